Source: an optimization exercise on an open RTL-to-GDS flow (aim: small area). Production flows keep margins and buffers that such runs may drop. The RTL was checked by simulation tests, not by an equivalence proof against the original design. Runs are listed by start time; runs that overlapped did not see each other's results, and the first one shown may already differ from the original design. Some runs may be left out. An edit can pass the tests and still lose a function that they never use. The clock cells of runs 6 to 13 come from the design's own scripts or RTL, not from TritonCTS. The flow treats the clock pin as an ideal source. Dropping or thinning the clock tree relies on that and would not hold on a real chip. Power figures rest on the tool's default switching activity, not on a simulated workload.

**flow/run.sh**
```bash
#!/bin/bash
# synth_recipe.tcl (not shown) runs the flow's synth.tcl, then flattens the netlist and writes it again
# the make line also repeats each setting of config.mk as NAME=value (left out here)
make -C /OpenROAD-flow-scripts/flow DESIGN_CONFIG=/design/flow/config.mk WORK_HOME=/design/flow/orfs CLKGATE_MAP_FILE= SYNTH_SCRIPT=/design/flow/synth_recipe.tcl finish
```
**flow/config.mk**
```make
export PLATFORM = sky130hd
export DESIGN_NAME = AHB_MC
export DESIGN_NICKNAME = AHB_MC
export VERILOG_FILES = /design/flow/design.v
export SDC_FILE = /design/flow/constraint.sdc
export NUM_CORES = 4
export LEC_CHECK = 0
export CAP_MARGIN = 20
export CORE_MARGIN = 2
export CORE_UTILIZATION = 40
export PLACE_DENSITY = 0.6
export SLEW_MARGIN = 20
```
**flow/constraint.sdc**
```tcl
create_clock -name core_clock -period 8.0 [get_ports {HCLK}]
set_input_delay 1.6000 -clock core_clock [delete_from_list [all_inputs] [get_ports {HCLK}]]
set_output_delay 1.6000 -clock core_clock [all_outputs]
set_load 0.01 [all_outputs]
```
**flow/design.v**
```verilog
module MC(
	input HCLK,
	input HRESETn,
	input [2:0] BEMF,
	output [2:0] VH,
	output [2:0] VL,
	input [28:0] boot_cmd,
	output [9:0] boot_addr,
	input [11:0] Prediv,
	input [11:0] close_loop_pwm,
	input [9:0] comp_delay,
	input [11:0] ph_overflow,
	input orientation,
	input restart_en,
	input en,
	output [2:0] status,
	output [11:0] ph_cnt,
	output stuck
);
parameter [6:0] IDLE        = 7'b0000001;
parameter [6:0] DELAY       = 7'b0000010;
parameter [6:0] RD_CMD      = 7'b0000100;
parameter [6:0] EXE_CMD     = 7'b0001000;
parameter [6:0] COMP_DELAY  = 7'b0010000;
parameter [6:0] RD_BEMF     = 7'b0100000;
parameter [6:0] EXE_LOOP    = 7'b1000000;
parameter [8:0] PH0 = 9'b000_000_000;
parameter [8:0] PH1 = 9'b100_010_001;
parameter [8:0] PH2 = 9'b010_100_001;
parameter [8:0] PH3 = 9'b001_100_010;
parameter [8:0] PH4 = 9'b100_001_010;
parameter [8:0] PH5 = 9'b010_001_100;
parameter [8:0] PH6 = 9'b001_010_100;
(* mark_debug="true" *)reg [6:0] current_state;
wire [6:0] next_state;
always@(posedge HCLK or negedge HRESETn) begin
  if(~HRESETn) current_state <= IDLE;
  else current_state <= next_state;
end
(* mark_debug="true" *)reg [9:0]  shad_comp_delay;        
(* mark_debug="true" *)reg        shad_orientation;       
(* mark_debug="true" *)reg        shad_restart_en;        
(* mark_debug="true" *)reg [11:0] shad_ph_overflow;       
(* mark_debug="true" *)reg [11:0] shad_Prediv;            
(* mark_debug="true" *)reg [11:0] shad_close_loop_pwm;    
(* mark_debug="true" *)reg [11:0] shad_phcnt;             
(* mark_debug="true" *)reg [13:0] shad_cmd_delay;         
(* mark_debug="true" *)reg [11:0] shad_cmd_PWM;           
(* mark_debug="true" *)reg [2:0] BEMF_reg;
(* mark_debug="true" *)reg [13:0] cmd_delay_cnt;    
(* mark_debug="true" *)reg [8:0] current_phase;     
(* mark_debug="true" *)reg [8:0] last_phase;        
(* mark_debug="true" *)reg [11:0] PWM_cnt;          
(* mark_debug="true" *)reg [10:0] addr_cnt;         
(* mark_debug="true" *)reg [11:0] phase_cnt;        
(* mark_debug="true" *)reg [9:0] comp_delay_cnt;    
(* mark_debug="true" *)reg [2:0] BEMF_cnt;          
(* mark_debug="true" *)reg [2:0] BEMF_HI_cnt;       
(* mark_debug="true" *)wire PWM_cnt_done         = (PWM_cnt == shad_Prediv)? 1'b1 : 1'b0;                    
(* mark_debug="true" *)wire PWM_CMD              = (PWM_cnt <= shad_cmd_PWM)? 1'b1 : 1'b0;
(* mark_debug="true" *)wire PWM_LOOP             = (PWM_cnt <= shad_close_loop_pwm)? 1'b1 : 1'b0;
(* mark_debug="true" *)wire PWM_OUT              = (current_state == EXE_CMD)? PWM_CMD : PWM_LOOP;          
(* mark_debug="true" *)wire CMD_empty            = ((boot_cmd[14:12] == 3'b0) | addr_cnt[10])? 1'b1 : 1'b0;   
(* mark_debug="true" *)wire EXE_CMD_done         = (cmd_delay_cnt == shad_cmd_delay)? 1'b1 : 1'b0;           
(* mark_debug="true" *)wire COMP_DELAY_done      = (comp_delay_cnt == shad_comp_delay)? 1'b1 : 1'b0;         
(* mark_debug="true" *)wire RD_BEMF_done         = (BEMF_cnt == 3'd7)? 1'b1 : 1'b0;                          
(* mark_debug="true" *)wire EXE_LOOP_done        = (PWM_cnt_done)? 1'b1 : 1'b0;                              
(* mark_debug="true" *)wire phase_overflow       = (phase_cnt == shad_ph_overflow)? 1'b1 : 1'b0;             
(* mark_debug="true" *)wire phase_change         = (current_phase == last_phase)? 1'b0 : 1'b1;               
(* mark_debug="true" *)wire BEMF_HI              = (BEMF_HI_cnt <= 3'd3)? 1'b0 : 1'b1;                       
wire [8:0] next_phase_cmd  = {(9){(boot_cmd[14:12] == 3'd0)}} & PH0 |                 
                              {(9){(boot_cmd[14:12] == 3'd1)}} & PH1 |
							  {(9){(boot_cmd[14:12] == 3'd2)}} & PH2 |
							  {(9){(boot_cmd[14:12] == 3'd3)}} & PH3 |
							  {(9){(boot_cmd[14:12] == 3'd4)}} & PH4 |
							  {(9){(boot_cmd[14:12] == 3'd5)}} & PH5 |
							  {(9){(boot_cmd[14:12] == 3'd6)}} & PH6;
wire [8:0] next_phase_loop_cw  = {(9){((current_phase == PH1) & BEMF_HI) | ((current_phase == PH6) & BEMF_HI)}} & PH1 |        
                                  {(9){((current_phase == PH2) & ~BEMF_HI) | ((current_phase == PH1) & ~BEMF_HI)}} & PH2 |
								  {(9){((current_phase == PH3) & BEMF_HI) | ((current_phase == PH2) & BEMF_HI)}} & PH3 |
								  {(9){((current_phase == PH4) & ~BEMF_HI) | ((current_phase == PH3) & ~BEMF_HI)}} & PH4 |
								  {(9){((current_phase == PH5) & BEMF_HI) | ((current_phase == PH4) & BEMF_HI)}} & PH5 |
								  {(9){((current_phase == PH6) & ~BEMF_HI) | ((current_phase == PH5) & ~BEMF_HI)}} & PH6;
wire [8:0] next_phase_loop_ccw  = {(9){((current_phase == PH6) & BEMF_HI) | ((current_phase == PH1) & BEMF_HI)}} & PH6 |        
                                   {(9){((current_phase == PH5) & ~BEMF_HI) | ((current_phase == PH6) & ~BEMF_HI)}} & PH5 |
								   {(9){((current_phase == PH4) & BEMF_HI) | ((current_phase == PH5) & BEMF_HI)}} & PH4 |
								   {(9){((current_phase == PH3) & ~BEMF_HI) | ((current_phase == PH4) & ~BEMF_HI)}} & PH3 |
								   {(9){((current_phase == PH2) & BEMF_HI) | ((current_phase == PH3) & BEMF_HI)}} & PH2 |
								   {(9){((current_phase == PH1) & ~BEMF_HI) | ((current_phase == PH2) & ~BEMF_HI)}} & PH1;									 
wire [8:0] next_phase_loop = (shad_orientation)? next_phase_loop_ccw : next_phase_loop_cw;
(* mark_debug="true" *)wire [8:0] next_phase      = (current_state == RD_CMD)? next_phase_cmd : next_phase_loop;
(* mark_debug="true" *)wire phase_change_pulse;          
(* mark_debug="true" *)reg phase_change_reg0;
always@(posedge HCLK) begin
    phase_change_reg0 <= phase_change;
end
assign phase_change_pulse = ~phase_change_reg0 & phase_change;
always@(posedge HCLK) begin
    BEMF_reg <= BEMF;
end
always@(posedge HCLK or negedge HRESETn) begin
	if(~HRESETn) shad_comp_delay <= 10'b0;
	else if(current_state == DELAY) shad_comp_delay <= comp_delay;
end
always@(posedge HCLK or negedge HRESETn) begin
	if(~HRESETn) shad_orientation <= 1'b0;
	else if(current_state == DELAY) shad_orientation <= orientation;
end
always@(posedge HCLK or negedge HRESETn) begin
	if(~HRESETn) shad_restart_en <= 1'b0;
	else if(current_state == DELAY) shad_restart_en <= restart_en;
end
always@(posedge HCLK or negedge HRESETn) begin
	if(~HRESETn) shad_Prediv <= 12'b0;
	else if((current_state == DELAY) | COMP_DELAY_done) shad_Prediv <= Prediv;
end
always@(posedge HCLK or negedge HRESETn) begin
	if(~HRESETn) shad_ph_overflow <= 12'b0;
	else if(current_state == DELAY) shad_ph_overflow <= ph_overflow;
end
always@(posedge HCLK or negedge HRESETn) begin
	if(~HRESETn) shad_close_loop_pwm <= 8'b0;
	else if(COMP_DELAY_done) shad_close_loop_pwm <= close_loop_pwm;
end
always@(posedge HCLK or negedge HRESETn) begin
	if(~HRESETn) shad_phcnt <= 12'b0;
	else if(phase_change_pulse) shad_phcnt <= phase_cnt;
end
always@(posedge HCLK or negedge HRESETn) begin
	if(~HRESETn) shad_cmd_delay <= 14'b0;
	else if(current_state == RD_CMD) shad_cmd_delay <= boot_cmd[28:15];
end
always@(posedge HCLK or negedge HRESETn) begin
	if(~HRESETn) shad_cmd_PWM <= 12'b0;
	else if(current_state == RD_CMD) shad_cmd_PWM <= boot_cmd[11:0];
end
always@(posedge HCLK or negedge HRESETn) begin
	if(~HRESETn) cmd_delay_cnt <= 14'b0;
	else if(~(current_state == EXE_CMD)) cmd_delay_cnt <= 14'b0;
	else if((current_state == EXE_CMD) & PWM_cnt_done) cmd_delay_cnt <= cmd_delay_cnt + 1'b1;
end
always@(posedge HCLK or negedge HRESETn) begin
	if(~HRESETn) current_phase <= PH0;
	else if(RD_BEMF_done | ((current_state == RD_CMD) & ~CMD_empty)) current_phase <= next_phase;
end
always@(posedge HCLK or negedge HRESETn) begin
	if(~HRESETn) last_phase <= PH0;
	else if(RD_BEMF_done) last_phase <= current_phase;
end
always@(posedge HCLK or negedge HRESETn) begin
	if(~HRESETn) PWM_cnt <= 12'b0;
	else if(~((current_state == EXE_CMD) | (current_state == EXE_LOOP)) | PWM_cnt_done) PWM_cnt <= 12'b0;
	else PWM_cnt <= PWM_cnt + 1'b1;
end
always@(posedge HCLK or negedge HRESETn) begin
	if(~HRESETn) addr_cnt <= 11'b0;
	else if(~((current_state == RD_CMD) | (current_state == EXE_CMD))) addr_cnt <= 11'b0;
	else if(current_state == RD_CMD) addr_cnt <= addr_cnt + 1'b1;
end
always@(posedge HCLK or negedge HRESETn) begin
	if(~HRESETn) phase_cnt <= 14'b0;
	else if(phase_change_pulse | ~((current_state == COMP_DELAY) | (current_state == RD_BEMF) | (current_state == EXE_LOOP))) phase_cnt <= 14'b0;
	else if(~phase_change_pulse & RD_BEMF_done) phase_cnt <= phase_cnt + 1'b1;
end
always@(posedge HCLK or negedge HRESETn) begin
	if(~HRESETn) comp_delay_cnt <= 10'b0;
	else if(current_state == COMP_DELAY) comp_delay_cnt <= comp_delay_cnt + 1'b1;
	else comp_delay_cnt <= 10'b0;
end
always@(posedge HCLK or negedge HRESETn) begin
	if(~HRESETn) BEMF_cnt <= 3'b0;
	else if(current_state == RD_BEMF) BEMF_cnt <= BEMF_cnt + 1'b1;
	else BEMF_cnt <= 3'b0;
end
always@(posedge HCLK or negedge HRESETn) begin
	if(~HRESETn) BEMF_HI_cnt <= 3'b0;
	else if(~(current_state == RD_BEMF)) BEMF_HI_cnt <= 3'b0;
	else if((current_state == RD_BEMF) & (|(current_phase[8:6] & BEMF_reg))) BEMF_HI_cnt <= BEMF_HI_cnt + 1'b1;
end
assign next_state = (((current_state == EXE_CMD) & ~en) | ((current_state == EXE_LOOP) & ((en & phase_overflow & ~shad_restart_en) | ~en)))? IDLE :
                    (((current_state == IDLE) & en) | ((current_state == EXE_LOOP) & (phase_overflow & en & shad_restart_en)))? DELAY :
					((current_state == DELAY) | ((current_state == EXE_CMD) & en & EXE_CMD_done))? RD_CMD :
					((current_state == RD_CMD) & ~CMD_empty)? EXE_CMD :
					(((current_state == RD_CMD) & CMD_empty) | ((current_state == EXE_LOOP) & (en & EXE_LOOP_done)))? COMP_DELAY :
					((current_state == COMP_DELAY) & COMP_DELAY_done)? RD_BEMF :
					((current_state == RD_BEMF) & RD_BEMF_done)? EXE_LOOP :
					current_state;
assign stuck = phase_overflow & (current_state == EXE_LOOP) ;
assign ph_cnt = shad_phcnt;
assign status[0] = (current_state == IDLE)? 1'b0 : 1'b1;
assign status[1] = ((current_state == COMP_DELAY) | (current_state == RD_BEMF) | (current_state == EXE_LOOP))? 1'b1 : 1'b0;
assign status[2] = ((current_state == EXE_CMD) | (current_state == EXE_LOOP))? 1'b1 : 1'b0;
assign {VL,VH} = ((current_state == EXE_CMD) | (current_state == EXE_LOOP))? {current_phase[5:3],current_phase[2:0] & {(3){PWM_OUT}}} : 6'b0;
assign boot_addr = addr_cnt[9:0];
endmodule
module AHB_MC(
	input HCLK,
	input HRESETn,
	input HSEL,
	input [1:0] HTRANS,
	input HREADY,
	input [31:0] HADDR,
	input [31:0] HWDATA,
	input HWRITE,
	output [31:0] HRDATA,
	output HRESP,
	output HREADYOUT,
	input [2:0] BEMF,
	output [2:0] VH,
	output [2:0] VL,
	output stuck,
	output cmd_we,
	output [9:0] cmd_addr,
	output [28:0] cmd_wdata,
	input [28:0] cmd_rdata
);
assign HRESP = 1'b0;
assign HREADYOUT = 1'b1;
reg [11:0] Prediv;   
reg [11:0] ph_overflow;   
reg [11:0] close_loop_pwm;   
reg [9:0] comp_delay;   
reg [1:0] ctrl;   
reg en;   
wire [2:0] status;   
wire [9:0] boot_addr;   
wire [9:0] boot_addr_wr;
wire [9:0] boot_addr_rd;
wire [28:0] boot_cmd_wr;   
wire [28:0] boot_cmd_rd;
wire [11:0] ph_cnt;
wire boot_wr_en;
wire [11:0] Prediv_next = (|HWDATA[11:8])? HWDATA[11:0] : 12'd256;
wire write_en = HSEL & HTRANS[1] & HREADY & HWRITE;
wire read_en = HSEL & HTRANS[1] & HREADY & (~HWRITE);
reg wr_en_reg;
reg rd_en_reg;
reg [10:0] addr_reg;
always@(posedge HCLK or negedge HRESETn) begin
  if(~HRESETn) wr_en_reg <= 1'b0;
  else if(write_en) wr_en_reg <= 1'b1;
  else wr_en_reg <= 1'b0;
end
always@(posedge HCLK or negedge HRESETn) begin
  if(~HRESETn) rd_en_reg <= 1'b0;
  else if(read_en) rd_en_reg <= 1'b1;
  else rd_en_reg <= 1'b0;
end
always@(posedge HCLK or negedge HRESETn) begin
  if(~HRESETn) addr_reg <= 11'b0;
  else if(write_en | read_en) addr_reg <= HADDR[12:2];
end
assign boot_addr = (en)? boot_addr_rd : boot_addr_wr;
assign boot_addr_wr = addr_reg[9:0];
assign boot_wr_en = (wr_en_reg & ~addr_reg[10] & ~en);
assign boot_cmd_wr = {HWDATA[29:16],HWDATA[14:12],HWDATA[11:0]};
assign HRDATA = (rd_en_reg & addr_reg[10])? (
                {(32){(addr_reg[2:0] == 3'd0)}} & {20'b0,close_loop_pwm} |
                {(32){(addr_reg[2:0] == 3'd1)}} & {20'b0,Prediv} |
                {(32){(addr_reg[2:0] == 3'd2)}} & {22'b0,comp_delay} |
                {(32){(addr_reg[2:0] == 3'd3)}} & {30'b0,ctrl} |
				{(32){(addr_reg[2:0] == 3'd4)}} & {20'b0,ph_cnt} |
				{(32){(addr_reg[2:0] == 3'd5)}} & {31'b0,en} |
				{(32){(addr_reg[2:0] == 3'd6)}} & {29'b0,status} |
				{(32){(addr_reg[2:0] == 3'd7)}} & {20'b0,ph_overflow}
				)
		        : 32'b0;
always@(posedge HCLK or negedge HRESETn) begin
  if(~HRESETn) close_loop_pwm <= 12'b0;
  else if(wr_en_reg & addr_reg[10] & (addr_reg[2:0] == 3'd0)) close_loop_pwm <= HWDATA[11:0];
end
always@(posedge HCLK or negedge HRESETn) begin
  if(~HRESETn) Prediv <= 12'd2048;
  else if(wr_en_reg & addr_reg[10] & (addr_reg[2:0] == 3'd1)) Prediv <= Prediv_next;
end
always@(posedge HCLK or negedge HRESETn) begin
  if(~HRESETn) comp_delay <= 10'd512;
  else if(wr_en_reg & addr_reg[10] & (addr_reg[2:0] == 3'd2)) comp_delay <= HWDATA[9:0];
end
always@(posedge HCLK or negedge HRESETn) begin
  if(~HRESETn) ctrl <= 2'b0;
  else if(wr_en_reg & addr_reg[10] & (addr_reg[2:0] == 3'd3)) ctrl <= HWDATA[1:0];
end
always@(posedge HCLK or negedge HRESETn) begin
  if(~HRESETn) ph_overflow <= 12'd2048;
  else if(wr_en_reg & addr_reg[10] & (addr_reg[2:0] == 3'd7)) ph_overflow <= HWDATA[11:0];
end
always@(posedge HCLK or negedge HRESETn) begin
  if(~HRESETn) en <= 1'b0;
  else if(wr_en_reg & addr_reg[10] & (addr_reg[2:0] == 3'd5)) en <= HWDATA[0:0];
  else if(stuck & ~ctrl[1]) en <= 1'b0;
end
MC u1_MC(
	.HCLK             (HCLK),
	.HRESETn          (HRESETn),
	.BEMF             (BEMF),
	.VH               (VH),
	.VL               (VL),
	.boot_cmd         (boot_cmd_rd),
	.boot_addr        (boot_addr_rd),
	.Prediv           (Prediv),
	.close_loop_pwm   (close_loop_pwm),
	.comp_delay       (comp_delay),
	.ph_overflow      (ph_overflow),
	.orientation      (ctrl[0]),
	.restart_en       (ctrl[1]),
	.en               (en),
	.status           (status),
	.ph_cnt           (ph_cnt),
	.stuck            (stuck)
);
assign cmd_we = boot_wr_en;
assign cmd_addr = boot_addr;
assign cmd_wdata = boot_cmd_wr;
assign boot_cmd_rd = cmd_rdata;
endmodule
```
==> results.yml, run 1 <==
run_status:
  status: "finished clean"
die:
  rows: 64
  die_area_sq_um: 32900
  start_util_pct: 40.9
  core_sq_um: 30800
  die_x_um: 181
  die_y_um: 181
  pin_count: 184
final_layout:
  fin_cells: 1731
  reg.largest.list: "u1_MC.cmd_delay_cnt (14), u1_MC.shad_cmd_delay (14)"
  finalCoreUtilization_pct: 47.0
  diodes: 0
  drive_above_1_share_pct: 12.3
  area_growth_pct: 15.1
  fin_nets: 1451
cts:
  cts_root_buf: "clkbuf_16"
  cts_tree: "done"
  clk_path_buf_depth: 3
  path_clk_slew_ns: 0.06
  post_cts_buffers: 0
  worstSkewPairLatency_ns: 0.54
  htree_levels: 1
  clock_sinks: 242
  ctsResizeCount: 0
  cts_hold_buf: 0
  cts_made_buffers: 28
job:
  drv_cap: 0
logic_synthesis:
  yosysWarningCount: 2
  synth.most_common_cell: "dfrtp_1"
  synth_top_cell_area_share_pct: 46.5
  synth_ff_type: "dfrtp_1"
  synth_commonest_cells: "234 x dfrtp_1, 204 x nand2_1, 106 x nor2_1"
  async_flop_share_pct: 98.3
  synth_area_leaders: "dfrtp_1 46%, mux2_2 7.8%, nand2_1 6.1%"
  synth_top_cell_by_area: "dfrtp_1"
  synth.distinct_cells: 67
  syn-instance-count: 1261
  synth_edf_count: 0
  ys_ff_latch: 242
  syn-cell-area_sq_um: 12600
  synth_area_per_cell_sq_um: 9.99
  ys_seq_area_share_pct: 47.9
global_routing:
  grt_antenna_before_repair: 0
  grt_pass1_vias: 8933
  overflow: 0
  track_usage_pct: 18.4
  grt_pass1_wl_um: 49100
  grt_max_degree: 136
route:
  top_layer_used: "met4"
  drtPass1Iterations: 4
  drtIter0Drc: 566
  wl_met3_um: 869
  wl_met2_um: 14400
  wirelength_um: 29900
  wire_per_inst_um: 17.3
  drc: 0
  via_per_inst: 5.18
  met1Wirelength_um: 13800
  postRouteAntennaNets: 0
  via_count: 8959
worst_setup_path:
  r2r_slack_ns: 5.33
  startpoint_type: "flop"
  cp.required_ns: 6.40
  setup.worst_path.class: "reg -> out"
  endpoint_kind: "output port"
  crit_fanout: 7
  cp_data_arrival_time_ns: 3.43
power:
  ir_worst_vdd_v: 0.000182
  total_power_w: 0.00410
  p_leak_nw: 6.56
  p_per_area_nw_per_um2: 283
sta:
  max_slew_margin_pct: 26.4
  fmax_ghz: 0.199
  fin_tns_setup_ns: 0
  hold_violations: 0
  rsz0062_at_grt: "no"
  worst-slew-pin-transition_ns: 1.10
  final.setup_skew_ns: 0.0146
  layout_min_cycle_time_ns: 5.03
  setup_ws_ns: 2.97
  setup_viol: 0
  maxSlewViolCount: 0
  layout_worst_path_cycle_share_pct: 62.9
placed_design:
  dpl.hpwl_um: 21200
  dpl_worst_slack_ns: 3.44
  gp_congestion: 0.876
  numPortBuffers: 102
  place_inst: 1681
worst_hold_path:
  min_path_type: "reg -> reg"
## critical path, stage by stage (launching register included)
cell	delay [ns]
dfrtp_1	0.49
ha_1	0.35
a21oi_1	0.14
o22ai_1	0.10
o21a_1	0.17
a2111oi_0	0.55
o31a_1	0.36
and3_1	0.19
clkdlybuf4s50_1	0.56
## cell usage in the layout, fill, tap and decap left out, drive strengths merged, types with 42 or more instances in the layout
master / synthesis / routed
xnor2: 58 / 58
mux2: 97 / 97
o21ai: 56 / 56
nand3: 42 / 42
nor2: 106 / 106
dfrtp: 234 / 234
clkdlybuf4s50: 0 / 101
nand2: 204 / 204
xor2: 47 / 47
## report_power, final
part | switching (W) | internal, W | total, W | leakage, nW
sequential | 0.000244 | 0.00146 | 0.00170 | 3.14
clock | 0.000495 | 0.000706 | 0.00120 | 0.433
combinational | 0.000685 | 0.000514 | 0.00120 | 2.98
total | 0.00142 | 0.00268 | 0.00410 | 6.56
## kinds of logic (layout without fill, tap and decap cells)
group | after synthesis | count (layout) | synth area share [%]
xor gates and xnor gates | 105 | 105 | 7.30
adders and majority gates | 33 | 33 | 3.28
and+or+nand+nor | 466 | 466 | 17.3
buffers and inverters | 151 | 205 | 6.51
other | 2 | 22 | 0.0596
AOI/OAI and AO/OA | 149 | 149 | 7.36
DFF | 242 | 242 | 47.9
muxes | 113 | 113 | 10.2
## final cells by class
type / count / area [sq um]
Clock buffer: 41 / 821
Clock inverter: 9 / 47.5
Fill cell: 2863 / 16300
Inverter: 42 / 158
Multi-Input combinational cell: 888 / 5820
Sequential cell: 242 / 6040
Tap cell: 396 / 495
Timing Repair Buffer: 113 / 1120
## layer usage
layer / track usage [%] / vias to the layer above
met5: 0 / -
met4: 5.53 / 0
met3: 2.31 / 47
met2: 31.1 / 159
met1: 24.8 / 4411
li1: - / 4342
## per-stage QoR
step	area [sq um]	hold slack [ns]
finish	14500	0.442
global route	14500	0.475
CTS	14500	0.439
detailed placement	13600	0.432
global placement	13600	0.424
floorplan	12700	0.410
## final timing paths
path	startpoint	end	depth (start not counted)
max in group asynchronous	HRESETn	u1_MC.last_phase[0]	2
min	u1_MC.BEMF_cnt[0]	u1_MC.BEMF_cnt[0]	1
min in group asynchronous	HRESETn	u1_MC.shad_Prediv[4]	1
max reg2reg	u1_MC.current_state[3]	u1_MC.current_phase[0]	6
max	u1_MC.PWM_cnt[2]	VH[0]	8
min reg2reg	u1_MC.BEMF_cnt[0]	u1_MC.BEMF_cnt[0]	1
==> run 2: changes to the inputs <==
==> flow/design.v (replaced) <==
module MC(
	input HCLK,
	input HRESETn,
	input [2:0] BEMF,
	output [2:0] VH,
	output [2:0] VL,
	input [28:0] boot_cmd,
	output [9:0] boot_addr,
	input [11:0] Prediv,
	input [11:0] close_loop_pwm,
	input [9:0] comp_delay,
	input [11:0] ph_overflow,
	input orientation,
	input restart_en,
	input en,
	output [2:0] status,
	output [11:0] ph_cnt,
	output stuck
);
localparam [2:0] IDLE       = 3'b000;
localparam [2:0] DELAY      = 3'b001;
localparam [2:0] RD_CMD     = 3'b010;
localparam [2:0] EXE_CMD    = 3'b011;
localparam [2:0] COMP_DELAY = 3'b100;
localparam [2:0] RD_BEMF    = 3'b101;
localparam [2:0] EXE_LOOP   = 3'b111;
reg [2:0] state;
reg [2:0] next_state;
wire s_idle  = (state == IDLE);
wire s_delay = (state == DELAY);
wire s_rd    = (state == RD_CMD);
wire s_exc   = (state == EXE_CMD);
wire s_comp  = (state == COMP_DELAY);
wire s_rb    = (state == RD_BEMF);
wire s_exl   = (state == EXE_LOOP);
wire s_loop  = state[2];
wire s_drive = s_exc | s_exl;
reg [9:0]  shad_comp_delay;    
reg        shad_orientation;   
reg        shad_restart_en;    
reg [11:0] shad_ph_overflow;   
reg [11:0] shad_Prediv;        
reg [11:0] duty;               
reg [11:0] shad_phcnt;         
reg [11:0] pwm_cnt;     
reg [13:0] dly_cnt;     
reg [11:0] seq_cnt;     
reg [2:0]  hi_cnt;      
reg [2:0]  cur_phase;   
reg [2:0]  last_phase;
reg        bemf_s;
reg        phase_change_reg0;
wire [2:0] cmd_phase = boot_cmd[14:12];
wire cmd_empty   = (cmd_phase == 3'd0) | seq_cnt[10];
wire pwm_done    = (pwm_cnt == shad_Prediv);
wire pwm_out     = (pwm_cnt <= duty);
wire dly_done    = (dly_cnt == 14'd0);
wire cd_eq       = (pwm_cnt[9:0] == shad_comp_delay);
wire cd_zero     = (shad_comp_delay == 10'd0);
wire rb_first    = s_rb & (pwm_cnt[2:0] == 3'd0);
wire cd_done     = s_comp ? cd_eq : (cd_zero & ~rb_first);
wire rb_done     = s_rb & (pwm_cnt[2:0] == 3'd7);
wire ph_ovf      = (seq_cnt == shad_ph_overflow);
wire bemf_hi     = hi_cnt[2];
wire phase_change = (cur_phase != last_phase);
wire phase_change_pulse = ~phase_change_reg0 & phase_change;
wire adv = bemf_hi ^ cur_phase[0] ^ shad_orientation;
wire [2:0] ph_fwd = (cur_phase == 3'd6) ? 3'd1 : cur_phase + 3'd1;
wire [2:0] ph_bwd = (cur_phase == 3'd1) ? 3'd6 : cur_phase - 3'd1;
wire [2:0] next_phase_loop = (cur_phase == 3'd0 | ~adv) ? cur_phase :
                             shad_orientation ? ph_bwd : ph_fwd;
wire [2:0] next_phase_cmd = (cmd_phase == 3'd7) ? 3'd0 : cmd_phase;
wire bemf_sel = ((cur_phase == 3'd1) | (cur_phase == 3'd4)) & BEMF[2] |
                ((cur_phase == 3'd2) | (cur_phase == 3'd5)) & BEMF[1] |
                ((cur_phase == 3'd3) | (cur_phase == 3'd6)) & BEMF[0];
always@(posedge HCLK) begin
  phase_change_reg0 <= phase_change;
  bemf_s <= bemf_sel;
end
always@(posedge HCLK) begin
  if(s_delay) begin
    shad_comp_delay <= comp_delay;
    shad_orientation <= orientation;
    shad_restart_en <= restart_en;
    shad_ph_overflow <= ph_overflow;
  end
  if(s_delay | cd_done) shad_Prediv <= Prediv;
  if(s_rd) duty <= boot_cmd[11:0];
  else if(cd_done & ~s_exc) duty <= close_loop_pwm;
  if(s_rd) dly_cnt <= boot_cmd[28:15];
  else if(s_exc & pwm_done) dly_cnt <= dly_cnt - 1'b1;
  if(~s_rb) hi_cnt <= 3'd0;
  else if(bemf_s) hi_cnt <= hi_cnt + 1'b1;
  if(~(s_loop | s_exc) | (s_drive & pwm_done) | (s_comp & cd_eq) | rb_done) pwm_cnt <= 12'd0;
  else pwm_cnt <= pwm_cnt + 1'b1;
  if(s_idle | s_delay | (s_rd & cmd_empty) | (phase_change_pulse & s_loop) | (s_exl & (ph_ovf | ~en))) seq_cnt <= 12'd0;
  else if((s_rd & ~cmd_empty) | rb_done) seq_cnt <= seq_cnt + 1'b1;
end
always@(posedge HCLK or negedge HRESETn) begin
  if(~HRESETn) shad_phcnt <= 12'b0;
  else if(phase_change_pulse) shad_phcnt <= seq_cnt & {12{s_loop}};
end
always@(posedge HCLK or negedge HRESETn) begin
  if(~HRESETn) cur_phase <= 3'd0;
  else if(rb_done) cur_phase <= next_phase_loop;
  else if(s_rd & ~cmd_empty) cur_phase <= next_phase_cmd;
end
always@(posedge HCLK or negedge HRESETn) begin
  if(~HRESETn) last_phase <= 3'd0;
  else if(rb_done) last_phase <= cur_phase;
end
always@(*) begin
  case(state)
    IDLE:       next_state = en ? DELAY : IDLE;
    DELAY:      next_state = RD_CMD;
    RD_CMD:     next_state = cmd_empty ? COMP_DELAY : EXE_CMD;
    EXE_CMD:    next_state = ~en ? IDLE : dly_done ? RD_CMD : EXE_CMD;
    COMP_DELAY: next_state = cd_eq ? RD_BEMF : COMP_DELAY;
    RD_BEMF:    next_state = rb_done ? EXE_LOOP : RD_BEMF;
    EXE_LOOP:   next_state = ~en ? IDLE : ph_ovf ? (shad_restart_en ? DELAY : IDLE) :
                             pwm_done ? COMP_DELAY : EXE_LOOP;
    default:    next_state = IDLE;
  endcase
end
always@(posedge HCLK or negedge HRESETn) begin
  if(~HRESETn) state <= IDLE;
  else state <= next_state;
end
reg [2:0] vh_p, vl_p;
always@(*) begin
  case(cur_phase)
    3'd1: begin vl_p = 3'b010; vh_p = 3'b001; end
    3'd2: begin vl_p = 3'b100; vh_p = 3'b001; end
    3'd3: begin vl_p = 3'b100; vh_p = 3'b010; end
    3'd4: begin vl_p = 3'b001; vh_p = 3'b010; end
    3'd5: begin vl_p = 3'b001; vh_p = 3'b100; end
    3'd6: begin vl_p = 3'b010; vh_p = 3'b100; end
    default: begin vl_p = 3'b000; vh_p = 3'b000; end
  endcase
end
assign VL = vl_p & {3{s_drive}};
assign VH = vh_p & {3{s_drive & pwm_out}};
assign stuck = ph_ovf & s_exl;
assign ph_cnt = shad_phcnt;
assign status = {s_drive, s_loop, ~s_idle};
assign boot_addr = seq_cnt[9:0];
endmodule
module AHB_MC(
	input HCLK,
	input HRESETn,
	input HSEL,
	input [1:0] HTRANS,
	input HREADY,
	input [31:0] HADDR,
	input [31:0] HWDATA,
	input HWRITE,
	output [31:0] HRDATA,
	output HRESP,
	output HREADYOUT,
	input [2:0] BEMF,
	output [2:0] VH,
	output [2:0] VL,
	output stuck,
	output cmd_we,
	output [9:0] cmd_addr,
	output [28:0] cmd_wdata,
	input [28:0] cmd_rdata
);
assign HRESP = 1'b0;
assign HREADYOUT = 1'b1;
reg [11:0] Prediv;
reg [11:0] ph_overflow;
reg [11:0] close_loop_pwm;
reg [9:0] comp_delay;
reg [1:0] ctrl;
reg en;
wire [2:0] status;
wire [9:0] boot_addr_rd;
wire [11:0] ph_cnt;
wire sel = HSEL & HTRANS[1] & HREADY;
reg wr_en_reg;
reg [10:0] addr_reg;    
always@(posedge HCLK or negedge HRESETn) begin
  if(~HRESETn) wr_en_reg <= 1'b0;
  else wr_en_reg <= sel & HWRITE;
end
always@(posedge HCLK) begin
  if(sel) addr_reg <= HADDR[12:2];
end
wire wr_reg = wr_en_reg & addr_reg[10];
wire [2:0] idx = addr_reg[2:0];
reg [11:0] rd_mux;
always@(*) begin
  case(idx)
    3'd0: rd_mux = close_loop_pwm;
    3'd1: rd_mux = Prediv;
    3'd2: rd_mux = {2'b0, comp_delay};
    3'd3: rd_mux = {10'b0, ctrl};
    3'd4: rd_mux = ph_cnt;
    3'd5: rd_mux = {11'b0, en};
    3'd6: rd_mux = {9'b0, status};
    default: rd_mux = ph_overflow;
  endcase
end
assign HRDATA = {20'b0, rd_mux & {12{addr_reg[10]}}};
wire [11:0] Prediv_next = (|HWDATA[11:8])? HWDATA[11:0] : 12'd256;
always@(posedge HCLK or negedge HRESETn) begin
  if(~HRESETn) close_loop_pwm <= 12'b0;
  else if(wr_reg & (idx == 3'd0)) close_loop_pwm <= HWDATA[11:0];
end
always@(posedge HCLK or negedge HRESETn) begin
  if(~HRESETn) Prediv <= 12'd2048;
  else if(wr_reg & (idx == 3'd1)) Prediv <= Prediv_next;
end
always@(posedge HCLK or negedge HRESETn) begin
  if(~HRESETn) comp_delay <= 10'd512;
  else if(wr_reg & (idx == 3'd2)) comp_delay <= HWDATA[9:0];
end
always@(posedge HCLK or negedge HRESETn) begin
  if(~HRESETn) ctrl <= 2'b0;
  else if(wr_reg & (idx == 3'd3)) ctrl <= HWDATA[1:0];
end
always@(posedge HCLK or negedge HRESETn) begin
  if(~HRESETn) ph_overflow <= 12'd2048;
  else if(wr_reg & (idx == 3'd7)) ph_overflow <= HWDATA[11:0];
end
always@(posedge HCLK or negedge HRESETn) begin
  if(~HRESETn) en <= 1'b0;
  else if(wr_reg & (idx == 3'd5)) en <= HWDATA[0];
  else if(stuck & ~ctrl[1]) en <= 1'b0;
end
MC u1_MC(
	.HCLK             (HCLK),
	.HRESETn          (HRESETn),
	.BEMF             (BEMF),
	.VH               (VH),
	.VL               (VL),
	.boot_cmd         (cmd_rdata),
	.boot_addr        (boot_addr_rd),
	.Prediv           (Prediv),
	.close_loop_pwm   (close_loop_pwm),
	.comp_delay       (comp_delay),
	.ph_overflow      (ph_overflow),
	.orientation      (ctrl[0]),
	.restart_en       (ctrl[1]),
	.en               (en),
	.status           (status),
	.ph_cnt           (ph_cnt),
	.stuck            (stuck)
);
assign cmd_we = wr_en_reg & ~addr_reg[10] & ~en;
assign cmd_addr = en ? boot_addr_rd : addr_reg[9:0];
assign cmd_wdata = {HWDATA[29:16], HWDATA[14:12], HWDATA[11:0]};
endmodule
==> run 2 against run 1 <==
Net effect:
- final area shrank 27%
- clock skew fell by 0.0046 ns
- hold slack improved by 0.036 ns
==> results.yml, run 2 <==
worst_setup_path:
  setup.worst_path.class: "reg -> out"
  r2r_slack_ns: 5.11
  path_delay_family: "compound AO/OA/AOI/OAI gates"
  cp.required_ns: 6.40
  worstPathCellList: "ha_1 > a21o_1 > a221o_1 > a22o_1 > o32a_1 > nor4_1 > clkdlybuf4s50_1"
  startpoint_type: "flop"
  timing.rr.start: "u1_MC.state[0]"
  crit_fanout: 6
  cpPeakStageDelay_ns: 0.60
  cp_data_arrival_time_ns: 3.21
  rr_endpoint: "u1_MC.cur_phase[2]"
  endpoint_kind: "output port"
  reg2reg_depth: 4
  crit_buf_inv: 1
  worst_path_max_delay_cell: "clkdlybuf4s50_1"
worst_hold_path:
  min_path_cells: 0
  min_to: "u1_MC.shad_ph_overflow[1]"
  min_path_type: "reg -> reg"
  min_from: "ph_overflow[1]"
logic_synthesis:
  synth_ff_type: "edfxtp_1"
  synth_commonest_cells: "123 x nand2_1, 73 x edfxtp_1, 68 x dfrtp_1"
  synth_top_family_by_area: "simple AND/OR/NAND/NOR gates"
  synth-simple-area-share_pct: 15.4
  synth_top_cell_area_share_pct: 24.2
  synth_area_per_cell_sq_um: 10.4
  synth_compound_area_share_pct: 8.34
  synth-xor-area-share_pct: 6.96
  syn-cell-area_sq_um: 9060
  synth_area_leaders: "edfxtp_1 24%, dfrtp_1 19%, mux2_2 6.5%"
  synth.distinct_cells: 63
  synthAdderAreaFrac_pct: 3.45
  yosysWarningCount: 2
  muxShareOfSynthArea_pct: 8.26
  synth_top_cell_by_area: "edfxtp_1"
  synth.most_common_cell: "nand2_1"
  ys_seq_area_share_pct: 50.2
  async_flop_share_pct: 41.0
  synth_edf_count: 73
  ys_ff_latch: 173
  syn-instance-count: 872
cts:
  path_clk_slew_ns: 0.07
  cts_root_buf: "clkbuf_16"
  post_cts_buffers: 0
  cts_hold_buf: 0
  clk_path_buf_depth: 2
  clock_sinks: 173
  cts_made_buffers: 17
  htree_levels: 4
  ctsResizeCount: 0
  worstSkewPairLatency_ns: 0.43
  cts_tree: "done"
sta:
  fin_tns_setup_ns: 0
  maxSlewViolCount: 0
  hold_violations: 0
  rsz0062_at_grt: "no"
  worst-slew-pin-transition_ns: 0.966
  layout_min_cycle_time_ns: 4.81
  fmax_ghz: 0.208
  hold_slack_ns: 0.478
  setup_viol: 0
  layout_worst_path_cycle_share_pct: 60.1
  setup_ws_ns: 3.19
  final.setup_skew_ns: 0.0100
  max_slew_margin_pct: 35.6
route:
  drtPass1Iterations: 4
  via_count: 6331
  drc: 0
  postRouteAntennaNets: 0
  drtIter0Drc: 519
  wirelength_um: 21700
  via_per_inst: 5.17
  wire_per_inst_um: 17.7
final_layout:
  top_register: "u1_MC.dly_cnt"
  final_cell_mix: "123 x nand2_1, 101 x clkdlybuf4s50_1, 73 x edfxtp_1"
  diodes: 0
  area_growth_pct: 17.1
  seq_area_sq_um: 4550
  nFillCells: 2089
  drive_above_1_share_pct: 11.4
  layout_commonest_cell: "nand2_1"
  multi_input_area_sq_um: 3950
  fin_nets: 1055
  largest_reg_flops: 14
  fin_cells: 1225
die:
  rows: 55
  core_sq_um: 22400
  die_y_um: 155
  start_util_pct: 40.4
  die_x_um: 155
  die_area_sq_um: 23900
  pin_count: 184
power:
  internal-power_w: 0.00190
  p_leak_nw: 4.28
  p_comb_share_pct: 27.5
  sw_frac_of_total_pct: 35.2
  clkPwrFrac_pct: 27.5
  power_frac_seq_pct: 45.0
  p_sw_w: 0.00103
  p_per_area_nw_per_um2: 277
  total_power_w: 0.00294
  ir_worst_vdd_v: 0.000171
placed_design:
  dpl_worst_slack_ns: 3.52
  place_inst: 1192
  dpl.hpwl_um: 15600
  numPortBuffers: 102
  gp_congestion: 0.835
global_routing:
  grt_pass1_vias: 6114
  grt_max_degree: 72
  grt_pass1_wl_um: 34100
  track_usage_pct: 18.5
  overflow: 0
  grt_antenna_before_repair: 0
job:
  drv_cap: 0
run_status:
  status: "finished clean"
[run 2: cell type report]
cell class	instances	share of cell area (%)
sequential	173	42.9
tap	285	3.36
inverter	25	0.885
clock buffer	17	4.01
timing repair buffer	111	10.3
clock inverter	15	1.30
multi-input combinational	599	37.3
[run 2: per-layer routing]
layer | share of wire (%) | track usage [%]
met2 | 47 | 29.1
met4 | 2.3 | 7.14
met3 | 4.0 | 3.25
met1 | 47 | 25.6
met5 | 0 | 0
[run 2: worst register-to-register path, stage by stage, from the launching register on]
cell     delay, ns
dfrtp_1       0.55
or3b_1        0.83
o31ai_4       0.77
o21ai_1       0.29
mux2_2        0.34
[run 2: worst max path at each step]
stage,depth (start not counted),to,startpoint
2_1_floorplan,6,VH[0],u1_MC.pwm_cnt[5]
3_5_place_dp,2,cmd_wdata[4],HWDATA[4]
3_3_place_gp,2,cmd_wdata[4],HWDATA[4]
6_report,7,VH[2],u1_MC.pwm_cnt[5]
4_1_cts,7,VH[2],u1_MC.pwm_cnt[5]
5_1_grt,7,VH[2],u1_MC.pwm_cnt[5]
[run 2: kinds of logic (layout without fill, tap and decap cells)]
group | count (synthesis) | after routing
AND/OR/NAND/NOR | 296 | 296
flip-flops | 173 | 173
buffers and inverters | 120 | 168
AO/OA/AOI/OAI | 117 | 117
XOR/XNOR | 72 | 72
multiplexers | 67 | 67
adder cells (fa/ha/maj) | 25 | 25
other | 2 | 22
[run 2: stage by stage]
stage	instance area, sq um	utilization (%)
global placement	10000	44.7
detailed placement	10000	44.7
global route	10600	47.3
finish	10600	47.3
CTS	10600	47.2
floorplan	9140	-
[run 2: power groups by stage]
stage / combinational, W / clock (W) / sequential (W)
6_report: 0.000807 / 0.000807 / 0.00132
5_1_grt: 0.000907 / 0.000859 / 0.00135
4_1_cts: 0.000814 / 0.000822 / 0.00132
3_5_place_dp: 0.000810 / 0 / 0.00134
3_3_place_gp: 0.000794 / 0 / 0.00134
2_1_floorplan: 0.000617 / 0 / 0.00127
==> run 3: changes to the inputs <==
==> flow/flow/run.sh (new file) <==
#!/bin/bash
# Standard layout with smaller port buffers and clock buffers, no CTS dummy loads,
# and power recovery (downsizing of non-critical cells) after global routing.
set -euo pipefail
bash standard.sh \
  "BUFFER_PORTS_ARGS=-buffer_cell sky130_fd_sc_hd__buf_1" \
  "CTS_ARGS=-sink_clustering_enable -repair_clock_nets -dont_use_dummy_load -buf_list {sky130_fd_sc_hd__clkbuf_2 sky130_fd_sc_hd__clkbuf_4 sky130_fd_sc_hd__clkbuf_8}" \
  "RECOVER_POWER=100" \
  finish > make.log 2>&1
==> flow/standard.sh (new file) <==
#!/bin/bash
# synth_recipe.tcl (not shown) runs the flow's synth.tcl, then flattens the netlist and writes it again
# the make line also repeats each setting of config.mk as NAME=value (left out here)
make -C /OpenROAD-flow-scripts/flow DESIGN_CONFIG=/design/flow/config.mk WORK_HOME=/design/flow/orfs CLKGATE_MAP_FILE= SYNTH_SCRIPT=/design/flow/synth_recipe.tcl "${@:-finish}"
removed: flow/run.sh
==> run 3 against run 2 <==
Net effect:
- the layout now fails its checks (capacitance limit, slew limit)
- count of clock-buffer cells in the layout is the same
- wire length down 3.4%
- area after synthesis stayed put
- worst setup slack lost 0.17 ns
- final area shrank 9.8%
- hold slack worse by 0.012 ns
- clock skew rose by 0.029 ns
- combinational power is 8.1% lower
- sequential power hardly changed
- register-to-register slack worse by 1.7 ns
- final cell count shrank 1.3%
- critical path type is now in -> async
- critical endpoint is now close_loop_pwm[0]
- highest routed layer unchanged
==> results.yml, run 3 <==
run_status:
  status: "finished with violations"
  so.violations: "capacitance limit, slew limit"
cts:
  clock_sinks: 173
  cts_root_buf: "clkbuf_8"
  cts_made_buffers: 17
  ctsResizeCount: 0
  cts_tree: "done"
  cts_hold_buf: 0
  htree_levels: 4
  post_cts_buffers: 0
  clk_path_buf_depth: 2
  worstSkewPairLatency_ns: 0.48
  path_clk_slew_ns: 0.09
die:
  die_x_um: 155
  core_sq_um: 22400
  die_area_sq_um: 23900
  die_y_um: 155
  start_util_pct: 40.4
  pin_count: 184
  rows: 55
placed_design:
  placed_cell_area_sq_um: 9400
  gp_congestion: 0.905
  numPortBuffers: 102
  place_inst: 1192
  dpl.hpwl_um: 15300
worst_hold_path:
  min_path_type: "reg -> reg"
  min_path_cells: 0
  min_from: "ph_overflow[2]"
  min_to: "u1_MC.shad_ph_overflow[2]"
worst_setup_path:
  cp_data_arrival_time_ns: 4.58
  crit_buf_inv: 2
  critPathLaunch: "HRESETn"
  reg2reg_depth: 5
  cpPeakStageDelay_ns: 2.79
  endpoint_kind: "async pin"
  worstPathCellList: "buf_2 > clkbuf_1"
  path_delay_family: "buffers and inverters"
  startpoint_type: "input port"
  rr_endpoint: "u1_MC.cur_phase[1]"
  crit_fanout: 71
  cp.required_ns: 7.61
  timing.rr.start: "u1_MC.state[2]"
  setup.worst_path.class: "in -> async"
  r2r_slack_ns: 3.42
  worst_path_max_delay_cell: "clkbuf_1"
sta:
  fmax_ghz: 0.201
  maxSlewViolCount: 185
  hold_slack_ns: 0.466
  final.setup_skew_ns: 0.0387
  layout_worst_path_cycle_share_pct: 62.1
  max_slew_margin_pct: -169
  worst-slew-pin-transition_ns: 4.04
  rsz0062_at_grt: "no"
  hold_violations: 0
  setup_viol: 0
  fin_tns_setup_ns: 0
  layout_min_cycle_time_ns: 4.97
route:
  postRouteAntennaNets: 0
  wirelength_um: 21000
  via_per_inst: 5.16
  via_count: 6237
  wire_per_inst_um: 17.3
  drtIter0Drc: 456
  drtPass1Iterations: 5
  drc: 0
logic_synthesis:
  syn-instance-count: 872
  synth_area_leaders: "edfxtp_1 24%, dfrtp_1 19%, mux2_2 6.5%"
  synth_top_cell_area_share_pct: 24.2
  ys_ff_latch: 173
  synth_ff_type: "edfxtp_1"
  synth_commonest_cells: "123 x nand2_1, 73 x edfxtp_1, 68 x dfrtp_1"
  synth.most_common_cell: "nand2_1"
  synth_area_per_cell_sq_um: 10.4
  synth_top_cell_by_area: "edfxtp_1"
  synth.distinct_cells: 63
  syn-cell-area_sq_um: 9060
  synth_edf_count: 73
  ys_seq_area_share_pct: 50.2
  yosysWarningCount: 2
  async_flop_share_pct: 41.0
final_layout:
  nFillCells: 2190
  final_cell_mix: "123 x nand2_1, 91 x buf_1, 73 x edfxtp_1"
  diodes: 0
  fin_nets: 1054
  layout_commonest_cell: "nand2_1"
  fin_cells: 1209
  largest_reg_flops: 14
  final_area_sq_um: 9570
  drive_above_1_share_pct: 8.12
  area_growth_pct: 5.62
  top_register: "u1_MC.dly_cnt"
global_routing:
  grt_pass1_wl_um: 32900
  overflow: 0
  grt_antenna_before_repair: 0
  track_usage_pct: 18.0
  grt_pass1_vias: 6001
  grt_max_degree: 72
power:
  p_per_area_nw_per_um2: 264
  ir_worst_vdd_v: 0.000118
  p_leak_nw: 3.82
job:
  drv_cap: 6
==> run 3: cell count changes in the layout (fill, tap and decap cells not counted), sizes merged <==
cell           before  now
clkbuf             17   34
inv                38   25
clkdlybuf4s50     101    0
buf                10   93
clkinvlp            1    0
clkinv              1    0
==> run 3: how the worst max path moves through the flow <==
stage | endpoint | slack (ns) | cells past startpoint
after floorplan | VH[0] | 4.32 | 6
after global placement | VH[0] | 4.05 | 7
after detailed placement | VH[2] | 4.07 | 7
after CTS | VH[2] | 3.54 | 7
after global routing | close_loop_pwm[10] | 2.34 | 2
final | close_loop_pwm[0] | 3.03 | 2
==> run 3: per-stage QoR <==
step | total power, W | utilization, % | worst slack (ns)
CTS | 0.00256 | 42.9 | 3.54
finish | 0.00253 | 42.7 | 3.03
global route | 0.00271 | 42.7 | 2.34
detailed placement | 0.00210 | 41.9 | 4.07
global placement | 0.00209 | 41.8 | 4.05
floorplan | 0.00189 | - | 4.32
==> run 3: final cells by class <==
class	count	area (sq um)	area share, %
multi-input cells	599	3920	40.9
repair buffers	110	418	4.37
flip-flops and latches	173	4550	47.6
inverters	25	93.8	0.981
well taps	285	357	3.73
clock buffers	17	234	2.44
==> run 3: per-layer routing <==
metal  global-route usage, %  vias to the layer above  share of wire [%]
met1                    24.3                     2972                 46
met5                       0                        -                  0
met4                    5.82                        0                2.0
li1                        -                     3074                  -
met2                    29.1                      164                 48
met3                    3.64                       27                4.4
==> run 3: cells by family (layout without fill, tap and decap cells) <==
group | count (synthesis) | count (layout) | synth area share, %
and+or+nand+nor | 296 | 296 | 15.4
DFF | 173 | 173 | 50.2
buffers and inverters | 120 | 152 | 7.30
AOI/OAI and AO/OA | 117 | 117 | 8.34
xor gates and xnor gates | 72 | 72 | 6.96
muxes | 67 | 67 | 8.26
adders and majority gates | 25 | 25 | 3.45
other | 2 | 22 | 0.0829
==> run 3: power breakdown <==
part / internal, W / switching, W
registers: 0.00116 / 0.000160
clock network: 0.000188 / 0.000274
logic: 0.000273 / 0.000468
total: 0.00162 / 0.000902
==> run 4: changes to the inputs <==
==> flow/flow/run.sh (replaced) <==
#!/bin/bash
# Standard layout with smaller port buffers and clock buffers, and no CTS dummy loads.
set -euo pipefail
bash standard.sh \
  "BUFFER_PORTS_ARGS=-buffer_cell sky130_fd_sc_hd__buf_1" \
  "CTS_ARGS=-sink_clustering_enable -repair_clock_nets -dont_use_dummy_load -buf_list {sky130_fd_sc_hd__clkbuf_2 sky130_fd_sc_hd__clkbuf_4 sky130_fd_sc_hd__clkbuf_8}" \
  finish > make.log 2>&1
==> run 4 against run 3 <==
Net effect:
- the run now finishes clean
- flip-flop and latch count stayed put
- non-clock buffer count stayed put
- die area stayed put
- total power increased by 0.43%
- sequential share of layout area is 0.31 points lower
- core utilization rose by 0.28 points
- maximum frequency grew 13%
- first-iteration DRC count shrank 9.6%
- synthesized cell count did not move
- critical endpoint is now VH[2]
==> results.yml, run 4 <==
run_status:
  status: "finished clean"
worst_setup_path:
  r2r_slack_ns: 5.12
  cp_data_arrival_time_ns: 2.80
  rr_endpoint: "Prediv[10]"
  endpoint_kind: "output port"
  timing.rr.start: "addr_reg[2]"
  setup.worst_path.class: "reg -> out"
  cp.required_ns: 6.40
  startpoint_type: "flop"
  reg2reg_depth: 3
  crit_fanout: 6
die:
  core_sq_um: 22400
  die_area_sq_um: 23900
  die_y_um: 155
  start_util_pct: 40.4
  pin_count: 184
  rows: 55
  die_x_um: 155
placed_design:
  gp_congestion: 0.905
  dpl_worst_slack_ns: 4.07
  dpl.hpwl_um: 15300
  numPortBuffers: 102
logic_synthesis:
  syn-instance-count: 872
  ys_ff_latch: 173
  synth_top_cell_by_area: "edfxtp_1"
  synth_edf_count: 73
  synth_area_leaders: "edfxtp_1 24%, dfrtp_1 19%, mux2_2 6.5%"
  synth.distinct_cells: 63
  synth_ff_type: "edfxtp_1"
  syn-cell-area_sq_um: 9060
  synth_area_per_cell_sq_um: 10.4
  yosysWarningCount: 2
  synth_commonest_cells: "123 x nand2_1, 73 x edfxtp_1, 68 x dfrtp_1"
  async_flop_share_pct: 41.0
  synth.most_common_cell: "nand2_1"
  ys_seq_area_share_pct: 50.2
  synth_top_cell_area_share_pct: 24.2
sta:
  rsz0062_at_grt: "no"
  worst-slew-pin-transition_ns: 1.02
  max_slew_margin_pct: 32.1
  setup_viol: 0
  setup_ws_ns: 3.60
  hold_violations: 0
  maxSlewViolCount: 0
  final.setup_skew_ns: 0.0397
  layout_worst_path_cycle_share_pct: 55.0
  fmax_ghz: 0.227
  layout_min_cycle_time_ns: 4.40
  fin_tns_setup_ns: 0
cts:
  cts_hold_buf: 0
  cts_made_buffers: 17
  clk_path_buf_depth: 2
  post_cts_buffers: 0
  cts_root_buf: "clkbuf_8"
  htree_levels: 4
  ctsResizeCount: 0
  cts_tree: "done"
  worstSkewPairLatency_ns: 0.47
  path_clk_slew_ns: 0.09
  clock_sinks: 173
worst_hold_path:
  min_from: "ph_overflow[2]"
  min_to: "u1_MC.shad_ph_overflow[2]"
  min_path_type: "reg -> reg"
  min_path_cells: 0
final_layout:
  layout_commonest_cell: "nand2_1"
  nFillCells: 2179
  top_register: "u1_MC.dly_cnt"
  largest_reg_flops: 14
  fin_nets: 1054
  diodes: 0
  final_cell_mix: "123 x nand2_1, 101 x buf_1, 73 x edfxtp_1"
  drive_above_1_share_pct: 9.74
  area_growth_pct: 6.31
power:
  p_per_area_nw_per_um2: 263
  ir_worst_vdd_v: 0.000117
  p_leak_nw: 3.85
job:
  drv_cap: 0
global_routing:
  grt_pass1_wl_um: 32900
  track_usage_pct: 18.0
  overflow: 0
  grt_max_degree: 72
  grt_pass1_vias: 6001
  grt_antenna_before_repair: 0
route:
  drtPass1Iterations: 5
  via_per_inst: 5.19
  drtIter0Drc: 412
  drc: 0
  wirelength_um: 20900
  via_count: 6269
  postRouteAntennaNets: 0
  wire_per_inst_um: 17.3
==> run 4: cell counts after synthesis <==
Identical to the previous run, type by type.
==> run 4: metrics by stage <==
stage               cells  utilization [%]  cell area (sq um)  total power [W]  hold slack (ns)
CTS                  1209             42.9               9630          0.00256            0.457
global placement     1191             41.8               9380          0.00209            0.446
floorplan             892                -               9140          0.00189            0.436
detailed placement   1192             41.9               9400          0.00210            0.454
global route         1209             42.9               9630          0.00272            0.480
finish               1209             42.9               9630          0.00254            0.460
==> run 4: area by class of cell <==
type / instances / area, sq um / area share [%]
clock buffers: 17 / 234 / 2.43
inverters: 25 / 93.8 / 0.974
multi-input cells: 599 / 3950 / 41.0
flip-flops and latches: 173 / 4550 / 47.3
well taps: 285 / 357 / 3.70
repair buffers: 110 / 444 / 4.61
==> run 4: routing by layer <==
metal	vias to the layer above	track usage (%)	part of all wire (%)	wire (um)
met4	0	5.82	2.2	456
met5	-	0	0	0
met3	31	3.64	4.8	1000
li1	3080	-	-	-
met2	178	29.1	48	9980
met1	2980	24.3	45	9440
==> run 4: cell families after synthesis <==
kind of cell	Yosys count	share of synthesized area (%)
simple gates	296	15.4
flops	173	50.2
buf+inv	120	7.30
compound gates	117	8.34
xor+xnor	72	6.96
mux	67	8.26
fa+ha+maj	25	3.45
other cells	2	0.0829
==> run 4: worst max-delay path: stages, from the launching register on <==
cell and delay (ns):
dfxtp_1 0.49, ha_1 0.30, a21o_1 0.18, a221o_1 0.31
a22o_1 0.19, o32a_1 0.40, nor4_1 0.27, buf_1 0.19
==> run 4: power breakdown <==
group / total [W] / switching, W / internal [W]
logic: 0.000754 / 0.000469 / 0.000284
registers: 0.00132 / 0.000161 / 0.00116
clock network: 0.000462 / 0.000274 / 0.000188
total: 0.00254 / 0.000905 / 0.00163
==> run 4: worst max path at each step <==
stage                           startpoint    end
after floorplan           u1_MC.pwm_cnt[5]  VH[0]
after global placement    u1_MC.pwm_cnt[5]  VH[0]
after detailed placement  u1_MC.pwm_cnt[5]  VH[2]
after CTS                 u1_MC.pwm_cnt[5]  VH[2]
after global routing      u1_MC.pwm_cnt[5]  VH[2]
final                     u1_MC.pwm_cnt[5]  VH[2]
==> run 5: changes to the inputs <==
==> flow/flow/run.sh (replaced) <==
#!/bin/bash
# Standard layout with smaller port buffers and clock buffers, no CTS dummy loads, and
# after global routing a downsizing pass for non-critical cells (flow/post_grt.tcl).
set -euo pipefail
bash standard.sh \
  "BUFFER_PORTS_ARGS=-buffer_cell sky130_fd_sc_hd__buf_1" \
  "CTS_ARGS=-sink_clustering_enable -repair_clock_nets -dont_use_dummy_load -buf_list {sky130_fd_sc_hd__clkbuf_2 sky130_fd_sc_hd__clkbuf_4 sky130_fd_sc_hd__clkbuf_8}" \
  "POST_GLOBAL_ROUTE_TCL=$PWD/flow/post_grt.tcl" \
  finish > make.log 2>&1
==> flow/flow/post_grt.tcl (new file) <==
# After global routing: downsize cells that have timing slack to spare, then repair any
# slew/capacitance violations this causes, re-legalise, re-route the changed nets and
# rewrite the route guides for detailed routing.
global_route -start_incremental
repair_timing -recover_power 100 -verbose
repair_design -verbose -cap_margin 20 -slew_margin 20
detailed_placement
global_route -end_incremental
estimate_parasitics -global_routing
repair_timing -setup -hold -verbose
write_guides $::env(RESULTS_DIR)/route.guide
==> run 5 against run 4 <==
Net effect:
- sequential power about the same
- combinational power up 0.7%
- maximum frequency about the same
- wire length up 0.20%
- clock skew about the same
- synthesized cell count unchanged
- hold slack better by 0.012 ns
- total power up 0.19%
- critical path type unchanged
- critical endpoint unchanged
- largest cell class unchanged
==> results.yml, run 5 <==
cts:
  path_clk_slew_ns: 0.09
  cts_tree: "done"
  post_cts_buffers: 0
  clk_path_buf_depth: 2
  htree_levels: 4
  clock_sinks: 173
  ctsResizeCount: 0
  cts_made_buffers: 17
  cts_hold_buf: 0
  cts_root_buf: "clkbuf_8"
  worstSkewPairLatency_ns: 0.47
power:
  p_comb_share_pct: 29.8
  clkPwrFrac_pct: 18.2
  internal-power_w: 0.00163
  power_frac_seq_pct: 52.0
  sw_frac_of_total_pct: 35.7
  p_per_area_nw_per_um2: 263
  p_leak_nw: 3.87
  ir_worst_vdd_v: 0.000114
  p_sw_w: 0.000907
job:
  drv_cap: 0
logic_synthesis:
  synth.distinct_cells: 63
  async_flop_share_pct: 41.0
  synth_ff_type: "edfxtp_1"
  ys_seq_area_share_pct: 50.2
  synth_area_leaders: "edfxtp_1 24%, dfrtp_1 19%, mux2_2 6.5%"
  synth_edf_count: 73
  syn-cell-area_sq_um: 9060
  synth_commonest_cells: "123 x nand2_1, 73 x edfxtp_1, 68 x dfrtp_1"
  ys_ff_latch: 173
  yosysWarningCount: 2
  synth_area_per_cell_sq_um: 10.4
  synth_top_cell_area_share_pct: 24.2
  syn-instance-count: 872
  synth.most_common_cell: "nand2_1"
  synth_top_cell_by_area: "edfxtp_1"
route:
  wire_per_inst_um: 17.2
  postRouteAntennaNets: 0
  drtIter0Drc: 445
  wirelength_um: 20900
  via_per_inst: 5.18
  via_count: 6288
  drc: 0
  drtPass1Iterations: 5
sta:
  fin_tns_setup_ns: 0
  maxSlewViolCount: 0
  layout_min_cycle_time_ns: 4.40
  fmax_ghz: 0.227
  max_slew_margin_pct: 37.3
  final.setup_skew_ns: 0.0394
  hold_violations: 0
  setup_ws_ns: 3.60
  layout_worst_path_cycle_share_pct: 55.0
  setup_viol: 0
  worst-slew-pin-transition_ns: 0.940
die:
  die_area_sq_um: 23900
  die_x_um: 155
  rows: 55
  die_y_um: 155
  core_sq_um: 22400
  start_util_pct: 40.4
  pin_count: 184
worst_hold_path:
  min_from: "ph_overflow[2]"
  min_path_cells: 0
  min_to: "u1_MC.shad_ph_overflow[2]"
  min_path_type: "reg -> reg"
final_layout:
  top_register: "u1_MC.dly_cnt"
  largest_reg_flops: 14
  diodes: 0
  layout_commonest_cell: "nand2_1"
  area_growth_pct: 6.57
  final_cell_mix: "123 x nand2_1, 91 x buf_1, 73 x edfxtp_1"
  finalCoreUtilization_pct: 43.0
  drive_above_1_share_pct: 9.36
  fin_nets: 1059
global_routing:
  grt_pass1_vias: 6001
  overflow: 0
  grt_antenna_before_repair: 0
  track_usage_pct: 18.0
  grt_max_degree: 72
  grt_pass1_wl_um: 32900
worst_setup_path:
  rr_endpoint: "u1_MC.cur_phase[1]"
  cp_data_arrival_time_ns: 2.80
  cpPeakStageDelay_ns: 0.49
  timing.rr.start: "u1_MC.state[2]"
  r2r_slack_ns: 4.76
  endpoint_kind: "output port"
  worst_path_max_delay_cell: "dfxtp_1"
  crit_buf_inv: 1
  cp.required_ns: 6.40
  path_delay_family: "compound AO/OA/AOI/OAI gates"
  setup.worst_path.class: "reg -> out"
  worstPathCellList: "ha_1 > a21o_1 > a221o_1 > a22o_1 > o32a_1 > nor4_1 > buf_1"
  reg2reg_depth: 5
  startpoint_type: "flop"
  crit_fanout: 6
placed_design:
  gp_congestion: 0.905
  dpl_worst_slack_ns: 4.07
  numPortBuffers: 102
  dpl.hpwl_um: 15300
run_status:
  status: "finished clean"
## run 5: metrics by stage
stage / hold slack, ns / cell area, sq um / instances / power, W
global placement: 0.446 / 9380 / 1191 / 0.00209
CTS: 0.457 / 9630 / 1209 / 0.00256
detailed placement: 0.454 / 9400 / 1192 / 0.00210
floorplan: 0.436 / 9140 / 892 / 0.00189
finish: 0.472 / 9660 / 1214 / 0.00254
## run 5: area by class of cell
cell class	count	area [sq um]
timing repair buffer	115	482
fill	2187	12800
multi-input combinational	599	3940
tap	285	357
sequential	173	4550
inverter	25	93.8
clock buffer	17	234
## run 5: cells by family (layout without fill, tap and decap cells)
group / count (synthesis) / count (layout) / synth area share, %
XOR/XNOR: 72 / 72 / 6.96
AND/OR/NAND/NOR: 296 / 296 / 15.4
buffers and inverters: 120 / 157 / 7.30
adder cells (fa/ha/maj): 25 / 25 / 3.45
flip-flops: 173 / 173 / 50.2
other: 2 / 22 / 0.0829
AO/OA/AOI/OAI: 117 / 117 / 8.34
multiplexers: 67 / 67 / 8.26
## run 5: worst max-delay path by stage
stage             to  slack, ns             start  cells past startpoint
6_report       VH[2]       3.60  u1_MC.pwm_cnt[5]                      7
4_1_cts        VH[2]       3.54  u1_MC.pwm_cnt[5]                      7
3_3_place_gp   VH[0]       4.05  u1_MC.pwm_cnt[5]                      7
2_1_floorplan  VH[0]       4.32  u1_MC.pwm_cnt[5]                      6
3_5_place_dp   VH[2]       4.07  u1_MC.pwm_cnt[5]                      7
## run 5: power by group through the flow
stage                     logic, W  registers [W]  clock network [W]
final                     0.000759        0.00132           0.000462
after CTS                 0.000767        0.00132           0.000476
after detailed placement  0.000763        0.00134                  0
after global placement    0.000751        0.00134                  0
after floorplan           0.000617        0.00127                  0
## run 5: layer usage
metal	GRT usage, %	vias to the layer above	share of wire (%)
met5	0	-	0
met4	5.82	0	2.0
met3	3.64	28	4.9
met2	29.1	166	48
met1	24.3	3011	45
li1	-	3083	-
==> run 6: changes to the inputs <==
--- a/flow/design.v
+++ b/flow/design.v
@@ -50,3 +50,2 @@
 reg [2:0]  last_phase;
-reg        bemf_s;
 reg        phase_change_reg0;
@@ -59,4 +58,3 @@
 wire cd_zero     = (shad_comp_delay == 10'd0);
-wire rb_first    = s_rb & (pwm_cnt[2:0] == 3'd0);
-wire cd_done     = s_comp ? cd_eq : (cd_zero & ~rb_first);
+wire cd_done     = (s_comp & cd_eq) | cd_zero;
 wire rb_done     = s_rb & (pwm_cnt[2:0] == 3'd7);
@@ -77,3 +75,2 @@
   phase_change_reg0 <= phase_change;
-  bemf_s <= bemf_sel;
 end
@@ -91,4 +88,4 @@
   else if(s_exc & pwm_done) dly_cnt <= dly_cnt - 1'b1;
-  if(~s_rb) hi_cnt <= 3'd0;
-  else if(bemf_s) hi_cnt <= hi_cnt + 1'b1;
+  if(s_comp & cd_eq) hi_cnt <= {2'b0, bemf_sel};
+  else if(s_rb & ~(pwm_cnt[2] & pwm_cnt[1])) hi_cnt <= hi_cnt + bemf_sel;
   if(~(s_loop | s_exc) | (s_drive & pwm_done) | (s_comp & cd_eq) | rb_done) pwm_cnt <= 12'd0;
@@ -187,3 +184,4 @@
 always@(posedge HCLK) begin
-  if(sel) addr_reg <= HADDR[12:2];
+  if(sel) addr_reg[9:0] <= HADDR[11:2];
+  addr_reg[10] <= HADDR[12];    
 end
@@ -191,15 +189,11 @@
 wire [2:0] idx = addr_reg[2:0];
-reg [11:0] rd_mux;
-always@(*) begin
-  case(idx)
-    3'd0: rd_mux = close_loop_pwm;
-    3'd1: rd_mux = Prediv;
-    3'd2: rd_mux = {2'b0, comp_delay};
-    3'd3: rd_mux = {10'b0, ctrl};
-    3'd4: rd_mux = ph_cnt;
-    3'd5: rd_mux = {11'b0, en};
-    3'd6: rd_mux = {9'b0, status};
-    default: rd_mux = ph_overflow;
-  endcase
-end
+wire [7:0] rsel = 8'd1 << idx;
+wire [11:0] rd_mux = {12{rsel[0]}} & close_loop_pwm |
+                     {12{rsel[1]}} & Prediv |
+                     {12{rsel[2]}} & {2'b0, comp_delay} |
+                     {12{rsel[3]}} & {10'b0, ctrl} |
+                     {12{rsel[4]}} & ph_cnt |
+                     {12{rsel[5]}} & {11'b0, en} |
+                     {12{rsel[6]}} & {9'b0, status} |
+                     {12{rsel[7]}} & ph_overflow;
 assign HRDATA = {20'b0, rd_mux & {12{addr_reg[10]}}};
==> flow/flow/run.sh (replaced) <==
#!/bin/bash
# Standard layout with smaller port buffers, one tie cell for all constant outputs, and a
# two-level clock tree built by flow/pre_cts.tcl in place of TritonCTS.
set -euo pipefail
bash standard.sh \
  "BUFFER_PORTS_ARGS=-buffer_cell sky130_fd_sc_hd__buf_1" \
  "SKIP_REPAIR_TIE_FANOUT=1" \
  "PRE_CTS_TCL=$PWD/flow/pre_cts.tcl" \
  finish > make.log 2>&1
==> flow/flow/pre_cts.tcl (new file) <==
# Clock tree built here instead of by TritonCTS: the flip-flops are split into nclk groups of
# about equal size by k-means on their placed positions; each group is driven by one leaf
# clock buffer at the group's centre, and the leaves by one root buffer at their centre, which
# is the clock port's only load.
set nclk 11
set clkbuf_master sky130_fd_sc_hd__clkbuf_8
set root_master sky130_fd_sc_hd__clkbuf_8
proc clock_tree_synthesis {args} { puts "clock tree already built by pre_cts.tcl" }

set block [ord::get_db_block]
set clk_port_net [$block findNet HCLK]
set sinks [$clk_port_net getITerms]
set xs {}; set ys {}
foreach it $sinks {
  set bb [[$it getInst] getBBox]
  lappend xs [expr {([$bb xMin] + [$bb xMax]) / 2.0}]
  lappend ys [expr {([$bb yMin] + [$bb yMax]) / 2.0}]
}
set n [llength $sinks]
# initial centres: a grid over the sinks' bounding box
set x0 [tcl::mathfunc::min {*}$xs]; set x1 [tcl::mathfunc::max {*}$xs]
set y0 [tcl::mathfunc::min {*}$ys]; set y1 [tcl::mathfunc::max {*}$ys]
set nr [expr {max(1, int(round(sqrt($nclk))))}]
set nc [expr {int(ceil($nclk / double($nr)))}]
set cx {}; set cy {}
for {set k 0} {$k < $nclk} {incr k} {
  set r [expr {$k / $nc}]; set c [expr {$k % $nc}]
  lappend cx [expr {$x0 + ($x1-$x0)*($c+0.5)/$nc}]
  lappend cy [expr {$y0 + ($y1-$y0)*($r+0.5)/$nr}]
}
set cap [expr {int(ceil($n / double($nclk)))}]
for {set iter 0} {$iter < 30} {incr iter} {
  # balanced assignment: sinks in order of how much they prefer their best centre
  set cnt [lrepeat $nclk 0]
  set assign [lrepeat $n -1]
  set order {}
  for {set i 0} {$i < $n} {incr i} {
    set ds {}
    for {set k 0} {$k < $nclk} {incr k} {
      lappend ds [expr {abs([lindex $xs $i]-[lindex $cx $k]) + abs([lindex $ys $i]-[lindex $cy $k])}]
    }
    set s [lsort -real $ds]
    lappend order [list $i [expr {[lindex $s 1] - [lindex $s 0]}] $ds]
  }
  foreach e [lsort -real -decreasing -index 1 $order] {
    lassign $e i regret ds
    set best -1; set bd 1e18
    for {set k 0} {$k < $nclk} {incr k} {
      if {[lindex $cnt $k] < $cap && [lindex $ds $k] < $bd} { set bd [lindex $ds $k]; set best $k }
    }
    lset assign $i $best
    lset cnt $best [expr {[lindex $cnt $best] + 1}]
  }
  set sx [lrepeat $nclk 0.0]; set sy [lrepeat $nclk 0.0]
  for {set i 0} {$i < $n} {incr i} {
    set k [lindex $assign $i]
    lset sx $k [expr {[lindex $sx $k] + [lindex $xs $i]}]
    lset sy $k [expr {[lindex $sy $k] + [lindex $ys $i]}]
  }
  for {set k 0} {$k < $nclk} {incr k} {
    if {[lindex $cnt $k] > 0} {
      lset cx $k [expr {[lindex $sx $k] / [lindex $cnt $k]}]
      lset cy $k [expr {[lindex $sy $k] / [lindex $cnt $k]}]
    }
  }
}
puts "clock groups: $cnt"
set master [[ord::get_db] findMaster $clkbuf_master]
set rmaster [[ord::get_db] findMaster $root_master]
set root [odb::dbInst_create $block $rmaster "clkbuf_root"]
set rootnet [odb::dbNet_create $block "clknet_root"]
$rootnet setSigType CLOCK
[$root findITerm A] connect $clk_port_net
[$root findITerm X] connect $rootnet
set w [[$root getBBox] getDX]; set h [[$root getBBox] getDY]
set mx [expr {([tcl::mathfunc::min {*}$cx] + [tcl::mathfunc::max {*}$cx]) / 2}]
set my [expr {([tcl::mathfunc::min {*}$cy] + [tcl::mathfunc::max {*}$cy]) / 2}]
$root setLocation [expr {int($mx - $w/2)}] [expr {int($my - $h/2)}]
$root setPlacementStatus PLACED
for {set k 0} {$k < $nclk} {incr k} {
  set inst [odb::dbInst_create $block $master "clkbuf_grp_$k"]
  set net [odb::dbNet_create $block "clknet_grp_$k"]
  $net setSigType CLOCK
  [$inst findITerm A] connect $rootnet
  [$inst findITerm X] connect $net
  set w [[$inst getBBox] getDX]; set h [[$inst getBBox] getDY]
  $inst setLocation [expr {int([lindex $cx $k] - $w/2)}] [expr {int([lindex $cy $k] - $h/2)}]
  $inst setPlacementStatus PLACED
  set grpnet($k) $net
}
for {set i 0} {$i < $n} {incr i} {
  set it [lindex $sinks $i]
  $it disconnect
  $it connect $grpnet([lindex $assign $i])
}
global_connect
set_propagated_clock [all_clocks]
removed: flow/flow/post_grt.tcl
==> run 6 against run 5 <==
Net effect:
- via count down 2.6%
- clock power down 14%
- flip-flop and latch count down 1
- combinational power down 16%
- critical path type unchanged
- sequential power down 5%
- register-to-register slack better by 0.21 ns
- largest power group unchanged
- hold slack worse by 0.00063 ns
- critical path depth down 1
- final area down 2.5%
- wire length up 1.0%
==> results.yml, run 6 <==
run_status:
  status: "finished clean"
power:
  ir_worst_vdd_v: 0.000128
  sw_frac_of_total_pct: 34.7
  p_per_area_nw_per_um2: 244
  clkPwrFrac_pct: 17.3
  p_comb_share_pct: 27.8
  internal-power_w: 0.00150
  p_sw_w: 0.000797
  total_power_w: 0.00230
  p_leak_nw: 3.69
  power_frac_seq_pct: 54.8
sta:
  max_slew_margin_pct: 27.7
  hold_slack_ns: 0.471
  final.setup_skew_ns: 0.0130
  maxSlewViolCount: 0
  rsz0062_at_grt: "no"
  fin_tns_setup_ns: 0
  layout_min_cycle_time_ns: 4.58
  hold_violations: 0
  setup_viol: 0
  layout_worst_path_cycle_share_pct: 57.2
  fmax_ghz: 0.218
  worst-slew-pin-transition_ns: 1.08
logic_synthesis:
  syn-instance-count: 855
  synth_area_per_cell_sq_um: 10.6
  syn-cell-area_sq_um: 9020
  synth_ff_type: "edfxtp_1"
  synth_top_cell_by_area: "edfxtp_1"
  ys_ff_latch: 172
  synth_area_leaders: "edfxtp_1 24%, dfrtp_1 19%, mux2_2 7.1%"
  yosysWarningCount: 2
  synth_commonest_cells: "114 x nand2_1, 73 x edfxtp_1, 68 x dfrtp_1"
  ys_seq_area_share_pct: 50.2
  synth_top_cell_area_share_pct: 24.3
  synth_edf_count: 73
  synth.distinct_cells: 68
  async_flop_share_pct: 41.3
  synth.most_common_cell: "nand2_1"
die:
  rows: 54
  start_util_pct: 41.1
  die_area_sq_um: 23800
  core_sq_um: 22000
  die_y_um: 154
  pin_count: 184
  die_x_um: 154
cts:
  ctsResizeCount: 0
  cts_hold_buf: 0
  worstSkewPairLatency_ns: 0.45
  path_clk_slew_ns: 0.10
  post_cts_buffers: 0
final_layout:
  fin_cells: 1160
  multi_input_area_sq_um: 3830
  nFillCells: 2103
  layout_commonest_cell: "nand2_1"
  area_growth_pct: 4.34
  fin_nets: 1007
  top_register: "u1_MC.dly_cnt"
  drive_above_1_share_pct: 11.3
  seq_area_sq_um: 4530
  final_cell_mix: "114 x nand2_1, 101 x buf_1, 73 x edfxtp_1"
  largest_reg_flops: 14
worst_setup_path:
  crit_path_frequent_cell: "nor2b_1"
  worst_path_max_delay_cell: "edfxtp_1"
  worstPathCellList: "nor2b_1 > nor2b_1 > a22oi_1 > o21ai_0 > and2_1 > buf_1"
  endpoint_kind: "output port"
  setup.worst_path.class: "reg -> out"
  startpoint_type: "flop"
  cp.required_ns: 6.40
  cpPeakStageDelay_ns: 0.91
  reg2reg_depth: 5
  cp_data_arrival_time_ns: 2.98
  timing.rr.start: "u1_MC.state[2]"
  rr_endpoint: "u1_MC.shad_Prediv[10]"
  crit_fanout: 22
  r2r_slack_ns: 4.97
worst_hold_path:
  min_path_cells: 0
  min_path_type: "reg -> reg"
  min_from: "comp_delay[4]"
  min_to: "u1_MC.shad_comp_delay[4]"
placed_design:
  place_inst: 1147
  dpl.hpwl_um: 15100
  gp_congestion: 0.809
  numPortBuffers: 102
global_routing:
  grt_max_degree: 72
  grt_antenna_before_repair: 1
  overflow: 0
  grt_pass1_vias: 5984
  grt_pass1_wl_um: 33100
  track_usage_pct: 17.3
route:
  via_count: 6123
  wirelength_um: 21100
  wire_per_inst_um: 18.2
  drc: 0
  via_per_inst: 5.28
  drtPass1Iterations: 5
  postRouteAntennaNets: 0
  drtIter0Drc: 401
job:
  drv_cap: 0
## run 6: cell types whose count changed after synthesis, sizes merged, moves of 3 or more
| cell | previous run | this run |
|---|---|---|
| a22o | 3 | 0 |
| a22oi | 4 | 12 |
| inv | 25 | 22 |
| mux2 | 52 | 57 |
| nand2 | 123 | 114 |
| a211oi | 8 | 1 |
| nor3b | 12 | 2 |
| or2 | 0 | 3 |
| nor2 | 64 | 55 |
| a221oi | 7 | 2 |
| and2 | 6 | 10 |
| o211a | 3 | 0 |
## run 6: worst max path at each step
stage | endpoint | startpoint | cells past startpoint | slack, ns
6_report | HRDATA[7] | addr_reg[2] | 6 | 3.42
5_1_grt | HRDATA[3] | addr_reg[2] | 6 | 3.22
4_1_cts | HRDATA[7] | addr_reg[2] | 6 | 3.44
3_5_place_dp | HRDATA[7] | addr_reg[2] | 6 | 3.96
3_3_place_gp | HRDATA[3] | addr_reg[2] | 6 | 3.98
2_1_floorplan | cmd_wdata[0] | HWDATA[0] | 1 | 4.68
## run 6: cell type report
class	instances	share of cell area [%]
inverter	22	0.877
timing repair buffer	111	4.80
buffer	12	1.75
tap	280	3.72
antenna	1	0.0266
sequential	172	48.2
multi-input combinational	562	40.7
## run 6: power by group through the flow
stage	logic, W	clock network (W)	registers, W
6_report	0.000639	0.000399	0.00126
5_1_grt	0.000728	0.000438	0.00128
4_1_cts	0.000650	0.000415	0.00126
3_5_place_dp	0.000647	0	0.00128
3_3_place_gp	0.000634	0	0.00127
2_1_floorplan	0.000537	0	0.00121
## run 6: metrics by stage
stage / utilization, % / instance area, sq um / setup WS (ns)
CTS: 42.9 / 9410 / 3.44
global placement: 42.1 / 9250 / 3.98
floorplan: - / 9020 / 4.68
finish: 42.9 / 9410 / 3.42
global route: 42.9 / 9410 / 3.22
detailed placement: 42.1 / 9250 / 3.96
## run 6: critical path: cells and delay by family, from the launching register on
family	cells	cell delay, ns
buffers and inverters	1	0.17
DFF	1	0.91
AOI/OAI and AO/OA	2	0.31
and+or+nand+nor	3	1.14
## run 6: cell families after synthesis
kind of cell | count (synthesis) | share of synthesized area, %
AOI/OAI and AO/OA | 112 | 7.90
other | 2 | 0.0832
xor gates and xnor gates | 71 | 6.89
buffers and inverters | 121 | 7.54
adders and majority gates | 23 | 3.19
muxes | 74 | 9.28
and+or+nand+nor | 280 | 14.9
DFF | 172 | 50.2
## run 6: routing by layer
layer	track usage (%)	wire, um	vias to the layer above
met3	1.46	967	24
met2	28.3	9520	164
met4	3.25	429	0
met5	0	0	-
met1	25.5	10200	2965
li1	-	-	2970
==> run 7: changes to the inputs <==
--- a/flow/design.v
+++ b/flow/design.v
@@ -189,3 +189,3 @@
 wire [2:0] idx = addr_reg[2:0];
-wire [7:0] rsel = 8'd1 << idx;
+wire [7:0] rsel = {8{addr_reg[10]}} & (8'd1 << idx);    
 wire [11:0] rd_mux = {12{rsel[0]}} & close_loop_pwm |
@@ -198,3 +198,3 @@
                      {12{rsel[7]}} & ph_overflow;
-assign HRDATA = {20'b0, rd_mux & {12{addr_reg[10]}}};
+assign HRDATA = {20'b0, rd_mux};
 wire [11:0] Prediv_next = (|HWDATA[11:8])? HWDATA[11:0] : 12'd256;
--- a/flow/flow/pre_cts.tcl
+++ b/flow/flow/pre_cts.tcl
@@ -2,8 +2,12 @@
 # about equal size by k-means on their placed positions; each group is driven by one leaf
-# clock buffer at the group's centre, and the leaves by one root buffer at their centre, which
-# is the clock port's only load.
-set nclk 11
-set clkbuf_master sky130_fd_sc_hd__clkbuf_8
-set root_master sky130_fd_sc_hd__clkbuf_8
+# inverter at the group's centre, and the leaves by one root inverter at their centre, which
+# is the clock port's only load (two inversions, so the flip-flops see the clock's polarity).
+set nclk 6
+set clkbuf_master sky130_fd_sc_hd__inv_16
+set root_master sky130_fd_sc_hd__inv_8
+proc repair_clock_inverters {args} { puts "clock inverters are placed by pre_cts.tcl" }
 proc clock_tree_synthesis {args} { puts "clock tree already built by pre_cts.tcl" }
+proc out_iterm {inst} {
+  foreach it [$inst getITerms] { if {[$it isOutputSignal]} { return $it } }
+}
 
@@ -73,3 +77,3 @@
 [$root findITerm A] connect $clk_port_net
-[$root findITerm X] connect $rootnet
+[out_iterm $root] connect $rootnet
 set w [[$root getBBox] getDX]; set h [[$root getBBox] getDY]
@@ -84,3 +88,3 @@
   [$inst findITerm A] connect $rootnet
-  [$inst findITerm X] connect $net
+  [out_iterm $inst] connect $net
   set w [[$inst getBBox] getDX]; set h [[$inst getBBox] getDY]
==> run 7 against run 6 <==
Net effect:
- final cell count is 0.26% lower
- final area fell by 2.2%
- core utilization fell by 0.53 points
- maximum frequency grew 14%
- sequential share of layout area up 1.1 points
- clock power fell by 5.3%
- sequential power barely moved
- clock skew increased by 0.0039 ns
- still clean on timing, DRC and antenna
- flip-flop and latch count unchanged
- hold slack gained 0.00095 ns
- synthesized cell count is 0.23% lower
==> results.yml, run 7 <==
logic_synthesis:
  synth_top_cell_by_area: "edfxtp_1"
  synth_area_leaders: "edfxtp_1 25%, dfrtp_1 19%, dfxtp_1 6.4%"
  ys_seq_area_share_pct: 51.4
  muxShareOfSynthArea_pct: 7.10
  synth.most_common_cell: "nand2_1"
  synth-simple-area-share_pct: 14.8
  synth_commonest_cells: "127 x nand2_1, 73 x edfxtp_1, 68 x dfrtp_1"
  synthAdderAreaFrac_pct: 3.27
  synth_ff_type: "edfxtp_1"
  yosysWarningCount: 2
  async_flop_share_pct: 41.3
  syn-cell-area_sq_um: 8810
  synth_compound_area_share_pct: 9.09
  synth_edf_count: 73
  ys_ff_latch: 172
  synth_top_family_by_area: "simple AND/OR/NAND/NOR gates"
  syn-instance-count: 853
  synth_area_per_cell_sq_um: 10.3
  synth-xor-area-share_pct: 6.86
  synth_top_cell_area_share_pct: 24.9
  synth.distinct_cells: 59
placed_design:
  place_inst: 1150
  gp_congestion: 0.890
  numPortBuffers: 102
  dpl.hpwl_um: 15500
  placed_cell_area_sq_um: 9080
sta:
  setup_viol: 0
  rsz0062_at_grt: "no"
  layout_min_cycle_time_ns: 4.01
  fmax_ghz: 0.250
  final.setup_skew_ns: 0.0169
  maxSlewViolCount: 0
  layout_worst_path_cycle_share_pct: 50.1
  fin_tns_setup_ns: 0
  max_slew_margin_pct: 33.2
  hold_violations: 0
  hold_slack_ns: 0.472
  worst-slew-pin-transition_ns: 0.999
die:
  die_x_um: 152
  pin_count: 184
  core_sq_um: 21800
  rows: 54
  die_y_um: 152
  die_area_sq_um: 23200
  start_util_pct: 40.5
power:
  internal-power_w: 0.00142
  sw_frac_of_total_pct: 38.0
  p_comb_share_pct: 27.8
  total_power_w: 0.00229
  p_leak_nw: 3.48
  power_frac_seq_pct: 55.7
  p_per_area_nw_per_um2: 249
  ir_worst_vdd_v: 0.000182
  p_sw_w: 0.000871
  clkPwrFrac_pct: 16.5
cts:
  path_clk_slew_ns: 0.10
  ctsResizeCount: 0
  cts_hold_buf: 0
  post_cts_buffers: 0
  worstSkewPairLatency_ns: 0.26
worst_setup_path:
  cpPeakStageDelay_ns: 0.66
  worst_path_max_delay_cell: "nor2_1"
  crit_buf_inv: 1
  worstPathCellList: "nand2b_1 > nor2_1 > a222oi_1 > o21ai_0 > buf_1"
  path_delay_family: "simple AND/OR/NAND/NOR gates"
  cp_data_arrival_time_ns: 2.41
  setup.worst_path.class: "reg -> out"
  endpoint_kind: "output port"
  crit_fanout: 12
  cp.required_ns: 6.40
  startpoint_type: "flop"
route:
  drc: 0
  drtPass1Iterations: 5
  wire_per_inst_um: 18.2
  via_count: 6178
  wirelength_um: 21100
  postRouteAntennaNets: 0
  drtIter0Drc: 432
  via_per_inst: 5.34
job:
  drv_cap: 0
final_layout:
  drive_above_1_share_pct: 7.87
  seq_area_sq_um: 4530
  top_register: "u1_MC.dly_cnt"
  area_growth_pct: 4.53
  fin_cells: 1157
  layout_commonest_cell: "nand2_1"
  nFillCells: 2151
  final_cell_mix: "127 x nand2_1, 101 x buf_1, 73 x edfxtp_1"
  multi_input_area_sq_um: 3650
  largest_reg_flops: 14
  final_area_sq_um: 9210
  diodes: 0
  fin_nets: 1005
global_routing:
  grt_pass1_vias: 5979
  track_usage_pct: 17.5
  grt_antenna_before_repair: 0
  grt_pass1_wl_um: 33300
  overflow: 0
  grt_max_degree: 72
worst_hold_path:
  min_path_type: "reg -> reg"
run_status:
  status: "finished clean"
run 7: cell types whose count changed after synthesis, moves of 10 or more:
cell	delta
mux2_1	+10
mux2_2	-15
mux2i_1	-11
nand2_1	+13
o21ai_0	-10
o21ai_1	+12
run 7: path summary, 6_finish.rpt:
path                                 start             endpoint  slack [ns]  cells past startpoint
max                            addr_reg[1]            HRDATA[0]        3.99                      5
min                        u1_MC.hi_cnt[1]      u1_MC.hi_cnt[1]        0.47                      2
max reg2reg                 u1_MC.state[1]     u1_MC.seq_cnt[9]        5.06                      5
min reg2reg                u1_MC.hi_cnt[1]      u1_MC.hi_cnt[1]        0.47                      2
max in group asynchronous          HRESETn            Prediv[2]        5.76                      2
min in group asynchronous          HRESETn  u1_MC.last_phase[1]        1.57                      2
run 7: per-stage QoR:
step | setup WS, ns | util, %
2_1_floorplan | 4.54 | -
3_3_place_gp | 4.16 | 41.7
3_5_place_dp | 4.18 | 41.7
4_1_cts | 3.98 | 42.3
5_1_grt | 3.83 | 42.3
6_report | 3.99 | 42.3
run 7: routing by layer:
metal  track usage [%]  share of wire, %  up-vias
met5                 0                 0        -
met4              3.62               2.3        0
met3              1.42               4.2       26
met2              29.8                47      158
met1              24.9                47     3011
li1                  -                 -     2983
run 7: kinds of logic after synthesis:
family,Yosys count
compound gates,126
xor+xnor,69
fa+ha+maj,23
buf+inv,120
flops,172
mux,56
other cells,2
simple gates,285
run 7: layout make-up:
type,count,share of cell area [%]
flip-flops and latches,172,49.2
multi-input cells,561,39.6
repair buffers,110,4.85
well taps,280,3.80
inverters,34,2.53
run 7: worst register-to-register path: cells and delay by family (launching register included):
kind               cells  cell delay [ns]
and+or+nand+nor        3             1.43
AOI/OAI and AO/OA      2             0.77
DFF                    1             0.67
run 7: power by group through the flow:
| stage | clock [W] | combinational, W | sequential, W |
|---|---|---|---|
| 2_1_floorplan | 0 | 0.000514 | 0.00123 |
| 3_3_place_gp | 0 | 0.000633 | 0.00129 |
| 3_5_place_dp | 0 | 0.000641 | 0.00130 |
| 4_1_cts | 0.000395 | 0.000646 | 0.00128 |
| 5_1_grt | 0.000422 | 0.000729 | 0.00130 |
| 6_report | 0.000378 | 0.000638 | 0.00128 |
==> run 8: changes to the inputs <==
==> flow/flow/run.sh (replaced) <==
#!/bin/bash
# Standard layout with: synthesis whose ABC step is area-oriented (flow/synth.tcl), smaller
# port buffers, one tie cell for all constant outputs, and a two-level clock tree built by
# flow/pre_cts.tcl in place of TritonCTS.
set -euo pipefail
bash standard.sh \
  "SYNTH_SCRIPT=$PWD/flow/synth.tcl" \
  "BUFFER_PORTS_ARGS=-buffer_cell sky130_fd_sc_hd__buf_1" \
  "SKIP_REPAIR_TIE_FANOUT=1" \
  "PRE_CTS_TCL=$PWD/flow/pre_cts.tcl" \
  finish > make.log 2>&1
==> flow/flow/synth.tcl (new file) <==
# The standard synthesis (synth_recipe.tcl), except that ABC maps the logic with an
# area-oriented script instead of ORFS's delay-oriented abc_speed.script. The flip-flops are
# mapped before ABC runs, so they keep the standard synthesis's names and cells.
proc synth {args} { yosys synth -nofsm -noshare {*}$args }
proc abc {args} {
  set keep {}
  set i 0
  while {$i < [llength $args]} {
    set a [lindex $args $i]
    if {$a in {-script -D}} {
      incr i 2
    } else {
      lappend keep $a
      incr i
    }
  }
  yosys abc -script "+strash;ifraig;scorr;dc2;strash;&get,-n;&dch,-f;&nf;&put;" {*}$keep
}
source $::env(SCRIPTS_DIR)/synth.tcl
# left out here: clear keep_hierarchy, flatten, clean up, hide names made inside functions, write 1_2_yosys.v
==> run 8 against run 7 <==
Net effect:
- maximum frequency increased by 0.88%
- combinational power increased by 3.9%
- area after synthesis decreased by 4.7%
- highest routed layer unchanged
==> results.yml, run 8 <==
run_status:
  status: "finished clean"
die:
  start_util_pct: 40.3
  core_sq_um: 20800
  pin_count: 184
  rows: 53
  die_area_sq_um: 22200
  die_x_um: 149
  die_y_um: 149
worst_setup_path:
  timing.rr.start: "u1_MC.state[2]"
  path_delay_family: "compound AO/OA/AOI/OAI gates"
  r2r_slack_ns: 4.96
  crit_fanout: 9
  worstPathCellList: "ha_1 > a21oi_1 > o21ai_0 > a21oi_1 > o311a_1 > a21oi_1 > nor4_1 > buf_1"
  crit_buf_inv: 1
  cp.required_ns: 6.40
  rr_endpoint: "u1_MC.seq_cnt[10]"
  cp_data_arrival_time_ns: 2.37
  worst_path_max_delay_cell: "dfxtp_1"
  startpoint_type: "flop"
  reg2reg_depth: 7
  setup.worst_path.class: "reg -> out"
  cpPeakStageDelay_ns: 0.58
  crit_path_frequent_cell: "a21oi_1"
  endpoint_kind: "output port"
route:
  drtPass1Iterations: 4
  postRouteAntennaNets: 0
  wl_met2_um: 8990
  drc: 0
  drtIter0Drc: 410
  met1Wirelength_um: 9090
  wire_per_inst_um: 17.6
  via_per_inst: 5.36
  wirelength_um: 19200
  via_count: 5843
  wl_met3_um: 723
  top_layer_used: "met4"
sta:
  max_slew_margin_pct: 29.4
  layout_min_cycle_time_ns: 3.97
  fmax_ghz: 0.252
  maxSlewViolCount: 0
  hold_violations: 0
  final.setup_skew_ns: 0.0123
  setup_viol: 0
  fin_tns_setup_ns: 0
  worst-slew-pin-transition_ns: 1.05
  rsz0062_at_grt: "no"
  layout_worst_path_cycle_share_pct: 49.6
placed_design:
  gp_congestion: 0.805
  dpl.hpwl_um: 14300
  place_inst: 1083
  numPortBuffers: 102
  placed_cell_area_sq_um: 8810
final_layout:
  fin_nets: 943
  fin_cells: 1090
  final_cell_mix: "102 x nand2_1, 101 x buf_1, 73 x edfxtp_1"
  largest_reg_flops: 14
  diodes: 0
  layout_commonest_cell: "nand2_1"
  final_area_sq_um: 8940
  top_register: "u1_MC.dly_cnt"
  finalCoreUtilization_pct: 43.0
  drive_above_1_share_pct: 2.58
  area_growth_pct: 6.51
cts:
  worstSkewPairLatency_ns: 0.25
  post_cts_buffers: 0
  cts_hold_buf: 0
  path_clk_slew_ns: 0.10
  ctsResizeCount: 0
logic_synthesis:
  synth.most_common_cell: "nand2_1"
  synth_top_cell_area_share_pct: 26.1
  synth_edf_count: 73
  synth_area_per_cell_sq_um: 11.2
  ys_ff_latch: 172
  synth_top_cell_by_area: "edfxtp_1"
  ys_seq_area_share_pct: 54.0
  syn-instance-count: 749
  synth_commonest_cells: "102 x nand2_1, 73 x edfxtp_1, 68 x dfrtp_1"
  synth_ff_type: "edfxtp_1"
  async_flop_share_pct: 41.3
  syn-cell-area_sq_um: 8400
  yosysWarningCount: 2
  synth.distinct_cells: 52
  synth_area_leaders: "edfxtp_1 26%, dfrtp_1 20%, mux2_1 6.7%"
job:
  drv_cap: 0
worst_hold_path:
  min_path_cells: 0
  min_from: "ph_overflow[5]"
  min_to: "u1_MC.shad_ph_overflow[5]"
  min_path_type: "reg -> reg"
global_routing:
  grt_pass1_vias: 5637
  grt_antenna_before_repair: 0
  overflow: 0
  grt_pass1_wl_um: 30300
  track_usage_pct: 17.0
  grt_max_degree: 72
power:
  p_leak_nw: 3.40
  ir_worst_vdd_v: 0.000164
  p_per_area_nw_per_um2: 265
-- run 8: per-layer routing --
layer	track usage (%)	vias up
met2	28.5	137
met3	1.22	25
met4	3.71	0
met1	24.2	2830
met5	0	-
li1	-	2851
-- run 8: how the worst max path moves through the flow --
stage	slack, ns	start	end	cells past startpoint
final	4.03	u1_MC.pwm_cnt[2]	VH[1]	8
after global routing	3.86	u1_MC.pwm_cnt[2]	VH[1]	8
after CTS	3.99	u1_MC.pwm_cnt[2]	VH[1]	8
after detailed placement	4.29	u1_MC.pwm_cnt[2]	VH[1]	8
after global placement	4.31	u1_MC.pwm_cnt[2]	VH[1]	8
after floorplan	4.64	u1_MC.pwm_cnt[5]	VH[1]	7
-- run 8: kinds of logic (layout without fill, tap and decap cells) --
| group | after synthesis | after routing | share of synthesized area (%) |
|---|---|---|---|
| compound gates | 132 | 132 | 10.7 |
| other cells | 2 | 2 | 0.0894 |
| flops | 172 | 172 | 54.0 |
| simple gates | 246 | 246 | 14.2 |
| fa+ha+maj | 23 | 23 | 3.43 |
| mux | 52 | 52 | 6.94 |
| xor+xnor | 49 | 49 | 5.11 |
| buf+inv | 73 | 139 | 5.54 |
-- run 8: power by group --
| group | internal, W | switching [W] |
|---|---|---|
| clock network | 0.0000540 | 0.000322 |
| registers | 0.00116 | 0.000162 |
| logic | 0.000243 | 0.000420 |
| total | 0.00146 | 0.000904 |
-- run 8: cell type report --
class | instances | area [sq um]
fill | 2029 | 11900
sequential | 172 | 4530
multi-input combinational | 504 | 3410
timing repair buffer | 110 | 444
tap | 275 | 344
inverter | 29 | 214
-- run 8: per-stage QoR --
step	power, W	hold WS (ns)	setup WS, ns
detailed placement	0.00202	0.464	4.29
global placement	0.00201	0.462	4.31
finish	0.00237	0.487	4.03
floorplan	0.00179	0.442	4.64
global route	0.00253	0.507	3.86
CTS	0.00240	0.487	3.99
==> run 9: changes to the inputs <==
--- a/flow/flow/synth.tcl
+++ b/flow/flow/synth.tcl
@@ -16,3 +16,3 @@
   }
-  yosys abc -script "+strash;ifraig;scorr;dc2;strash;&get,-n;&dch,-f;&nf;&put;" {*}$keep
+  yosys abc -script "+strash;ifraig;scorr;dc2;strash;&get,-n;&dch,-f;&nf,-R,1000,-p;&put;" {*}$keep
 }
==> run 9 against run 8 <==
Net effect:
- die area decreased by 1.3%
- total power rose by 3.1%
- register-to-register slack worse by 0.38 ns
- core utilization increased by 0.60 points
- flip-flop and latch count stayed put
- maximum frequency is 2.7% lower
- sequential share of layout area grew 0.60 points
- final area is 1.2% lower
- wire length shrank 6.7%
- global-route usage decreased by 0.92 points
- critical path type unchanged
==> results.yml, run 9 <==
worst_setup_path:
  timing.rr.start: "u1_MC.state[2]"
  endpoint_kind: "output port"
  worst_path_max_delay_cell: "dfxtp_1"
  cpPeakStageDelay_ns: 0.57
  r2r_slack_ns: 4.58
  critPathLaunch: "u1_MC.pwm_cnt[2]"
  cp.required_ns: 6.40
  setup.worst_path.class: "reg -> out"
  crit_buf_inv: 1
  crit_fanout: 9
  cp_data_arrival_time_ns: 2.48
  path_delay_family: "compound AO/OA/AOI/OAI gates"
  worstPathCellList: "ha_1 > a21oi_1 > o21ai_0 > a21oi_1 > o221ai_1 > nor2_1 > o21ai_0 > nor3_1 > buf_1"
  startpoint_type: "flop"
route:
  drtIter0Drc: 405
  wirelength_um: 17900
  top_layer_used: "met4"
  postRouteAntennaNets: 0
  drtPass1Iterations: 5
  via_count: 5666
  wl_met3_um: 819
  drc: 0
  wl_met2_um: 8410
  via_per_inst: 5.22
  met1Wirelength_um: 8450
  wire_per_inst_um: 16.5
die:
  die_x_um: 148
  start_util_pct: 40.8
  rows: 52
  pin_count: 184
  core_sq_um: 20300
  die_area_sq_um: 21900
  die_y_um: 148
power:
  p_leak_nw: 3.39
  power_frac_seq_pct: 55.5
  internal-power_w: 0.00150
  clkPwrFrac_pct: 14.8
  p_comb_share_pct: 29.7
  sw_frac_of_total_pct: 38.4
  p_sw_w: 0.000936
  p_per_area_nw_per_um2: 276
  ir_worst_vdd_v: 0.000184
logic_synthesis:
  syn-instance-count: 749
  synth_commonest_cells: "105 x nand2_1, 73 x edfxtp_1, 68 x dfrtp_1"
  yosysWarningCount: 2
  ys_seq_area_share_pct: 54.7
  synth_area_leaders: "edfxtp_1 26%, dfrtp_1 21%, dfxtp_1 6.8%"
  synth_area_per_cell_sq_um: 11.1
  async_flop_share_pct: 41.3
  ys_ff_latch: 172
  syn-cell-area_sq_um: 8290
  synth_top_cell_area_share_pct: 26.5
  synth.distinct_cells: 45
  synth.most_common_cell: "nand2_1"
  synth_top_cell_by_area: "edfxtp_1"
  synth_ff_type: "edfxtp_1"
  synth_edf_count: 73
global_routing:
  track_usage_pct: 16.1
  grt_pass1_vias: 5358
  grt_antenna_before_repair: 0
  overflow: 0
  grt_max_degree: 72
  grt_pass1_wl_um: 28600
final_layout:
  layout_commonest_cell: "nand2_1"
  top_register: "u1_MC.dly_cnt"
  diodes: 0
  final_area_sq_um: 8840
  drive_above_1_share_pct: 2.70
  nFillCells: 1954
  largest_reg_flops: 14
  area_growth_pct: 6.69
  fin_nets: 944
  final_cell_mix: "104 x nand2_1, 101 x buf_1, 73 x edfxtp_1"
sta:
  layout_min_cycle_time_ns: 4.08
  max_slew_margin_pct: 29.5
  fin_tns_setup_ns: 0
  layout_worst_path_cycle_share_pct: 51.0
  maxSlewViolCount: 0
  hold_violations: 0
  fmax_ghz: 0.245
  final.setup_skew_ns: 0.00814
  setup_viol: 0
  worst-slew-pin-transition_ns: 1.06
  rsz0062_at_grt: "no"
worst_hold_path:
  min_from: "comp_delay[2]"
  min_path_type: "reg -> reg"
cts:
  worstSkewPairLatency_ns: 0.25
  ctsResizeCount: 0
  cts_hold_buf: 0
  path_clk_slew_ns: 0.09
  post_cts_buffers: 0
placed_design:
  dpl.hpwl_um: 13700
  numPortBuffers: 102
  gp_congestion: 0.814
  placed_cell_area_sq_um: 8700
run_status:
  status: "finished clean"
job:
  drv_cap: 0
run 9: area by class of cell:
type | count | area [sq um] | share of cell area (%)
Sequential cell | 172 | 4530 | 51.3
Inverter | 28 | 210 | 2.38
Timing Repair Buffer | 111 | 452 | 5.11
Tap cell | 270 | 338 | 3.82
Multi-Input combinational cell | 505 | 3310 | 37.4
run 9: kinds of logic (layout without fill, tap and decap cells):
family | after synthesis | after routing | share of synthesized area, %
multiplexers | 48 | 48 | 6.49
AND/OR/NAND/NOR | 252 | 252 | 14.2
flip-flops | 172 | 172 | 54.7
XOR/XNOR | 44 | 44 | 4.65
adder cells (fa/ha/maj) | 23 | 23 | 3.47
AO/OA/AOI/OAI | 136 | 136 | 10.8
other | 2 | 2 | 0.0906
buffers and inverters | 72 | 139 | 5.57
run 9: layer usage:
layer,GRT usage [%],vias to the layer above
met5,0,-
met4,2.19,0
met3,1.20,23
met2,27.7,139
met1,22.9,2673
li1,-,2831
run 9: worst register-to-register path, delay by kind of cell (launching register included):
kind,cells,cell delay (ns)
flip-flops,1,0.52
AND/OR/NAND/NOR,9,2.50
AO/OA/AOI/OAI,2,0.32
run 9: stage by stage:
| stage | std cells | power, W | utilization, % | setup WS, ns | hold WS [ns] |
|---|---|---|---|---|---|
| global placement | 1079 | 0.00209 | 42.8 | 4.08 | 0.468 |
| detailed placement | 1079 | 0.00211 | 42.8 | 4.02 | 0.468 |
| global route | 1086 | 0.00262 | 43.5 | 3.68 | 0.510 |
| finish | 1086 | 0.00244 | 43.5 | 3.92 | 0.492 |
| floorplan | 749 | 0.00185 | - | 4.66 | 0.442 |
| CTS | 1086 | 0.00247 | 43.5 | 3.79 | 0.493 |
run 9: path summary, 6_finish.rpt:
| kind | endpoint | cells past startpoint |
|---|---|---|
| max | VH[1] | 9 |
| min | u1_MC.shad_comp_delay[2] | 0 |
| max reg2reg | u1_MC.seq_cnt[11] | 11 |
| min reg2reg | u1_MC.shad_comp_delay[2] | 0 |
| max in group asynchronous | close_loop_pwm[8] | 2 |
| min in group asynchronous | u1_MC.cur_phase[2] | 2 |
run 9: power by group through the flow:
stage / clock (W) / combinational, W / sequential [W]
floorplan: 0 / 0.000533 / 0.00132
global placement: 0 / 0.000725 / 0.00137
detailed placement: 0 / 0.000733 / 0.00137
CTS: 0.000378 / 0.000737 / 0.00135
global route: 0.000409 / 0.000831 / 0.00138
finish: 0.000361 / 0.000725 / 0.00135
==> run 10: changes to the inputs <==
==> flow/flow/run.sh (replaced) <==
#!/bin/bash
# Standard layout with: synthesis whose ABC step is area-oriented (flow/synth.tcl) and maps
# adders with the rest of the logic instead of into half/full-adder cells, smaller
# port buffers, one tie cell for all constant outputs, and a two-level clock tree built by
# flow/pre_cts.tcl in place of TritonCTS.
set -euo pipefail
bash standard.sh \
  "SYNTH_SCRIPT=$PWD/flow/synth.tcl" \
  "ADDER_MAP_FILE=" \
  "BUFFER_PORTS_ARGS=-buffer_cell sky130_fd_sc_hd__buf_1" \
  "SKIP_REPAIR_TIE_FANOUT=1" \
  "PRE_CTS_TCL=$PWD/flow/pre_cts.tcl" \
  finish > make.log 2>&1
==> run 10 against run 9 <==
Net effect:
- sequential share of layout area is 1.2 points higher
- via count is 2.9% lower
- global-route usage is 0.52 points higher
- flip-flop and latch count stayed put
- maximum frequency is 1.2% lower
- register-to-register slack worse by 0.59 ns
- die area is 2.1% lower
- critical endpoint is now u1_MC.seq_cnt[11]
==> results.yml, run 10 <==
run_status:
  status: "finished clean"
final_layout:
  diodes: 0
  area_growth_pct: 6.51
  drive_above_1_share_pct: 2.42
  largest_reg_flops: 14
  multi_input_area_sq_um: 3170
  nFillCells: 1964
  fin_nets: 891
  top_register: "u1_MC.dly_cnt"
  layout_commonest_cell: "nand2_1"
  final_cell_mix: "109 x nand2_1, 101 x buf_1, 73 x edfxtp_1"
  seq_area_sq_um: 4530
sta:
  rsz0062_at_grt: "no"
  final.setup_skew_ns: 0.00834
  hold_slack_ns: 0.488
  fin_tns_setup_ns: 0
  maxSlewViolCount: 0
  hold_violations: 0
  worst-slew-pin-transition_ns: 1.02
  layout_worst_path_cycle_share_pct: 51.6
  fmax_ghz: 0.242
  layout_min_cycle_time_ns: 4.13
  setup_viol: 0
  max_slew_margin_pct: 31.6
worst_setup_path:
  worstPathCellList: "buf_1 > nor3_1 > nor3_1 > or2_0 > and3_1 > and3_1 > and2_0 > and3_1 > and2_0 > and3_1 > nand2_1 > xor2_1 > nor2_1"
  cp_data_arrival_time_ns: 4.26
  crit_fanout: 5
  timing.rr.start: "u1_MC.state[2]"
  crit_path_frequent_cell: "and3_1"
  path_delay_family: "simple AND/OR/NAND/NOR gates"
  setup.worst_path.class: "in -> reg"
  worst_path_max_delay_cell: "or2_0"
  critPathLaunch: "cmd_rdata[13]"
  cp.depth: 13
  cpPeakStageDelay_ns: 0.37
  reg2reg_depth: 13
  startpoint_type: "input port"
  r2r_slack_ns: 3.99
  cp.required_ns: 8.13
  endpoint_kind: "flop"
  crit_path_end: "u1_MC.seq_cnt[11]"
  rr_endpoint: "u1_MC.seq_cnt[11]"
  crit_buf_inv: 1
placed_design:
  dpl.hpwl_um: 13400
  gp_congestion: 0.840
  numPortBuffers: 102
route:
  drtPass1Iterations: 5
  via_per_inst: 5.21
  drc: 0
  wire_per_inst_um: 17.1
  postRouteAntennaNets: 0
  drtIter0Drc: 532
  wirelength_um: 18000
  via_count: 5499
cts:
  worstSkewPairLatency_ns: 0.25
  cts_hold_buf: 0
  path_clk_slew_ns: 0.10
  ctsResizeCount: 0
  post_cts_buffers: 0
die:
  die_x_um: 146
  core_sq_um: 20000
  pin_count: 184
  rows: 52
  die_y_um: 146
  start_util_pct: 40.5
  die_area_sq_um: 21400
global_routing:
  overflow: 0
  track_usage_pct: 16.6
  grt_pass1_vias: 5308
  grt_antenna_before_repair: 0
  grt_max_degree: 72
  grt_pass1_wl_um: 29000
logic_synthesis:
  syn-instance-count: 721
  synth_area_per_cell_sq_um: 11.2
  ys_ff_latch: 172
  syn-cell-area_sq_um: 8110
  synth_ff_type: "edfxtp_1"
  yosysWarningCount: 2
  synth_top_cell_area_share_pct: 27.0
  ys_seq_area_share_pct: 55.9
  synth_commonest_cells: "109 x nand2_1, 73 x edfxtp_1, 68 x dfrtp_1"
  synth.most_common_cell: "nand2_1"
  synth_top_cell_by_area: "edfxtp_1"
  synth.distinct_cells: 48
  synth_edf_count: 73
  synth_area_leaders: "edfxtp_1 27%, dfrtp_1 21%, dfxtp_1 6.9%"
  async_flop_share_pct: 41.3
power:
  p_per_area_nw_per_um2: 268
  ir_worst_vdd_v: 0.000159
  p_leak_nw: 3.21
job:
  drv_cap: 0
worst_hold_path:
  min_from: "Prediv[9]"
  min_path_type: "reg -> reg"
-- run 10: cell types whose count changed after synthesis, moves of 5 or more --
| cell | change |
|---|---|
| a21oi_1 | -13 |
| clkinv_1 | -14 |
| nor2_1 | -7 |
| or3_1 | -5 |
| nor3_1 | -5 |
| o21a_1 | +6 |
| ha_1 | -23 |
| xnor2_1 | +16 |
| nand2b_1 | +8 |
-- run 10: kinds of logic after synthesis --
family	after synthesis	share of synthesized area (%)
compound gates	119	9.98
xor+xnor	64	6.91
fa+ha+maj	3	0.370
buf+inv	58	5.04
flops	172	55.9
mux	48	6.66
other cells	2	0.0926
simple gates	255	15.0
-- run 10: area by class of cell --
type / instances / area share [%]
inverter: 14 / 1.83
tap: 270 / 3.91
multi-input combinational: 491 / 36.7
sequential: 172 / 52.5
timing repair buffer: 109 / 5.06
-- run 10: how the worst min path moves through the flow --
stage / to / cells past startpoint
CTS: u1_MC.shad_comp_delay[6] / 0
global placement: u1_MC.shad_Prediv[9] / 0
finish: u1_MC.shad_Prediv[9] / 0
floorplan: u1_MC.shad_Prediv[9] / 0
detailed placement: u1_MC.shad_comp_delay[6] / 0
global route: u1_MC.shad_Prediv[9] / 0
-- run 10: worst reg2reg max path: stages, from the launching register on --
cell and delay (ns):
dfrtp_1 0.51, nor2_1 0.17, nand2_1 0.53, nor3_1 0.54
or2_0 0.37, and3_1 0.29, and3_1 0.22, and2_0 0.27
and3_1 0.24, and2_0 0.25, and3_1 0.23, nand2_1 0.08
xor2_1 0.15, nor2_1 0.05
-- run 10: report_power, final --
part	total, W	switching, W	internal (W)
Sequential	0.00133	0.000164	0.00116
Combinational	0.000618	0.000383	0.000235
Clock	0.000369	0.000315	0.0000539
-- run 10: metal layers --
metal | GRT usage, % | part of all wire (%)
met4 | 2.91 | 2.0
met1 | 24.2 | 47
met5 | 0 | 0
met2 | 27.6 | 47
met3 | 1.28 | 4.2
-- run 10: stage by stage --
| step | power [W] | area [sq um] | cells | setup WS, ns | util (%) |
|---|---|---|---|---|---|
| 2_1_floorplan | 0.00176 | 8110 | 721 | 4.18 | - |
| 3_3_place_gp | 0.00196 | 8510 | 1049 | 3.61 | 42.5 |
| 3_5_place_dp | 0.00197 | 8510 | 1049 | 3.59 | 42.5 |
| 4_1_cts | 0.00235 | 8640 | 1056 | 3.87 | 43.1 |
| 5_1_grt | 0.00248 | 8640 | 1056 | 3.58 | 43.1 |
| 6_report | 0.00232 | 8640 | 1056 | 3.87 | 43.1 |
==> run 11: changes to the inputs <==
--- a/flow/design.v
+++ b/flow/design.v
@@ -178,3 +178,4 @@
 reg wr_en_reg;
-reg [10:0] addr_reg;    
+reg [9:0] addr_reg;     
+reg addr_hi;            
 always@(posedge HCLK or negedge HRESETn) begin
@@ -184,8 +185,11 @@
 always@(posedge HCLK) begin
-  if(sel) addr_reg[9:0] <= HADDR[11:2];
-  addr_reg[10] <= HADDR[12];    
-end
-wire wr_reg = wr_en_reg & addr_reg[10];
+  if(sel) addr_reg <= HADDR[11:2];
+end
+always@(posedge HCLK or negedge HRESETn) begin
+  if(~HRESETn) addr_hi <= 1'b0;
+  else addr_hi <= HADDR[12];
+end
+wire wr_reg = wr_en_reg & addr_hi;
 wire [2:0] idx = addr_reg[2:0];
-wire [7:0] rsel = {8{addr_reg[10]}} & (8'd1 << idx);    
+wire [7:0] rsel = {8{addr_hi}} & (8'd1 << idx);    
 wire [11:0] rd_mux = {12{rsel[0]}} & close_loop_pwm |
@@ -244,4 +248,4 @@
 );
-assign cmd_we = wr_en_reg & ~addr_reg[10] & ~en;
-assign cmd_addr = en ? boot_addr_rd : addr_reg[9:0];
+assign cmd_we = wr_en_reg & ~addr_hi & ~en;
+assign cmd_addr = en ? boot_addr_rd : addr_reg;
 assign cmd_wdata = {HWDATA[29:16], HWDATA[14:12], HWDATA[11:0]};
==> flow/flow/run.sh (replaced) <==
#!/bin/bash
# Standard layout with: synthesis whose ABC step is area-oriented (flow/synth.tcl), with
# ripple-carry adders (flow/lcu_ripple.v) mapped with the rest of the logic instead of into
# half/full-adder cells, smaller port buffers, one tie cell for all constant outputs, and a
# two-level clock tree built by flow/pre_cts.tcl in place of TritonCTS.
set -euo pipefail
bash standard.sh \
  "SYNTH_SCRIPT=$PWD/flow/synth.tcl" \
  "ADDER_MAP_FILE=" \
  "SYNTH_OPERATIONS_ARGS=-extra-map $PWD/flow/lcu_ripple.v" \
  "BUFFER_PORTS_ARGS=-buffer_cell sky130_fd_sc_hd__buf_1" \
  "SKIP_REPAIR_TIE_FANOUT=1" \
  "PRE_CTS_TCL=$PWD/flow/pre_cts.tcl" \
  finish > make.log 2>&1
==> flow/flow/lcu_ripple.v (new file) <==
// Ripple-carry lookahead unit for synthesis (flow/run.sh passes it to synth with -extra-map),
// smaller than the Kogge-Stone one ORFS uses by default.
(* techmap_celltype = "$lcu" *)
module _80_lcu_ripple (P, G, CI, CO);
	parameter WIDTH = 2;

	(* force_downto *)
	input [WIDTH-1:0] P, G;
	input CI;

	(* force_downto *)
	output [WIDTH-1:0] CO;

	integer i;
	(* force_downto *)
	reg [WIDTH-1:0] c;

	wire [1023:0] _TECHMAP_DO_ = "proc; opt -fast";

	always @* begin
		c[0] = G[0] | (P[0] & CI);
		for (i = 1; i < WIDTH; i = i + 1)
			c[i] = G[i] | (P[i] & c[i-1]);
	end

	assign CO = c;
endmodule
==> run 11 against run 10 <==
Net effect:
- sequential power is 5% lower
- largest cell class unchanged
- sequential share of layout area is 0.48 points higher
- still clean on timing, DRC and antenna
- worst setup slack worse by 0.020 ns
==> results.yml, run 11 <==
cts:
  ctsResizeCount: 0
  cts_hold_buf: 0
  path_clk_slew_ns: 0.10
  post_cts_buffers: 0
  worstSkewPairLatency_ns: 0.26
worst_setup_path:
  startpoint_type: "input port"
  reg2reg_depth: 13
  endpoint_kind: "flop"
  worstPathCellList: "buf_1 > nor3_1 > nor3_1 > or2_0 > and3_1 > and3_1 > and2_0 > and3_1 > and2_0 > and3_1 > nand2_1 > xor2_1 > nor2_1"
  rr_endpoint: "u1_MC.seq_cnt[11]"
  path_delay_family: "simple AND/OR/NAND/NOR gates"
  timing.rr.start: "u1_MC.state[2]"
  worst_path_max_delay_cell: "or2_0"
  r2r_slack_ns: 3.98
  cp.required_ns: 8.13
  crit_buf_inv: 1
  cp_data_arrival_time_ns: 4.29
  setup.worst_path.class: "in -> reg"
  cp.depth: 13
  crit_path_frequent_cell: "and3_1"
  critPathLaunch: "cmd_rdata[13]"
  crit_path_end: "u1_MC.seq_cnt[11]"
  cpPeakStageDelay_ns: 0.40
  crit_fanout: 5
global_routing:
  grt_pass1_wl_um: 28500
  grt_pass1_vias: 5301
  grt_max_degree: 73
  overflow: 0
  track_usage_pct: 16.3
  grt_antenna_before_repair: 0
route:
  drtIter0Drc: 385
  via_per_inst: 5.28
  top_layer_used: "met4"
  drtPass1Iterations: 6
  wire_per_inst_um: 17.1
  wl_met2_um: 8340
  wl_met3_um: 792
  met1Wirelength_um: 8410
  drc: 0
  via_count: 5529
  postRouteAntennaNets: 0
  wirelength_um: 17900
die:
  die_x_um: 146
  start_util_pct: 41.0
  pin_count: 184
  die_y_um: 146
  core_sq_um: 19600
  rows: 51
  die_area_sq_um: 21200
worst_hold_path:
  min_path_cells: 0
  min_path_type: "reg -> reg"
logic_synthesis:
  async_flop_share_pct: 41.9
  synth.most_common_cell: "nand2_1"
  ys_seq_area_share_pct: 56.5
  synth.distinct_cells: 44
  syn-instance-count: 716
  syn-cell-area_sq_um: 8040
  yosysWarningCount: 2
  synth_commonest_cells: "101 x nand2_1, 73 x edfxtp_1, 69 x dfrtp_1"
  synth_top_cell_by_area: "edfxtp_1"
  synth_edf_count: 73
  synth_ff_type: "edfxtp_1"
  ys_ff_latch: 172
  synth_area_per_cell_sq_um: 11.2
  synth_top_cell_area_share_pct: 27.3
  synth_area_leaders: "edfxtp_1 27%, dfrtp_1 21%, mux2_1 7.1%"
final_layout:
  fin_nets: 887
  area_growth_pct: 6.65
  diodes: 0
  final_cell_mix: "101 x nand2_1, 101 x buf_1, 73 x edfxtp_1"
  drive_above_1_share_pct: 2.69
  top_register: "u1_MC.dly_cnt"
  fin_cells: 1047
  largest_reg_flops: 14
sta:
  fmax_ghz: 0.241
  fin_tns_setup_ns: 0
  maxSlewViolCount: 0
  layout_min_cycle_time_ns: 4.15
  max_slew_margin_pct: 30.2
  layout_worst_path_cycle_share_pct: 51.9
  final.setup_skew_ns: 0.0131
  setup_viol: 0
  worst-slew-pin-transition_ns: 1.04
  hold_violations: 0
  rsz0062_at_grt: "no"
placed_design:
  gp_congestion: 0.790
  dpl.hpwl_um: 13300
  place_inst: 1040
  numPortBuffers: 102
job:
  drv_cap: 0
power:
  p_leak_nw: 3.20
  p_per_area_nw_per_um2: 253
  ir_worst_vdd_v: 0.000196
run_status:
  status: "finished clean"
run 11: per-stage QoR:
step | util, % | hold WS, ns | area (sq um) | power (W) | worst slack, ns
6_report | 43.7 | 0.489 | 8570 | 0.00217 | 3.85
5_1_grt | 43.7 | 0.508 | 8570 | 0.00231 | 3.54
4_1_cts | 43.7 | 0.493 | 8570 | 0.00220 | 3.85
3_5_place_dp | 43.1 | 0.466 | 8440 | 0.00182 | 3.57
3_3_place_gp | 43.1 | 0.467 | 8440 | 0.00181 | 3.60
2_1_floorplan | - | 0.442 | 8040 | 0.00163 | 4.17
run 11: cell families after synthesis:
logic type / synth area share, %
flops: 56.5
other cells: 0.0935
buf+inv: 5.47
mux: 7.15
simple gates: 13.8
compound gates: 11.2
xor+xnor: 5.78
run 11: how the worst min path moves through the flow:
stage | to | startpoint | slack, ns
floorplan | u1_MC.shad_Prediv[9] | Prediv[9] | 0.44
global placement | u1_MC.shad_comp_delay[1] | comp_delay[1] | 0.47
detailed placement | u1_MC.shad_comp_delay[1] | comp_delay[1] | 0.47
CTS | u1_MC.shad_Prediv[9] | Prediv[9] | 0.49
global route | u1_MC.shad_orientation | ctrl[0] | 0.51
finish | u1_MC.shad_comp_delay[1] | comp_delay[1] | 0.49
run 11: report_power, final:
part | switching [W] | leakage (nW) | internal [W]
Combinational | 0.000334 | 1.39 | 0.000197
Sequential | 0.000137 | 1.75 | 0.00113
Clock | 0.000325 | 0.0648 | 0.0000540
run 11: final cells by class:
type	instances	area, sq um
repair buffers	110	447
multi-input cells	478	3070
inverters	22	188
flip-flops and latches	172	4540
well taps	265	332
fillers	1852	11000
run 11: per-layer routing:
metal	global-route usage (%)	up-vias
li1	-	2700
met5	0	-
met4	3.24	0
met2	27.3	137
met1	23.1	2672
met3	1.50	20
run 11: worst register-to-register path, cell delays in order, from the launching register on:
cell	delay, ns
dfrtp_1	0.53
nor2_1	0.18
nand2_1	0.51
nor3_1	0.52
or2_0	0.40
and3_1	0.29
and3_1	0.22
and2_0	0.26
and3_1	0.23
and2_0	0.25
and3_1	0.23
nand2_1	0.09
xor2_1	0.15
nor2_1	0.05
==> run 12: changes to the inputs <==
--- a/flow/design.v
+++ b/flow/design.v
@@ -47,3 +47,2 @@
 reg [11:0] seq_cnt;     
-reg [2:0]  hi_cnt;      
 reg [2:0]  cur_phase;   
@@ -61,3 +60,3 @@
 wire ph_ovf      = (seq_cnt == shad_ph_overflow);
-wire bemf_hi     = hi_cnt[2];
+wire bemf_hi     = pwm_cnt[5];    
 wire phase_change = (cur_phase != last_phase);
@@ -88,6 +87,6 @@
   else if(s_exc & pwm_done) dly_cnt <= dly_cnt - 1'b1;
-  if(s_comp & cd_eq) hi_cnt <= {2'b0, bemf_sel};
-  else if(s_rb & ~(pwm_cnt[2] & pwm_cnt[1])) hi_cnt <= hi_cnt + bemf_sel;
-  if(~(s_loop | s_exc) | (s_drive & pwm_done) | (s_comp & cd_eq) | rb_done) pwm_cnt <= 12'd0;
-  else pwm_cnt <= pwm_cnt + 1'b1;
+  if(~(s_loop | s_exc) | (s_drive & pwm_done) | rb_done) pwm_cnt <= 12'd0;
+  else if(s_comp & cd_eq) pwm_cnt <= {8'd0, bemf_sel, 3'd0};
+  else pwm_cnt <= {pwm_cnt[11:3] + ((&pwm_cnt[2:0]) | (bemf_sel & s_rb & ~(pwm_cnt[2] & pwm_cnt[1]))),
+                   pwm_cnt[2:0] + 3'd1};
   if(s_idle | s_delay | (s_rd & cmd_empty) | (phase_change_pulse & s_loop) | (s_exl & (ph_ovf | ~en))) seq_cnt <= 12'd0;
==> run 12 against run 11 <==
Net effect:
- core utilization down 0.22 points
- via count down 1.0%
- clock skew is 0.0018 ns lower
- total power is 3.3% higher
- final area decreased by 1.2%
- global-route usage rose by 1.1 points
- flip-flop and latch count down 3
==> results.yml, run 12 <==
worst_setup_path:
  worst_path_max_delay_cell: "nor4_1"
  endpoint_kind: "flop"
  setup.worst_path.class: "in -> reg"
  startpoint_type: "input port"
  cp_data_arrival_time_ns: 4.41
  cpPeakStageDelay_ns: 0.38
  crit_fanout: 5
  worstPathCellList: "buf_1 > nor3_1 > nor4_1 > or2_0 > and3_1 > and3_1 > and2_0 > and3_1 > and2_0 > and3_1 > nand2_1 > xor2_1 > nor2_1"
  crit_path_frequent_cell: "and3_1"
  cp.required_ns: 8.14
final_layout:
  top_register: "u1_MC.dly_cnt"
  final_area_sq_um: 8470
  seq_area_sq_um: 4470
  final_cell_mix: "101 x buf_1, 72 x edfxtp_1, 69 x dfrtp_1"
  layout_commonest_cell: "buf_1"
  drive_above_1_share_pct: 2.67
  diodes: 0
  finalCoreUtilization_pct: 43.5
  fin_nets: 853
  largest_reg_flops: 14
  multi_input_area_sq_um: 3050
  nFillCells: 1851
  area_growth_pct: 6.51
global_routing:
  grt_max_degree: 73
  track_usage_pct: 17.4
  grt_pass1_wl_um: 30200
  grt_antenna_before_repair: 0
  overflow: 0
  grt_pass1_vias: 5575
route:
  drc: 0
  wire_per_inst_um: 18.6
  postRouteAntennaNets: 0
  via_per_inst: 5.40
  wirelength_um: 18800
  drtIter0Drc: 425
  drtPass1Iterations: 7
  via_count: 5471
logic_synthesis:
  synth.distinct_cells: 48
  synth_commonest_cells: "72 x edfxtp_1, 69 x dfrtp_1, 66 x nand2_1"
  synth_area_leaders: "edfxtp_1 27%, dfrtp_1 22%, mux2_1 8.5%"
  async_flop_share_pct: 42.6
  synth_compound_area_share_pct: 11.6
  yosysWarningCount: 2
  muxShareOfSynthArea_pct: 8.50
  synthAdderAreaFrac_pct: 0
  syn-instance-count: 685
  synth_edf_count: 72
  synth_top_cell_area_share_pct: 27.2
  synth-xor-area-share_pct: 5.51
  synth-simple-area-share_pct: 12.5
  synth.most_common_cell: "edfxtp_1"
  ys_seq_area_share_pct: 56.2
  ys_ff_latch: 169
  synth_area_per_cell_sq_um: 11.6
  synth_top_cell_by_area: "edfxtp_1"
  syn-cell-area_sq_um: 7950
  synth_top_family_by_area: "simple AND/OR/NAND/NOR gates"
  synth_ff_type: "edfxtp_1"
sta:
  hold_violations: 0
  fin_tns_setup_ns: 0
  layout_worst_path_cycle_share_pct: 53.4
  rsz0062_at_grt: "no"
  final.setup_skew_ns: 0.0114
  setup_viol: 0
  worst-slew-pin-transition_ns: 0.961
  max_slew_margin_pct: 35.4
  maxSlewViolCount: 0
  layout_min_cycle_time_ns: 4.27
  fmax_ghz: 0.234
job:
  drv_cap: 0
cts:
  path_clk_slew_ns: 0.10
  worstSkewPairLatency_ns: 0.26
  ctsResizeCount: 0
  cts_hold_buf: 0
  post_cts_buffers: 0
power:
  p_leak_nw: 3.06
  p_per_area_nw_per_um2: 265
  ir_worst_vdd_v: 0.000198
worst_hold_path:
  min_path_type: "reg -> reg"
die:
  pin_count: 184
  start_util_pct: 40.9
  die_y_um: 145
  die_x_um: 145
  core_sq_um: 19500
  rows: 51
  die_area_sq_um: 21000
placed_design:
  numPortBuffers: 102
  gp_congestion: 0.836
  dpl.hpwl_um: 13800
  placed_cell_area_sq_um: 8330
run_status:
  status: "finished clean"
## run 12: changes by cell type after synthesis, sizes merged, moves of 4 or more
cell	previous run	this run
nor2	44	30
nand3	9	13
nand2b	11	19
nand2	101	66
xnor2	25	30
xor2	28	20
mux2	51	60
## run 12: final cells by class
cell class | instances | share of cell area [%]
timing repair buffer | 107 | 4.98
sequential | 169 | 52.7
multi-input combinational | 447 | 36.0
tap | 265 | 3.91
inverter | 25 | 2.35
## run 12: critical path, delay by kind of cell
kind | cells | cell delay [ns]
XOR/XNOR | 1 | 0.15
buffers and inverters | 1 | 0.14
AND/OR/NAND/NOR | 11 | 2.53
## run 12: cell families (layout without fill, tap and decap cells)
| family | Yosys count | count (layout) |
|---|---|---|
| AO/OA/AOI/OAI | 134 | 134 |
| flip-flops | 169 | 169 |
| buffers and inverters | 69 | 132 |
| AND/OR/NAND/NOR | 201 | 201 |
| multiplexers | 60 | 60 |
| other | 2 | 2 |
| XOR/XNOR | 50 | 50 |
## run 12: final timing paths
check                                     from                       end  slack [ns]  depth (start not counted)
max in group asynchronous              HRESETn                Prediv[10]        5.82                          2
worst max-delay path             cmd_rdata[13]         u1_MC.seq_cnt[11]        3.73                         13
worst min register to register   comp_delay[8]  u1_MC.shad_comp_delay[8]        0.48                          0
worst min-delay path             comp_delay[8]  u1_MC.shad_comp_delay[8]        0.48                          0
worst max register to register  u1_MC.state[1]         u1_MC.seq_cnt[11]        4.20                         13
min in group asynchronous              HRESETn        u1_MC.cur_phase[2]        1.56                          2
## run 12: routing by layer
layer  vias up  global-route usage [%]  wire (um)
li1       2610                       -          -
met1      2669                    23.6       8220
met2       160                    30.6       9240
met3        32                    1.45        909
met4         0                    3.66        432
met5         -                       0          0
## run 12: through the flow
stage	worst slack (ns)	cells	hold slack, ns	power [W]
5_1_grt	3.44	1013	0.499	0.00237
3_3_place_gp	3.60	1006	0.456	0.00186
2_1_floorplan	4.19	685	0.442	0.00170
6_report	3.73	1013	0.483	0.00224
4_1_cts	3.77	1013	0.489	0.00226
3_5_place_dp	3.51	1006	0.466	0.00189
## run 12: where the power goes
part           total [W]  internal (W)  switching (W)
Combinational   0.000577      0.000220       0.000357
Sequential       0.00130       0.00114       0.000157
Clock           0.000370     0.0000540       0.000316
==> run 13: changes to the inputs <==
--- a/flow/flow/synth.tcl
+++ b/flow/flow/synth.tcl
@@ -16,3 +16,3 @@
   }
-  yosys abc -script "+strash;ifraig;scorr;dc2;strash;&get,-n;&dch,-f;&nf,-R,1000,-p;&put;" {*}$keep
+  yosys abc -script "+strash;ifraig;scorr;dc2;strash;&get,-n;&dc2;&dc2;&dch,-f;&nf,-R,1000,-p;&put;" {*}$keep
 }
==> run 13 against run 12 <==
Net effect:
- hold slack is essentially flat
- total power grew 4.4%
- global-route usage fell by 0.43 points
==> results.yml, run 13 <==
run_status:
  status: "finished clean"
cts:
  path_clk_slew_ns: 0.10
  ctsResizeCount: 0
  cts_hold_buf: 0
  worstSkewPairLatency_ns: 0.25
  post_cts_buffers: 0
sta:
  maxSlewViolCount: 0
  layout_min_cycle_time_ns: 4.37
  final.setup_skew_ns: 0.00892
  setup_viol: 0
  rsz0062_at_grt: "no"
  layout_worst_path_cycle_share_pct: 54.6
  hold_violations: 0
  fin_tns_setup_ns: 0
  worst-slew-pin-transition_ns: 1.05
  max_slew_margin_pct: 29.9
  fmax_ghz: 0.229
die:
  pin_count: 184
  start_util_pct: 40.6
  core_sq_um: 19400
  rows: 51
  die_area_sq_um: 20800
  die_y_um: 144
  die_x_um: 144
worst_setup_path:
  crit_fanout: 3
  crit_path_frequent_cell: "a21oi_1"
  r2r_slack_ns: 4.10
  timing.rr.start: "u1_MC.state[1]"
  endpoint_kind: "output port"
  startpoint_type: "flop"
  crit_buf_inv: 2
  setup.worst_path.class: "reg -> out"
  critPathLaunch: "u1_MC.duty[10]"
  cp_data_arrival_time_ns: 2.77
  cp.required_ns: 6.40
  worstPathCellList: "clkinv_1 > o22ai_1 > a21oi_1 > a21oi_1 > a221oi_1 > o221ai_1 > a21oi_1 > a221oi_1 > nor3_1 > o31ai_1 > a21oi_1 > buf_1"
  path_delay_family: "compound AO/OA/AOI/OAI gates"
  worst_path_max_delay_cell: "o31ai_1"
  cpPeakStageDelay_ns: 0.66
worst_hold_path:
  min_path_type: "reg -> reg"
  min_from: "Prediv[4]"
logic_synthesis:
  synthAdderAreaFrac_pct: 0
  synth.distinct_cells: 45
  syn-cell-area_sq_um: 7880
  synth_commonest_cells: "102 x nand2_1, 72 x edfxtp_1, 69 x dfrtp_1"
  synth_compound_area_share_pct: 11.5
  synth_ff_type: "edfxtp_1"
  synth_top_cell_by_area: "edfxtp_1"
  synth_edf_count: 72
  synth_area_leaders: "edfxtp_1 27%, dfrtp_1 22%, mux2_1 7.3%"
  synth_top_family_by_area: "simple AND/OR/NAND/NOR gates"
  synth_top_cell_area_share_pct: 27.5
  synth-xor-area-share_pct: 4.56
  synth.most_common_cell: "nand2_1"
  synth_area_per_cell_sq_um: 11.1
  async_flop_share_pct: 42.6
  ys_ff_latch: 169
  ys_seq_area_share_pct: 56.7
  synth-simple-area-share_pct: 14.2
  yosysWarningCount: 2
  syn-instance-count: 707
  muxShareOfSynthArea_pct: 7.29
route:
  drtIter0Drc: 446
  drc: 0
  wire_per_inst_um: 17.3
  wirelength_um: 17900
  drtPass1Iterations: 5
  postRouteAntennaNets: 0
  via_count: 5397
  via_per_inst: 5.22
final_layout:
  fin_nets: 874
  finalCoreUtilization_pct: 43.2
  drive_above_1_share_pct: 2.21
  top_register: "u1_MC.dly_cnt"
  fin_cells: 1034
  nFillCells: 1892
  area_growth_pct: 6.40
  final_cell_mix: "102 x nand2_1, 101 x buf_1, 72 x edfxtp_1"
  largest_reg_flops: 14
  layout_commonest_cell: "nand2_1"
  diodes: 0
global_routing:
  overflow: 0
  grt_max_degree: 73
  grt_antenna_before_repair: 0
  track_usage_pct: 17.0
  grt_pass1_vias: 5125
  grt_pass1_wl_um: 27800
power:
  p_leak_nw: 3.13
  p_per_area_nw_per_um2: 280
  ir_worst_vdd_v: 0.000160
placed_design:
  gp_congestion: 0.850
  dpl.hpwl_um: 13400
  numPortBuffers: 102
  place_inst: 1027
job:
  drv_cap: 0
-- run 13: cell count changes after synthesis, sizes merged, moves of 3 or more --
cell / change
mux2: -9
a221oi: +3
nor2: +16
xnor2: -10
nor4: -4
nand2b: -3
nand2: +36
or3: +4
a21o: -5
o22ai: +4
-- run 13: cell families (layout without fill, tap and decap cells) --
family,Yosys count,in the layout
AO/OA/AOI/OAI,133,133
XOR/XNOR,41,41
buffers and inverters,68,130
flip-flops,169,169
multiplexers,51,51
other,2,2
AND/OR/NAND/NOR,243,243
-- run 13: final cells by class --
| cell class | count | area (sq um) | share of cell area, % |
|---|---|---|---|
| sequential | 169 | 4470 | 53.3 |
| multi-input combinational | 470 | 2970 | 35.4 |
| timing repair buffer | 106 | 417 | 4.97 |
| tap | 265 | 332 | 3.96 |
| inverter | 24 | 195 | 2.33 |
-- run 13: path summary, 6_finish.rpt --
kind                                         to  cells past startpoint
max                                       VH[1]                     12
min                        u1_MC.shad_Prediv[4]                      0
max reg2reg                   u1_MC.seq_cnt[11]                     13
min reg2reg                u1_MC.shad_Prediv[4]                      0
max in group asynchronous         comp_delay[8]                      1
min in group asynchronous               ctrl[0]                      1
-- run 13: per-stage QoR --
step | worst slack (ns) | instance area, sq um | hold slack [ns] | total power [W]
2_1_floorplan | 4.20 | 7880 | 0.442 | 0.00177
3_3_place_gp | 3.68 | 8250 | 0.461 | 0.00198
3_5_place_dp | 3.56 | 8250 | 0.466 | 0.00200
4_1_cts | 3.64 | 8380 | 0.486 | 0.00237
5_1_grt | 3.45 | 8380 | 0.503 | 0.00250
6_report | 3.63 | 8380 | 0.482 | 0.00234
-- run 13: report_power, final --
part / switching [W] / internal [W] / total [W]
Clock: 0.000321 / 0.0000539 / 0.000375
Sequential: 0.000160 / 0.00116 / 0.00132
Combinational: 0.000414 / 0.000230 / 0.000644
Total: 0.000895 / 0.00145 / 0.00234
-- run 13: per-layer routing --
metal / GRT usage [%] / wire, um / up-vias
li1: - / - / 2660
met1: 24.6 / 8340 / 2570
met2: 28.7 / 8430 / 139
met3: 1.32 / 917 / 28
met4: 2.15 / 244 / 0
met5: 0 / 0 / -

-- static timing again, ports no longer ideal --
In the flow no input, the clock included, has a driving cell. The finished layouts below were timed again as built, in two steps.
Step 1: set_driving_cell puts a clkbuf_16 on HCLK and a buf_2 on each other input, an assumption about the parent block.
Step 2 also shifts input and output timing later by t, the mid clock arrival at the registers, as if the neighbouring blocks saw the same clock.
Three values: ideal, step 1, step 2; two values: the first two.
run | t, ns | setup WS [ns] | worst setup path at the end | clock arrival spread, ns
run 1 | 0.583 | 2.968 / 2.917 / 3.415 | input to output | 0.015 / 0.015
run 2 | 0.473 | 3.195 / 3.151 / 3.492 | input to output | 0.010 / 0.010
run 3 | 0.499 | 3.029 / 3.051 / 2.552 | input, reset recovery | 0.040 / 0.040
run 4 | 0.496 | 3.599 / 3.558 / 4.054 | register to output | 0.041 / 0.041
run 5 | 0.498 | 3.602 / 3.560 / 4.058 | register to output | 0.040 / 0.040
run 6 | 0.490 | 3.420 / 3.374 / 3.865 | register to output | 0.015 / 0.015
run 7 | 0.314 | 3.995 / 3.936 / 4.104 | input to output | 0.017 / 0.017
run 8 | 0.303 | 4.030 / 3.975 / 4.278 | register to output | 0.014 / 0.014
run 9 | 0.303 | 3.920 / 3.864 / 4.015 | input to register | 0.009 / 0.008
run 10 | 0.300 | 3.869 / 3.869 / 3.597 | input to register | 0.009 / 0.009
run 11 | 0.304 | 3.849 / 3.881 / 3.577 | input to register | 0.015 / 0.015
run 12 | 0.305 | 3.732 / 3.761 / 3.456 | input to register | 0.012 / 0.011
run 13 | 0.300 | 3.632 / 3.580 / 3.520 | input to register | 0.009 / 0.009
For run 3, which loses most, drivers alone change the setup slack by +0.022 ns; drivers and shift together by -0.477 ns. Setup slack includes reset recovery checks.
